What follows belongs to an exercise in optimizing a design on an open flow for small area; a production flow would make more cautious choices. The RTL was checked by simulation tests, not by an equivalence proof against the original design. Order is by start time. A run may have started before the one above it ended, and the first run may already hold edits. The series may have gaps, and a smaller design here may also do less where the tests do not look. Power is estimated from default activity; no workload was simulated.

==> flow/design.v <==
module hsync_controller
  (input  logic       reset,
   input  logic       clck,
   output logic       sync,
   output logic [9:0] x,
   output logic       lineStart,
   input  logic       activeLine);
   logic [9:0]        counter;
   localparam int     FRONT_PORCH = 16;
   localparam int     SYNC_WIDTH = 96;
   localparam int     BACK_PORCH = 48;
   localparam int     ACTIVE_PIXELS = 640;
   always_ff @(posedge clck) begin
      if(reset) begin
         counter <= 0;
      end else begin
         if(counter == FRONT_PORCH + SYNC_WIDTH + BACK_PORCH + ACTIVE_PIXELS - 1) begin
            counter <= 0;
         end else begin
            counter <= counter + 1;
         end
      end
   end
   assign lineStart = counter == FRONT_PORCH + SYNC_WIDTH + BACK_PORCH + ACTIVE_PIXELS - 1;
   always_ff @(posedge clck) begin
      if(reset) begin
         sync <= 1;
         x <= 0;
      end else begin
         sync <= counter < FRONT_PORCH || counter >= FRONT_PORCH + SYNC_WIDTH;
         if(counter < FRONT_PORCH + SYNC_WIDTH + BACK_PORCH) begin
            x <= 0;
         end else begin
            if(activeLine) begin
               x <= counter - (FRONT_PORCH + SYNC_WIDTH + BACK_PORCH);
            end else begin
               x <= 0;
            end
         end
      end
   end
endmodule
module vsync_controller
  (input  logic       reset,
   input  logic       clck,
   input  logic       lineStart,
   output logic       vsync,
   output logic [8:0] y,
   output logic       activeLine);
   logic [9:0]        counter;
   localparam int     FRONT_PORCH = 10;
   localparam int     SYNC_WIDTH = 2;
   localparam int     BACK_PORCH = 33;
   localparam int     ACTIVE_LINES = 480;
   always_ff @(posedge clck) begin
      if(reset) begin
         vsync <= 1;
         activeLine <= 0;
         y <= 0;
      end else if(lineStart) begin
         vsync <= counter < FRONT_PORCH || counter >= FRONT_PORCH + SYNC_WIDTH;
         activeLine <= counter >= FRONT_PORCH + SYNC_WIDTH + BACK_PORCH;
         if(counter < FRONT_PORCH + SYNC_WIDTH + BACK_PORCH) begin
            y <= 0;
         end else begin
            y <= counter - (FRONT_PORCH + SYNC_WIDTH + BACK_PORCH);
         end
      end
   end
   always_ff @(posedge clck) begin
      if(reset) begin
         counter <= 0;
      end else begin
         if(lineStart) begin
            if(counter == FRONT_PORCH + SYNC_WIDTH + BACK_PORCH + ACTIVE_LINES - 1) begin
               counter <= 0;
            end else begin
               counter <= counter + 1;
            end
         end
      end
   end
endmodule
module vga
  (input  logic clck,
   input  logic reset,
   input  logic left_btn,
   input  logic right_btn,
   input  logic [9:0] serve_x,
   input  logic [8:0] serve_y,
   input  logic [2:0] serve_xv,
   input  logic [2:0] serve_yv,
   input  logic [9:0] paddle_x0,
   output logic hsync,
   output logic vsync,
   output logic r,
   output logic g,
   output logic b);
   logic        lineStart;
   logic        activeLine;
   logic [9:0]  x;
   logic [8:0]  y;
   hsync_controller hsc(reset, clck, hsync, x, lineStart, activeLine);
   vsync_controller vsc(reset, clck, lineStart, vsync, y, activeLine);
   logic left;
   logic right;
   debounce ldb(left_btn, clck, reset, left);
   debounce rdb(right_btn, clck, reset, right);
   logic paddle_update;
   logic paddle_pixel;
   logic [9:0] paddleX;
   paddle pad(left, right, paddle_update, clck, reset, paddle_x0, x, y, paddle_pixel, paddleX);
   logic ball_update;
   logic ball_pixel;
   ball ball_(clck, reset, serve_x, serve_y, serve_xv, serve_yv, x, y, ball_update, paddleX, ball_pixel);
   logic [2:0] paddleColour;
   logic       paddleColourUpdate;
   logic       paddleColourUpdate_prev;
   assign paddleColourUpdate = left || right;
   always_ff @(posedge clck) begin
      if(reset) begin
         paddleColour <= 1;
         paddleColourUpdate_prev <= 0;
      end else begin
         paddleColourUpdate_prev <= paddleColourUpdate;
         if(paddleColourUpdate && !paddleColourUpdate_prev) begin
            if(paddleColour == 7) begin
               paddleColour <= 1;
            end else begin
               paddleColour <= paddleColour + 1;
            end
         end
      end
   end
   logic [2:0] update_counter;
   assign paddle_update = update_counter == 0;
   assign ball_update = update_counter == 1;
   always_ff @(posedge clck) begin
      if(reset) begin
         update_counter <= 2;
      end else begin
         case(update_counter)
           0 : begin
              update_counter <= 1;
           end
           1 : begin
              update_counter <= 2;
           end
           2 : begin
              if(activeLine) begin
                 update_counter <= 3;
              end
           end
           3 : begin
              if(!activeLine) begin
                 update_counter <= 0;
              end
           end
           default : begin
              update_counter <= 2;
           end
         endcase
      end
   end
   assign r = (paddle_pixel & paddleColour[0]) | ball_pixel;
   assign g = (paddle_pixel & paddleColour[1]) | ball_pixel;
   assign b = (paddle_pixel & paddleColour[2]) | ball_pixel;
endmodule
module paddle
  (input  logic       left,
   input  logic       right,
   input  logic       update,
   input  logic       clck,
   input  logic       reset,
   input  logic [9:0] start_x,
   input  logic [9:0] vgax,
   input  logic [8:0] vgay,
   output logic       pixel,
   output logic [9:0] x);
   localparam int     SCREEN_WIDTH = 640;
   localparam int     PADDLE_WIDTH = 50;
   localparam int     PADDLE_MIN_Y = 440;
   localparam int     PADDLE_MAX_Y = 460;
   localparam int     X_SPEED = 2;
   always_ff @(posedge clck) begin
      if(reset) begin
         x <= start_x;
      end else if(update) begin
         if(!left && right) begin
            if(x + X_SPEED + PADDLE_WIDTH >= SCREEN_WIDTH) begin
               x <= SCREEN_WIDTH - PADDLE_WIDTH;
            end else begin
               x <= x + X_SPEED;
            end
         end else if(left && !right) begin
            if(x <= X_SPEED + 2) begin
               x <= 2;
            end else begin
               x <= x - X_SPEED;
            end
         end
      end
   end
   always_ff @(posedge clck) begin
      if(reset) begin
         pixel <= 0;
      end else begin
         pixel <= vgay >= PADDLE_MIN_Y && vgay <= PADDLE_MAX_Y && vgax >= x && vgax <= x + PADDLE_WIDTH;
      end
   end
endmodule
module ball
  (input  logic       clck,
   input  logic       reset,
   input  logic [9:0] serve_x,
   input  logic [8:0] serve_y,
   input  logic [2:0] serve_xv,
   input  logic [2:0] serve_yv,
   input  logic [9:0] vgax,
   input  logic [8:0] vgay,
   input  logic       update,
   input  logic [9:0] paddleX,
   output logic       pixel);
   localparam int SCREEN_WIDTH  = 640;
   localparam int SCREEN_HEIGHT = 480;
   localparam int BALL_SIZE = 10;
   logic [9:0]  x;
   logic [9:0]  y;
   logic [3:0]  xv;
   logic [3:0]  yv;
   logic [9:0]  nx;
   logic [9:0]  ny;
   assign nx = x + xv - 4;
   assign ny = y + yv - 4;
   logic [3:0]  xw;
   always_comb begin
      xw = xv;
      if(xv < 4 && nx < 8 - xv) begin
         xw = 8 - xv;
      end else if(xv > 4 && nx >= SCREEN_WIDTH - BALL_SIZE - (xv - 4)) begin
         xw = 8 - xv;
      end
   end
   always_ff @(posedge clck) begin
      if(reset) begin
         x <= serve_x;
         y <= {1'b0, serve_y};
         xv <= {1'b0, serve_xv};
         yv <= {1'b0, serve_yv};
      end else begin
         if(update) begin
            x <= nx;
            y <= ny;
            xv <= xw;
            if(yv < 4 && ny < 8 - yv) begin
               yv <= 8 - yv;
            end else if(yv > 4 && (ny >= 440 - BALL_SIZE - (yv - 4) && nx + BALL_SIZE >= paddleX && nx <= paddleX + 50)) begin
               yv <= 8 - yv;
               if(nx + 10 - paddleX < 60 / 5)
                 if(xw < 3) xv <= 1; else xv <= xw - 2;
               else if(nx + 10 - paddleX < 2 * 60 / 5)
                 if(xw < 2) xv <= 1; else xv <= xw - 1;
               else if(nx + 10 - paddleX < 3 * 60 / 5);
               else if(nx + 10 - paddleX < 4 * 60 / 5)
                 if(xw > 6) xv <= 7; else xv <= xw + 1;
               else if(nx + 10 - paddleX < 5 * 60 / 5)
                 if(xw > 5) xv <= 7; else xv <= xw + 2;
            end else if(yv > 4 &&
                        (ny >= SCREEN_HEIGHT - BALL_SIZE - (yv - 4))) begin
               yv <= 8 - yv;
            end
         end
      end
   end
   always_ff @(posedge clck) begin
      if(reset) begin
         pixel <= 0;
      end else begin
         pixel <= vgax >= x && vgax <= x + BALL_SIZE && vgay >= y && vgay <= y + BALL_SIZE;
      end
   end
endmodule
module debounce
  (input  logic btn,
   input  logic clck,
   input  logic reset,
   output logic debounced
   );
   logic [9:0]  divide;
   logic [15:0] buffer;
   always_ff @(posedge clck) begin
      if(reset) begin
         divide <= 0;
         buffer <= 0;
         debounced <= 0;
      end else begin
         if(divide == 0) begin
            buffer <= {buffer[14:0], ~btn};
            debounced <= |{buffer[14:0], ~btn};
         end
         divide <= divide + 1;
      end
   end
endmodule
==> flow/run.sh <==
#!/bin/bash
# synth_recipe.tcl (not shown) runs the flow's synth.tcl, then flattens the netlist and writes it again
# the make line also repeats each setting of config.mk as NAME=value (left out here)
make -C /OpenROAD-flow-scripts/flow DESIGN_CONFIG=/design/flow/config.mk WORK_HOME=/design/flow/orfs CLKGATE_MAP_FILE= SYNTH_SCRIPT=/design/flow/synth_recipe.tcl finish
==> flow/config.mk <==
export PLATFORM = sky130hd
export DESIGN_NAME = vga
export DESIGN_NICKNAME = vga
export VERILOG_FILES = /design/flow/design.v
export SDC_FILE = /design/flow/constraint.sdc
export NUM_CORES = 4
export LEC_CHECK = 0
export CAP_MARGIN = 20
export CORE_MARGIN = 2
export CORE_UTILIZATION = 40
export PLACE_DENSITY = 0.6
export SLEW_MARGIN = 20
==> flow/constraint.sdc <==
create_clock -name core_clock -period 10.0 [get_ports {clck}]
set_input_delay 2.0000 -clock core_clock [delete_from_list [all_inputs] [get_ports {clck}]]
set_output_delay 2.0000 -clock core_clock [all_outputs]
set_load 0.01 [all_outputs]
==> impl_metrics.yaml, run 1 <==
timing:
  slew_violations: 0
  rsz0062_at_grt: "no"
  timing.final.crit_share_pct: 63.7
  fmax_ghz: 0.157
  slew_headroom_pct: 29.5
  finalHoldViolations: 0
  worstMarginPinSlew_ps: 1060
  finalSetupViolCount: 0
  tns_ps: 0
  fin_worst_skew_ps: 14.3
  min_period_ps: 6370
  whs_ps: 467
setup_path:
  critPathLaunchType: "flop"
  path_max_fanout: 17
  cp_common_cell: "ha_1"
  path_class: "reg -> reg"
  crit_chain: "inv_1, ha_1, inv_1, ha_1, a21oi_1, xnor2_1, o21ai_0, or3_1, nor2_1, xor2_1, ha_1, and2_1, a221oi_1, o211a_1, ha_1, a31o_2, and2_1, and4_1, a21oi_1, mux2_2, o21ai_1, a221oi_2"
  cpMaxStageDelayCell: "dfxtp_1"
  arrival_ps: 6530
  max_stage_delay_ps: 680
  required_ps: 10160
  end_kind: "flop"
yosys:
  synth_seq_area_share_pct: 27.1
  synthArstFlopShare_pct: 0
  yosys.cell_types.count: 93
  synth.top_cell.area_share_pct: 20.0
  ys_seq_elements: 140
  synth_common_cells: "ha_1, nor2_1, dfxtp_1"
  synthCells: 1346
  synth_edf_count: 35
  avgSynthCellArea_sq_um: 8.65
  synth_ff_type: "dfxtp_1"
  yosys_warnings: 6
  syn_area_sq_um: 11600
  syn_nets: 1573
  synth_area_leaders: "ha_1, dfxtp_1, edfxtp_1"
  synth_top_cell_by_area: "ha_1"
  synth_most_common_cell: "ha_1"
layout:
  layout.nets: 1593
  multi_input_area_sq_um: 7970
  num_antenna_cells: 0
  ff_latch_area_sq_um: 3150
  syn2layout_area_growth_pct: 11.4
  nFillCells: 2824
  drive_gt1_share_pct: 5.73
floorplan:
  rows: 62
  ioPinCount: 44
  core_sq_um: 28700
  start_util_pct: 40.6
  die_area_sq_um: 30500
  die_h_um: 175
  chipWidth_um: 175
power_and_ir_drop:
  share_seq_of_total_power_pct: 17.2
  internal_power_uw: 2090
  pwr-share-clk_pct: 15.1
  ir_worst_vdd_v: 0.000191
  switching_power_uw: 2020
  netSwitchingFraction_pct: 49.2
  p_leak_uw: 0.00576
  power_density_nw_per_um2: 317
  pwr-share-comb_pct: 67.6
clock_tree:
  htree_levels: 4
  cts-root-buf: "clkbuf_16"
  insertion_delay_ps: 440
  cts_repair_resize_count: 0
  post_cts_buffers: 0
  clock_path_buffers: 2
  holdBufCountCts: 0
  clkTransAtPathRegs_ps: 80
  cts_buffers: 17
  numClockSinks: 140
  cts_tree: "yes"
flow_run:
  cap_violations: 0
run_status:
  status: "complete, no violations"
placed_design:
  port_buffers: 43
  gp_congestion: 0.880
  post-dp-hpwl_um: 21200
worst_hold_path:
  hp-class: "reg -> reg"
detailed_routing:
  drt_iter0_markers: 588
  firstDrtPassIters: 8
  via_per_inst: 5.37
  routedWlPerCell_um: 15.9
  wirelength_um: 28100
  ant_nets: 0
  routed-via-count: 9463
  drc_errors: 0
global_route:
  antenna_found_initial: 0
  grt_first_pass_wirelength_um: 46100
  grt-ovfl-total: 0
  grt_pass1_vias: 9040
  grt_max_degree: 78
  grt_use_total_pct: 18.6
-- power groups by stage --
| stage | Clock (uW) | Sequential, uW | Combinational (uW) |
|---|---|---|---|
| after floorplan | 0 | 688 | 2150 |
| after CTS | 637 | 708 | 2750 |
| after global placement | 0 | 717 | 2680 |
| after global routing | 660 | 716 | 3090 |
| after detailed placement | 0 | 719 | 2720 |
| final | 622 | 708 | 2780 |
-- per-layer routing --
| layer | vias to the layer above | wire, um | global-route usage [%] |
|---|---|---|---|
| met5 | - | 0 | 0 |
| met4 | 0 | 580 | 5.63 |
| met3 | 43 | 1060 | 2.98 |
| met2 | 192 | 12600 | 30.2 |
| met1 | 4364 | 13800 | 25.4 |
| li1 | 4864 | - | - |
-- metrics by stage --
step	instances	power (uW)	setup WS, ps	utilization, %	area (sq um)
after floorplan	1346	2840	4650	-	11600
after global placement	1730	3400	3940	43.2	12400
after detailed placement	1730	3440	3740	43.2	12400
after CTS	1762	4090	3700	45.1	13000
after global routing	1763	4460	3160	45.2	13000
final	1763	4110	3630	45.2	13000
-- area by class of cell --
type                       instances  share of cell area, %
multi-input combinational       1070                   61.5
clock inverter                    14                  0.984
timing repair buffer              47                   3.56
tap                              384                   3.70
inverter                          90                   2.60
clock buffer                      18                   3.39
sequential                       140                   24.3
-- critical path, delay by kind of cell (launching register included) --
kind	cells	cell delay, ps
compound gates	8	1600
fa+ha+maj	4	1240
simple gates	5	1190
xor+xnor	2	780
flops	1	680
buf+inv	2	310
mux	1	280
-- cells by family (layout without fill, tap and decap cells) --
logic type | count (synthesis) | after routing | synth area share (%)
xor+xnor | 102 | 102 | 7.74
simple gates | 448 | 448 | 19.1
buf+inv | 136 | 169 | 4.44
fa+ha+maj | 188 | 188 | 20.3
compound gates | 285 | 285 | 17.1
flops | 140 | 140 | 27.1
mux | 47 | 47 | 4.20
-- sequential cells by signal (all words and copies together), names as in the netlist, 3 cells and up --
register and count:
ball_.yv 4, ldb.buffer 15, ball_.y 10, rdb.buffer 15
vsc.y 9, hsc.counter 10, paddleColour 3, ldb.divide 10
ball_.xv 4, ball_.x 10, rdb.divide 10, vsc.counter 10
pad.x 10, hsc.x 10
-- final timing paths --
| check | startpoint | to | slack [ps] | depth (start not counted) |
|---|---|---|---|---|
| setup / recovery | ball_.xv[3] | ball_.xv[2] | 3630 | 22 |
| hold / removal | rdb.divide[0] | rdb.divide[0] | 470 | 1 |
| setup reg to reg | ball_.xv[3] | ball_.xv[2] | 3630 | 22 |
| hold reg to reg | rdb.divide[0] | rdb.divide[0] | 470 | 1 |
-- cell usage in the layout, fill, tap and decap left out, drive strengths merged, types with 18 or more instances in the layout --
cell | Yosys | final
ha | 186 | 186
nor2 | 160 | 160
dfxtp | 105 | 105
inv | 88 | 96
nand2 | 82 | 82
o21ai | 66 | 66
xnor2 | 62 | 62
a21oi | 54 | 54
a21o | 43 | 43
clkdlybuf4s50 | 0 | 42
xor2 | 40 | 40
nand3 | 39 | 39
edfxtp | 35 | 35
mux2i | 32 | 32
nor3 | 28 | 28
nand4 | 19 | 19
clkbuf | 34 | 18
==> run 2, diff against run 1 <==
==> flow/design.v (replaced) <==
module vga
  (input  logic clck,
   input  logic reset,
   input  logic left_btn,
   input  logic right_btn,
   input  logic [9:0] serve_x,
   input  logic [8:0] serve_y,
   input  logic [2:0] serve_xv,
   input  logic [2:0] serve_yv,
   input  logic [9:0] paddle_x0,
   output logic hsync,
   output logic vsync,
   output logic r,
   output logic g,
   output logic b);
   function automatic ge10(input [9:0] a, input [9:0] c);
      integer i;
      begin
         ge10 = 1'b1;
         for(i = 0; i < 10; i = i + 1) ge10 = (a[i] & ~c[i]) | ((a[i] | ~c[i]) & ge10);
      end
   endfunction
   logic [9:0] p;       
   logic [9:0] ln;      
   logic       first;   
   logic lineEnd;
   assign lineEnd = p == 638;
   logic upd_p, upd_b;
   assign upd_p = ln == 480 && p == 641;
   assign upd_b = ln == 480 && p == 642;
   always_ff @(posedge clck) begin
      if(reset) begin
         p <= 640;
         ln <= 479;
         first <= 1;
      end else begin
         p <= (p == 799) ? 10'd0 : p + 10'd1;
         if(lineEnd) ln <= (ln == 524) ? 10'd0 : ln + 10'd1;
         if(upd_b) first <= 0;
      end
   end
   logic active;
   assign active = !first && ln < 480;
   assign hsync = !(p >= 657 && p <= 752);
   assign vsync = (p == 639) ? !(ln == 491 || ln == 492) : !(ln == 490 || ln == 491);
   logic [9:0] div;
   logic [4:0] cl, cr;    
   always_ff @(posedge clck) begin
      if(reset) begin
         div <= 0;
         cl <= 16;
         cr <= 16;
      end else begin
         div <= div + 10'd1;
         if(div == 0) begin
            if(!left_btn) cl <= 0; else if(!cl[4]) cl <= cl + 5'd1;
            if(!right_btn) cr <= 0; else if(!cr[4]) cr <= cr + 5'd1;
         end
      end
   end
   logic left, right;
   assign left = !cl[4];
   assign right = !cr[4];
   logic [2:0] colour;
   logic       prev;
   always_ff @(posedge clck) begin
      if(reset) begin
         colour <= 1;
         prev <= 0;
      end else begin
         prev <= left | right;
         if((left | right) && !prev)
           colour <= (colour == 7) ? 3'd1 : colour + 3'd1;
      end
   end
   logic [9:0] px;
   always_ff @(posedge clck) begin
      if(reset) begin
         px <= paddle_x0;
      end else if(upd_p && !first) begin
         if(!left && right) begin
            if(px >= 588) px <= 590; else px <= px + 10'd2;
         end else if(left && !right) begin
            if(px <= 4) px <= 2; else px <= px - 10'd2;
         end
      end
   end
   logic [9:0] bx;
   logic [8:0] by;
   logic [2:0] xv, yv;
   logic [9:0] nbx;
   logic [8:0] nby;
   logic [2:0] nxv, nyv;
   ball_next bn(bx, by, xv, yv, px, nbx, nby, nxv, nyv);
   always_ff @(posedge clck) begin
      if(reset) begin
         bx <= serve_x;
         by <= serve_y;
         xv <= serve_xv;
         yv <= serve_yv;
      end else if(upd_b && !first) begin
         bx <= nbx;
         by <= nby;
         xv <= nxv;
         yv <= nyv;
      end
   end
   logic bcol, brow, pcol, prow;
   assign bcol = (p < 640) ? (ge10(p, bx) && ge10(bx + 10'd10, p)) : (bx == 0);
   assign brow = ge10(ln, {1'b0, by}) && ge10({1'b0, by} + 10'd10, ln);
   assign pcol = p < 640 && ge10(p, px) && ge10(px + 10'd50, p);
   assign prow = ln >= 440 && ln <= 460;
   logic bp1, pp1, bp2, pp2;
   always_ff @(posedge clck) begin
      if(reset) begin
         bp1 <= 0; pp1 <= 0; bp2 <= 0; pp2 <= 0;
      end else begin
         bp1 <= active && brow && bcol;
         pp1 <= active && prow && pcol;
         bp2 <= bp1;
         pp2 <= pp1;
      end
   end
   assign r = (pp2 & colour[0]) | bp2;
   assign g = (pp2 & colour[1]) | bp2;
   assign b = (pp2 & colour[2]) | bp2;
endmodule
module ball_next
  (input  logic [9:0] bx,
   input  logic [8:0] by,
   input  logic [2:0] xv,
   input  logic [2:0] yv,
   input  logic [9:0] px,
   output logic [9:0] nbx,
   output logic [8:0] nby,
   output logic [2:0] nxv,
   output logic [2:0] nyv);
   logic [9:0] nx;
   logic [8:0] ny;
   assign nx = bx + {{7{~xv[2]}}, ~xv[2], xv[1:0]};
   assign ny = by + {{6{~yv[2]}}, ~yv[2], yv[1:0]};
   logic [2:0] xw;
   always_comb begin
      xw = xv;
      if(!xv[2] && nx < 10'(8 - xv)) xw = -xv;
      else if(xv > 4 && nx >= 10'(634 - xv)) xw = -xv;
   end
   logic [10:0] d;
   assign d = {1'b0, nx} + 11'd10 - {1'b0, px};
   logic hitx;
   assign hitx = !d[10] && d <= 60;
   always_comb begin
      nbx = nx;
      nby = ny;
      nxv = xw;
      nyv = yv;
      if(!yv[2] && ny < 9'(8 - yv)) begin
         nyv = -yv;
      end else if(yv > 4 && ny >= 9'(434 - yv) && hitx) begin
         nyv = -yv;
         if(d < 12)      nxv = (xw < 3) ? 3'd1 : xw - 3'd2;
         else if(d < 24) nxv = (xw < 2) ? 3'd1 : xw - 3'd1;
         else if(d < 36) ;
         else if(d < 48) nxv = (xw > 6) ? 3'd7 : xw + 3'd1;
         else if(d < 60) nxv = (xw > 5) ? 3'd7 : xw + 3'd2;
      end else if(yv > 4 && ny >= 9'(474 - yv)) begin
         nyv = -yv;
      end
   end
endmodule
==> run 2 against run 1 <==
Critical path type unchanged. Combinational power is 42% lower. Core utilization is 0.37 points higher. Critical path depth is 3 lower. Flip-flop and latch count is 56 lower. Global-route usage is 0.84 points higher. Power is 42% lower.
==> impl_metrics.yaml, run 2 <==
run_status:
  status: "complete, no violations"
detailed_routing:
  routedWlPerCell_um: 15.6
  drt_iter0_markers: 394
  wirelength_um: 20500
  firstDrtPassIters: 5
  routed-via-count: 7277
  ant_nets: 0
  via_per_inst: 5.55
  drc_errors: 0
yosys:
  synth_top_cell_by_area: "edfxtp_1"
  synth_most_common_cell: "nand2_1"
  synth_area_leaders: "edfxtp_1, ha_1, dfxtp_1"
  yosys_warnings: 2
  syn_area_sq_um: 7990
  synth_seq_area_share_pct: 25.4
  ys_seq_elements: 84
  synth_edf_count: 35
  synth_ff_type: "dfxtp_1"
  synth.top_cell.area_share_pct: 13.1
  syn_nets: 1148
  synthCells: 1023
  synth_common_cells: "nand2_1, nor2_1, inv_1"
  avgSynthCellArea_sq_um: 7.81
  synthArstFlopShare_pct: 0
  yosys.cell_types.count: 79
clock_tree:
  clock_path_buffers: 2
  cts_buffers: 9
  cts_tree: "yes"
  insertion_delay_ps: 360
  clkTransAtPathRegs_ps: 60
  post_cts_buffers: 0
  cts_repair_resize_count: 0
  numClockSinks: 84
  cts-root-buf: "clkbuf_16"
  htree_levels: 3
  holdBufCountCts: 0
global_route:
  grt-ovfl-total: 0
  grt_use_total_pct: 19.4
  grt_max_degree: 55
  grt_pass1_vias: 6661
  grt_first_pass_wirelength_um: 33900
  antenna_found_initial: 0
layout:
  syn2layout_area_growth_pct: 11.3
  final_common_cell: "nand2_1"
  num_antenna_cells: 0
  drive_gt1_share_pct: 4.87
  stdcell_area_sq_um: 8890
  layout.nets: 1167
  layout.cells.most_common_list: "nand2_1, nor2_1, inv_1"
  final_cells: 1312
setup_path:
  end_kind: "flop"
  critPathLaunchType: "flop"
  arrival_ps: 5900
  required_ps: 10080
  path_class: "reg -> reg"
  path_max_fanout: 13
floorplan:
  die_h_um: 145
  core_sq_um: 19500
  rows: 51
  ioPinCount: 44
  start_util_pct: 40.9
  die_area_sq_um: 21100
  chipWidth_um: 145
placed_design:
  post-dp-hpwl_um: 15500
  placedCellCount: 1296
  port_buffers: 43
  gp_congestion: 0.875
  place_area_sq_um: 8600
power_and_ir_drop:
  total_power_uw: 2390
  ir_worst_vdd_v: 0.000161
  power_density_nw_per_um2: 269
  p_leak_uw: 0.00365
timing:
  rsz0062_at_grt: "no"
  worstMarginPinSlew_ps: 857
  slew_headroom_pct: 42.3
  fin_worst_skew_ps: 10.1
  tns_ps: 0
  timing.final.crit_share_pct: 58.2
  finalSetupViolCount: 0
  slew_violations: 0
  min_period_ps: 5820
  finalHoldViolations: 0
  fmax_ghz: 0.172
worst_hold_path:
  hp-class: "reg -> reg"
flow_run:
  cap_violations: 0
==> run 2: power breakdown <==
part           switching (uW)  total (uW)  leakage, uW  internal [uW]
Sequential               55.2         453     0.000742            398
Combinational            1000        1600      0.00276            603
Clock                     147         339     0.000149            192
Total                    1200        2390      0.00365           1190
==> run 2: worst max-delay path, stage by stage, from the launching register on <==
cell and delay (ps):
edfxtp_1 590, ha_1 260, inv_1 70, fa_1 450
nand2b_1 180, a21oi_1 250, o22ai_1 150, xnor2_1 400
ha_1 310, ha_1 350, o21a_1 140, o21ai_1 80
a221oi_2 280, o21ai_1 100, and3_1 190, or4b_4 620
or3_1 510, or2_0 270, a211oi_2 180, a21o_1 150
==> run 2: kinds of logic (layout without fill, tap and decap cells) <==
| kind of cell | Yosys count | after routing | share of synthesized area [%] |
|---|---|---|---|
| flip-flops | 84 | 84 | 25.4 |
| AO/OA/AOI/OAI | 262 | 262 | 21.5 |
| buffers and inverters | 124 | 148 | 6.17 |
| AND/OR/NAND/NOR | 374 | 374 | 22.3 |
| adder cells (fa/ha/maj) | 108 | 108 | 16.7 |
| XOR/XNOR | 63 | 63 | 6.90 |
| multiplexers | 8 | 8 | 1.06 |
==> run 2: final cells by class <==
| class | instances | area [sq um] |
|---|---|---|
| clock inverters | 4 | 28.8 |
| well taps | 265 | 332 |
| clock buffers | 12 | 268 |
| inverters | 87 | 327 |
| flip-flops and latches | 84 | 2030 |
| repair buffers | 45 | 440 |
| fillers | 2008 | 10600 |
| multi-input cells | 815 | 5470 |
==> run 2: per-layer routing <==
metal | routed length, um | track usage (%)
met1 | 10500 | 28.6
met2 | 9020 | 30.2
met5 | 0 | 0
met3 | 862 | 2.66
met4 | 163 | 4.46
==> run 2: path summary, 6_finish.rpt <==
path	from	to	slack, ps	cells after the start
min reg2reg	pp1	pp2	440	1
max reg2reg	xv[0]	xv[0]	4180	19
min	pp1	pp2	440	1
max	xv[0]	xv[0]	4180	19
==> run 2: through the flow <==
stage | util, % | hold slack [ps] | setup slack, ps
floorplan | - | 414 | 4830
global placement | 44.0 | 423 | 4330
detailed placement | 44.0 | 428 | 4210
CTS | 45.6 | 444 | 4190
global route | 45.6 | 465 | 3780
finish | 45.6 | 442 | 4180
==> run 3, diff against run 2 <==
==> flow/flow/run.sh (new file) <==
#!/bin/bash
# Standard ORFS layout, with an area-oriented ABC script in synthesis and
# no full/half adder cell extraction (ABC maps the adders instead).
set -euo pipefail
W=$PWD
rm -rf "$W/scripts_own"
cp -r "$FLOW_HOME/scripts" "$W/scripts_own"
cp "$W/flow/abc_area.script" "$W/scripts_own/abc_area.script"
bash "$W/standard.sh" SCRIPTS_DIR="$W/scripts_own" ADDER_MAP_FILE= ABC_AREA=1 finish > "$W/flow_make.log" 2>&1
==> flow/flow/abc_area.script (new file) <==
strash
ifraig
scorr
dc2
strash
dch -f
map -a
topo
stime -c
==> flow/standard.sh (new file) <==
#!/bin/bash
# synth_recipe.tcl (not shown) runs the flow's synth.tcl, then flattens the netlist and writes it again
# the make line also repeats each setting of config.mk as NAME=value (left out here)
make -C /OpenROAD-flow-scripts/flow DESIGN_CONFIG=/design/flow/config.mk WORK_HOME=/design/flow/orfs CLKGATE_MAP_FILE= SYNTH_SCRIPT=/design/flow/synth_recipe.tcl "${@:-finish}"
removed: flow/run.sh
==> run 3 against run 2 <==
Critical path depth is 8 higher. Sequential share of layout area up 4.5 points. Worst hold slack got worse by 45 ps. Synthesized cell count is 0.98% lower. Wire length down 14%. Cell count down 1.8%. Sequential power decreased by 8.6%. Clock skew decreased by 3.7 ps. Die area decreased by 20%. Synthesized area down 20%. Largest cell class unchanged. Largest power group is now registers.
==> impl_metrics.yaml, run 3 <==
run_status:
  status: "complete, no violations"
detailed_routing:
  wirelength_um: 17700
  ant_nets: 0
  routedWlPerCell_um: 13.7
  via_per_inst: 5.25
  drt_iter0_markers: 426
  firstDrtPassIters: 5
  drc_errors: 0
  routed-via-count: 6770
setup_path:
  arrival_ps: 5550
  path_max_fanout: 13
  critical_path_buf_inv_count: 4
  required_ps: 10110
  crit_family: "simple AND/OR/NAND/NOR gates"
  path_class: "reg -> reg"
  max_stage_delay_ps: 710
  cpMaxStageDelayCell: "edfxtp_1"
  cp_common_cell: "nor2_1"
  end_kind: "flop"
  critPathLaunchType: "flop"
worst_hold_path:
  hp-class: "reg -> reg"
yosys:
  syn_nets: 1052
  syn_area_sq_um: 6380
  synthArstFlopShare_pct: 0
  ys_seq_elements: 84
  avgSynthCellArea_sq_um: 6.29
  synth_edf_count: 35
  synth_area_leaders: "edfxtp_1, dfxtp_1, nor2_1"
  synthCells: 1013
  yosys_warnings: 2
  synth_common_cells: "nor2_1, clkinv_1, nand2_1"
  yosys.cell_types.count: 36
  synth_ff_type: "dfxtp_1"
  synth_top_cell_by_area: "edfxtp_1"
  synth.top_cell.area_share_pct: 16.5
  synth_seq_area_share_pct: 31.9
  synth_most_common_cell: "nor2_1"
layout:
  layout.nets: 1107
  syn2layout_area_growth_pct: 16.4
  final_cells: 1289
  final_util_pct: 47.2
  num_antenna_cells: 0
  nFillCells: 1659
  layout.cells.most_common_list: "nor2_1, clkinv_1, nand2_1"
  final_common_cell: "nor2_1"
  drive_gt1_share_pct: 2.80
timing:
  worstMarginPinSlew_ps: 1040
  fmax_ghz: 0.184
  slew_violations: 0
  finalHoldViolations: 0
  fin_ws_ps: 4560
  slew_headroom_pct: 30.2
  min_period_ps: 5440
  rsz0062_at_grt: "no"
  timing.final.crit_share_pct: 54.4
  fin_worst_skew_ps: 6.41
  finalSetupViolCount: 0
  tns_ps: 0
clock_tree:
  clkTransAtPathRegs_ps: 60
  cts_tree: "yes"
  insertion_delay_ps: 360
  htree_levels: 3
  cts_buffers: 9
  clock_path_buffers: 2
  post_cts_buffers: 0
  holdBufCountCts: 0
  cts_repair_resize_count: 0
  cts-root-buf: "clkbuf_16"
  numClockSinks: 84
placed_design:
  gp_congestion: 0.937
  placedCellCount: 1273
  pre_cts_ws_ps: 4660
  port_buffers: 43
  post-dp-hpwl_um: 13600
floorplan:
  chipWidth_um: 130
  rows: 46
  die_h_um: 130
  ioPinCount: 44
  die_area_sq_um: 17000
  core_sq_um: 15700
  start_util_pct: 40.6
global_route:
  grt_first_pass_wirelength_um: 29300
  grt_max_degree: 61
  grt_pass1_vias: 6032
  grt_use_total_pct: 21.8
  grt-ovfl-total: 0
  antenna_found_initial: 0
power_and_ir_drop:
  total_power_uw: 1140
  ir_worst_vdd_v: 0.0000915
  p_leak_uw: 0.00271
  power_density_nw_per_um2: 154
flow_run:
  cap_violations: 0
run 3: cell types whose count changed after synthesis, sizes merged, moves of 33 or more:
cell,previous run,this run
ha,83,0
nand2,111,149
nor2,98,242
o21ai,68,101
clkinv,0,174
inv,87,0
run 3: final cells by class:
type / instances / area [sq um] / share of cell area, %
Clock buffer: 15 / 333 / 4.48
Clock inverter: 1 / 5.00 / 0.0674
Inverter: 174 / 653 / 8.80
Multi-Input combinational cell: 754 / 3690 / 49.7
Sequential cell: 84 / 2030 / 27.4
Tap cell: 216 / 270 / 3.64
Timing Repair Buffer: 45 / 440 / 5.93
run 3: final timing paths:
| path | start | to | slack [ps] | depth (start not counted) |
|---|---|---|---|---|
| max | xv[2] | xv[1] | 4560 | 27 |
| min | pp1 | pp2 | 400 | 2 |
| max reg2reg | xv[2] | xv[1] | 4560 | 27 |
| min reg2reg | pp1 | pp2 | 400 | 2 |
run 3: layer usage:
layer  vias to the layer above  global-route usage, %  share of wire [%]
li1                       3550                      -                  -
met1                      3048                   30.4                 50
met2                       146                   35.0                 45
met3                        26                   3.85                4.3
met4                         0                   5.38                1.6
met5                         -                      0                  0
run 3: worst min-delay path: cells and delay by family (launching register included):
family	cells	cell delay, ps
buf+inv	1	40
flops	1	300
simple gates	1	30
run 3: cells by family after synthesis:
logic type               Yosys count  share of synthesized area (%)
AO/OA/AOI/OAI                    249                           23.1
XOR/XNOR                          30                           4.12
adder cells (fa/ha/maj)            4                          0.628
buffers and inverters            175                           10.3
flip-flops                        84                           31.9
AND/OR/NAND/NOR                  471                           30.0
run 3: through the flow:
| step | cell area, sq um | hold WS [ps] |
|---|---|---|
| 6_report | 7420 | 397 |
| 2_1_floorplan | 6380 | 383 |
| 4_1_cts | 7420 | 399 |
| 3_5_place_dp | 7080 | 389 |
| 5_1_grt | 7420 | 406 |
| 3_3_place_gp | 7080 | 385 |
run 3: power by group:
part,total (uW),leakage (uW),switching (uW),internal [uW]
Clock,371,0.000166,143,229
Combinational,357,0.00180,229,128
Sequential,414,0.000743,32.0,382
Total,1140,0.00271,404,739
==> run 4, diff against run 3 <==
==> flow/design.v (replaced) <==
module vga
  (input  logic clck,
   input  logic reset,
   input  logic left_btn,
   input  logic right_btn,
   input  logic [9:0] serve_x,
   input  logic [8:0] serve_y,
   input  logic [2:0] serve_xv,
   input  logic [2:0] serve_yv,
   input  logic [9:0] paddle_x0,
   output logic hsync,
   output logic vsync,
   output logic r,
   output logic g,
   output logic b);
   logic [9:0] p;       
   logic [9:0] ln;      
   logic       first;   
   logic lineEnd;
   assign lineEnd = p == 638;
   always_ff @(posedge clck) begin
      if(reset) begin
         p <= 639;
         ln <= 479;
         first <= 1;
      end else begin
         p <= (p == 799) ? 10'd0 : p + 10'd1;
         if(lineEnd) begin
            ln <= (ln == 524) ? 10'd0 : ln + 10'd1;
            if(ln == 481) first <= 0;
         end
      end
   end
   logic active;
   assign active = !first && ln < 480;
   assign hsync = !(p >= 656 && p <= 751);
   assign vsync = !(ln == 490 || ln == 491);
   logic [9:0] div;
   logic [4:0] cl, cr;    
   always_ff @(posedge clck) begin
      if(reset) begin
         div <= 0;
         cl <= 16;
         cr <= 16;
      end else begin
         div <= div + 10'd1;
         if(div == 0) begin
            if(!left_btn) cl <= 0; else if(!cl[4]) cl <= cl + 5'd1;
            if(!right_btn) cr <= 0; else if(!cr[4]) cr <= cr + 5'd1;
         end
      end
   end
   logic left, right;
   assign left = !cl[4];
   assign right = !cr[4];
   logic [2:0] colour;
   logic       prev;
   always_ff @(posedge clck) begin
      if(reset) begin
         colour <= 1;
         prev <= 0;
      end else begin
         prev <= left | right;
         if((left | right) && !prev)
           colour <= (colour == 7) ? 3'd1 : colour + 3'd1;
      end
   end
   logic [9:0] q;
   logic upd_p;
   assign upd_p = !first && ln == 480 && p == 640;
   always_ff @(posedge clck) begin
      if(reset) begin
         q <= 10'd639 - paddle_x0;
      end else if(upd_p && !left && right) begin
         q <= (q <= 52) ? 10'd51 : q - 10'd1;
      end else if(upd_p && left && !right) begin
         q <= (q >= 636) ? 10'd639 : q + 10'd3;
      end else begin
         q <= (q == 799) ? 10'd0 : q + 10'd1;
      end
   end
   logic [9:0] e;
   logic [8:0] by;
   logic [2:0] xv, yv;
   logic upd_b, upd_h;
   assign upd_b = !first && ln == 480 && p == 641;
   assign upd_h = !first && ln == 481 && e == 11;
   logic wl, wr, wt, wb, wp;
   always_comb begin
      case(xv)
        3'd1: wl = e >= 632;
        3'd2: wl = e >= 634;
        3'd3: wl = e >= 636;
        default: wl = 0;
      endcase
      case(xv)
        3'd5: wr = e <= 13;
        3'd6: wr = e <= 15;
        3'd7: wr = e <= 17;
        default: wr = 0;
      endcase
      case(yv)
        3'd1: wt = by < 10;
        3'd2: wt = by < 8;
        3'd3: wt = by < 6;
        default: wt = 0;
      endcase
      case(yv)
        3'd5: begin wp = by >= 429; wb = by >= 469; end
        3'd6: begin wp = by >= 428; wb = by >= 468; end
        3'd7: begin wp = by >= 427; wb = by >= 467; end
        default: begin wp = 0; wb = 0; end
      endcase
   end
   logic hit;
   assign hit = q >= 1 && q <= 61;
   always_ff @(posedge clck) begin
      if(reset) begin
         e <= 10'd639 - serve_x;
         by <= serve_y;
         xv <= serve_xv;
         yv <= serve_yv;
      end else begin
         if(upd_b) begin
            e <= e + 10'd5 - {7'd0, xv};
            by <= by + {{6{~yv[2]}}, ~yv[2], yv[1:0]};
            if(wl | wr) xv <= -xv;
            if(wt) yv <= -yv;
         end else begin
            e <= (e == 799) ? 10'd0 : e + 10'd1;
         end
         if(upd_h) begin
            if(wp && hit) begin
               yv <= -yv;
               if(q < 13)      xv <= (xv < 3) ? 3'd1 : xv - 3'd2;
               else if(q < 25) xv <= (xv < 2) ? 3'd1 : xv - 3'd1;
               else if(q < 37) ;
               else if(q < 49) xv <= (xv > 6) ? 3'd7 : xv + 3'd1;
               else if(q < 61) xv <= (xv > 5) ? 3'd7 : xv + 3'd2;
            end else if(wb) begin
               yv <= -yv;
            end
         end
      end
   end
   logic xzero;
   always_ff @(posedge clck) begin
      if(p == 639) xzero <= e == 639;
   end
   logic bcol, brow, pcol, prow;
   assign bcol = (p < 640) ? (e <= 10) : xzero;
   assign brow = ln[8:0] >= by && ln[8:0] <= by + 9'd10;
   assign pcol = p < 640 && q <= 50;
   assign prow = ln >= 440 && ln <= 460;
   logic bp, pp;
   always_ff @(posedge clck) begin
      if(reset) begin
         bp <= 0; pp <= 0;
      end else begin
         bp <= active && brow && bcol;
         pp <= active && prow && pcol;
      end
   end
   assign r = (pp & colour[0]) | bp;
   assign g = (pp & colour[1]) | bp;
   assign b = (pp & colour[2]) | bp;
endmodule
==> flow/flow/run.sh (replaced) <==
#!/bin/bash
set -euo pipefail
W=$PWD
rm -rf "$W/scripts_own"
cp -r "$FLOW_HOME/scripts" "$W/scripts_own"
cp "$W/flow/abc_area.script" "$W/scripts_own/abc_area.script"
bash "$W/standard.sh" SCRIPTS_DIR="$W/scripts_own" ADDER_MAP_FILE= ABC_AREA=1 \
  "BUFFER_PORTS_ARGS=-buffer_cell sky130_fd_sc_hd__buf_1" finish > "$W/flow_make.log" 2>&1
==> flow/flow/abc_area.script (replaced) <==
strash
ifraig
scorr
dc2
strash
&get -n
&deepsyn -T 60
&put
dch -f
amap
topo
stime -c
--- a/flow/config.mk
+++ b/flow/config.mk
@@ -9,4 +9,5 @@
 export CORE_MARGIN = 2
 export CORE_UTILIZATION = 40
+export CTS_BUF_LIST = sky130_fd_sc_hd__clkbuf_8
 export PLACE_DENSITY = 0.6
 export SLEW_MARGIN = 20
==> run 4 against run 3 <==
Via count decreased by 30%. First-iteration DRC count decreased by 34%. Non-clock buffer count unchanged. Critical endpoint is now q[9]. Combinational power decreased by 55%. Critical path type unchanged.
==> impl_metrics.yaml, run 4 <==
detailed_routing:
  firstDrtPassIters: 4
  wirelength_um: 11800
  drc_errors: 0
  drt_iter0_markers: 282
  routedWlPerCell_um: 13.8
  ant_nets: 0
  routed-via-count: 4735
  via_per_inst: 5.51
power_and_ir_drop:
  total_power_uw: 806
  power_density_nw_per_um2: 156
  ir_worst_vdd_v: 0.0000893
  p_leak_uw: 0.00178
floorplan:
  rows: 39
  die_h_um: 111
  core_sq_um: 11300
  ioPinCount: 44
  start_util_pct: 40.6
  die_area_sq_um: 12400
  chipWidth_um: 111
global_route:
  grt-ovfl-total: 0
  antenna_found_initial: 0
  grt_max_degree: 52
  grt_pass1_vias: 4402
  grt_first_pass_wirelength_um: 20400
  grt_use_total_pct: 19.8
timing:
  slew_violations: 0
  tns_ps: 0
  finalHoldViolations: 0
  finalSetupViolCount: 0
  timing.final.crit_share_pct: 38.9
  slew_headroom_pct: 47.9
  fmax_ghz: 0.257
  rsz0062_at_grt: "no"
  worstMarginPinSlew_ps: 770
  whs_ps: 445
  min_period_ps: 3890
  fin_worst_skew_ps: 12.4
yosys:
  synthCells: 655
  yosys_warnings: 1
  syn_nets: 694
  synth_area_leaders: "dfxtp_1, nor2_1, edfxtp_1"
  ys_seq_elements: 83
  synth_edf_count: 12
  synth_ff_type: "dfxtp_1"
  synthArstFlopShare_pct: 0
  yosys.cell_types.count: 44
  avgSynthCellArea_sq_um: 7.03
  synth.top_cell.area_share_pct: 30.9
  synth_most_common_cell: "nor2_1"
  synth_common_cells: "nor2_1, clkinv_1, dfxtp_1"
  synth_seq_area_share_pct: 38.7
  syn_area_sq_um: 4600
  synth_top_cell_by_area: "dfxtp_1"
setup_path:
  arrival_ps: 4150
  critPathLaunchType: "flop"
  r2r-end: "q[9]"
  crit_family: "simple AND/OR/NAND/NOR gates"
  crit_chain: "clkinv_1, nor3_1, nand4_1, or3_1, nor4b_1, nand4_1, clkinv_1, nor2_1, nor3_1, nand2_1, nor3_1, clkinv_1, nor2b_1, nor3_1, a221o_1"
  end_kind: "flop"
  max_stage_delay_ps: 720
  path_max_fanout: 8
  cpMaxStageDelayCell: "nor4b_1"
  path_class: "reg -> reg"
  worstReg2RegStart: "ln[5]"
  r2r.worst_path.cells: 15
  r2r_slack_ps: 6110
  cp_common_cell: "nor3_1"
  critical_path_buf_inv_count: 3
  required_ps: 10270
clock_tree:
  cts_repair_resize_count: 0
  cts_buffers: 9
  holdBufCountCts: 0
  numClockSinks: 83
  cts-root-buf: "clkbuf_8"
  clock_path_buffers: 2
  htree_levels: 3
  post_cts_buffers: 0
  insertion_delay_ps: 370
  cts_tree: "yes"
  clkTransAtPathRegs_ps: 90
flow_run:
  cap_violations: 0
run_status:
  status: "complete, no violations"
worst_hold_path:
  hp-class: "reg -> reg"
  hold_end: "p[0]"
  whs_path_depth: 1
  min_from: "p[0]"
layout:
  syn2layout_area_growth_pct: 12.1
  layout.nets: 750
  nFillCells: 1179
  final_common_cell: "nor2_1"
  num_antenna_cells: 0
  drive_gt1_share_pct: 2.51
  layout.cells.most_common_list: "nor2_1, clkinv_1, dfxtp_1"
placed_design:
  gp_congestion: 0.881
  post-dp-hpwl_um: 8930
  port_buffers: 43
run 4: changes by cell type after synthesis, sizes merged, moves of 11 or more:
cell / change
nor2: -97
nand2: -93
clkinv: -82
o21ai: -44
edfxtp: -23
dfxtp: +22
a21oi: -19
xor2: -18
nor3: +13
xnor2: -11
run 4: final cells by class:
cell class / instances / area (sq um) / area share [%]
timing repair buffer: 45 / 178 / 3.44
multi-input combinational: 480 / 2470 / 48.0
inverter: 92 / 345 / 6.70
sequential: 83 / 1780 / 34.5
clock inverter: 7 / 75.1 / 1.46
tap: 143 / 179 / 3.47
clock buffer: 9 / 124 / 2.40
run 4: through the flow:
stage	setup WS, ps	util, %	area, sq um	instances
final	6110	45.6	5160	859
after global routing	5560	45.6	5160	859
after CTS	6090	45.6	5160	859
after detailed placement	6020	43.8	4960	843
after global placement	6080	43.8	4960	843
after floorplan	6590	-	4600	655
run 4: routing by layer:
metal | vias up | track usage (%) | wire length (um)
met4 | 0 | 7.57 | 157
met5 | - | 0 | 0
met3 | 12 | 3.61 | 450
li1 | 2473 | - | -
met2 | 90 | 31.7 | 5410
met1 | 2160 | 26.6 | 5810
run 4: how the worst max path moves through the flow:
stage / start / endpoint / cells after the start
finish: ln[5] / q[9] / 15
global route: ln[5] / q[9] / 15
global placement: reset / e[1] / 7
CTS: ln[5] / q[9] / 15
floorplan: reset / e[1] / 4
detailed placement: reset / e[1] / 7
run 4: where the power goes:
part	switching [uW]	leakage (uW)	internal, uW
registers	30.2	0.000703	367
logic	102	0.000967	57.4
clock network	133	0.000106	117
total	265	0.00178	542
run 4: kinds of logic (layout without fill, tap and decap cells):
group,after synthesis,in the layout,share of synthesized area [%]
AO/OA/AOI/OAI,178,178,24.7
XOR/XNOR,1,1,0.190
buffers and inverters,92,153,7.50
flip-flops,83,83,38.7
AND/OR/NAND/NOR,301,301,28.9
==> run 5, diff against run 4 <==
--- a/flow/design.v
+++ b/flow/design.v
@@ -28,5 +28,5 @@
          if(lineEnd) begin
             ln <= (ln == 524) ? 10'd0 : ln + 10'd1;
-            if(ln == 481) first <= 0;
+            if(ln == 488) first <= 0;
          end
       end
@@ -36,5 +36,5 @@
    assign hsync = !(p >= 656 && p <= 751);
    assign vsync = !(ln == 490 || ln == 491);
-   logic [9:0] div;
+   logic [9:0] div;       
    logic [4:0] cl, cr;    
    always_ff @(posedge clck) begin
@@ -44,5 +44,5 @@
          cr <= 16;
       end else begin
-         div <= div + 10'd1;
+         div <= {div[8:0], div[9] ^ div[6] ^ (div[8:0] == 0)};
          if(div == 0) begin
             if(!left_btn) cl <= 0; else if(!cl[4]) cl <= cl + 5'd1;
@@ -81,33 +81,42 @@
    end
    logic [9:0] e;
-   logic [8:0] by;
+   logic [9:0] ry;
    logic [2:0] xv, yv;
-   logic upd_b, upd_h;
-   assign upd_b = !first && ln == 480 && p == 641;
-   assign upd_h = !first && ln == 481 && e == 11;
+   logic mv;             
+   assign mv = !first && ln[9:2] == 121 && ln[1:0] != 3;
+   logic hold_e;         
+   assign hold_e = mv && ln[1:0] == 0 &&
+                   (xv[2] ? (p < {8'd0, xv[1:0]}) : (xv[1:0] != 0 && p + {8'd0, xv[1:0]} >= 4));
+   logic ystep;          
+   assign ystep = mv && (yv[2] ? ln[1:0] < yv[1:0] : ln[1:0] < 2'(3'd4 - yv));
+   logic ry_inc;
+   assign ry_inc = (lineEnd && !(ystep && yv[2])) || (p == 639 && ystep && !yv[2]);
+   logic upd_w, upd_h;
+   assign upd_w = !first && ln == 487 && p == 640;
+   assign upd_h = !first && ln == 488 && e == 11;
    logic wl, wr, wt, wb, wp;
    always_comb begin
       case(xv)
-        3'd1: wl = e >= 632;
-        3'd2: wl = e >= 634;
+        3'd1: wl = e >= 634;
+        3'd2: wl = e >= 635;
         3'd3: wl = e >= 636;
         default: wl = 0;
       endcase
       case(xv)
-        3'd5: wr = e <= 13;
-        3'd6: wr = e <= 15;
-        3'd7: wr = e <= 17;
+        3'd5: wr = e <= 11;
+        3'd6: wr = e <= 12;
+        3'd7: wr = e <= 13;
         default: wr = 0;
       endcase
       case(yv)
-        3'd1: wt = by < 10;
-        3'd2: wt = by < 8;
-        3'd3: wt = by < 6;
+        3'd1: wt = ry >= 481;
+        3'd2: wt = ry >= 482;
+        3'd3: wt = ry >= 483;
         default: wt = 0;
       endcase
       case(yv)
-        3'd5: begin wp = by >= 429; wb = by >= 469; end
-        3'd6: begin wp = by >= 428; wb = by >= 468; end
-        3'd7: begin wp = by >= 427; wb = by >= 467; end
+        3'd5: begin wp = ry <= 59; wb = ry <= 19; end
+        3'd6: begin wp = ry <= 60; wb = ry <= 20; end
+        3'd7: begin wp = ry <= 61; wb = ry <= 21; end
         default: begin wp = 0; wb = 0; end
       endcase
@@ -118,15 +127,13 @@
       if(reset) begin
          e <= 10'd639 - serve_x;
-         by <= serve_y;
+         ry <= 10'd479 - {1'b0, serve_y};
          xv <= serve_xv;
          yv <= serve_yv;
       end else begin
-         if(upd_b) begin
-            e <= e + 10'd5 - {7'd0, xv};
-            by <= by + {{6{~yv[2]}}, ~yv[2], yv[1:0]};
+         if(!hold_e) e <= (e == 799) ? 10'd0 : e + 10'd1;
+         if(ry_inc) ry <= (ry == 524) ? 10'd0 : ry + 10'd1;
+         if(upd_w) begin
             if(wl | wr) xv <= -xv;
             if(wt) yv <= -yv;
-         end else begin
-            e <= (e == 799) ? 10'd0 : e + 10'd1;
          end
          if(upd_h) begin
@@ -150,5 +157,5 @@
    logic bcol, brow, pcol, prow;
    assign bcol = (p < 640) ? (e <= 10) : xzero;
-   assign brow = ln[8:0] >= by && ln[8:0] <= by + 9'd10;
+   assign brow = ry <= 10;
    assign pcol = p < 640 && q <= 50;
    assign prow = ln >= 440 && ln <= 460;
==> run 5 against run 4 <==
Power is 1.4% lower. Clock-buffer cell count is 3 higher. Synthesized cell count is 12% lower. Flip-flop and latch count is 1 higher. Synthesized area is 5.4% lower. Cell area is 4.6% lower. Combinational power is 19% lower. Sequential power is 5% higher. Worst hold slack worse by 23 ps. Critical path depth is 11 lower. Largest power group unchanged.
==> impl_metrics.yaml, run 5 <==
detailed_routing:
  routedWlPerCell_um: 13.5
  wirelength_um: 10500
  firstDrtPassIters: 5
  ant_nets: 0
  drc_errors: 0
  routed-via-count: 4143
  drt_iter0_markers: 289
  via_per_inst: 5.33
setup_path:
  critPathLaunchType: "flop"
  cpMaxStageDelayCell: "nor4_1"
  path_max_fanout: 4
  r2r.worst_path.cells: 10
  r2r-end: "q[3]"
  critical_path_buf_inv_count: 2
  crit_family: "simple AND/OR/NAND/NOR gates"
  crit_chain: "clkinv_1, nor4_1, nand2_1, buf_1"
  required_ps: 8000
  r2r_slack_ps: 6650
  path_class: "reg -> out"
  worstReg2RegStart: "p[5]"
  max_stage_delay_ps: 510
  end_kind: "primary output"
  arrival_ps: 1760
global_route:
  grt_max_degree: 54
  antenna_found_initial: 0
  grt_use_total_pct: 19.0
  grt_pass1_vias: 3910
  grt-ovfl-total: 0
  grt_first_pass_wirelength_um: 17700
timing:
  timing.final.crit_share_pct: 37.6
  slew_headroom_pct: 25.5
  fin_worst_skew_ps: 12.7
  finalSetupViolCount: 0
  rsz0062_at_grt: "no"
  fmax_ghz: 0.266
  tns_ps: 0
  finalHoldViolations: 0
  min_period_ps: 3760
  fin_ws_ps: 6240
  slew_violations: 0
  worstMarginPinSlew_ps: 1120
flow_run:
  cap_violations: 0
placed_design:
  pre_cts_ws_ps: 6090
  port_buffers: 43
  gp_congestion: 0.888
  post-dp-hpwl_um: 7790
yosys:
  synth_most_common_cell: "nor2_1"
  synth_seq_area_share_pct: 43.9
  yosys_warnings: 1
  synthArstFlopShare_pct: 0
  synth_common_cells: "nor2_1, clkinv_1, nand2_1"
  ys_seq_elements: 84
  syn_area_sq_um: 4350
  synth_area_leaders: "dfxtp_1, edfxtp_1, nor2_1"
  synth.top_cell.area_share_pct: 28.1
  synth_top_cell_by_area: "dfxtp_1"
  yosys.cell_types.count: 44
  synthCells: 575
  syn_nets: 614
  synth_edf_count: 23
  synth_ff_type: "dfxtp_1"
  avgSynthCellArea_sq_um: 7.57
run_status:
  status: "complete, no violations"
layout:
  layout.cells.most_common_list: "nor2_1, clkinv_1, nand2_1"
  multi_input_area_sq_um: 2160
  syn2layout_area_growth_pct: 13.0
  nFillCells: 1118
  num_antenna_cells: 0
  ff_latch_area_sq_um: 1910
  drive_gt1_share_pct: 2.67
  final_common_cell: "nor2_1"
  layout.nets: 671
  final_util_pct: 45.8
clock_tree:
  holdBufCountCts: 0
  cts_buffers: 9
  post_cts_buffers: 0
  cts-root-buf: "clkbuf_8"
  htree_levels: 3
  clkTransAtPathRegs_ps: 80
  cts_repair_resize_count: 0
  cts_tree: "yes"
  clock_path_buffers: 2
  numClockSinks: 84
  insertion_delay_ps: 360
worst_hold_path:
  hold_end: "div[5]"
  whs_path_depth: 2
  hp-class: "reg -> reg"
  min_from: "div[4]"
power_and_ir_drop:
  p_leak_uw: 0.00173
  power_density_nw_per_um2: 162
  ir_worst_vdd_v: 0.0000987
floorplan:
  core_sq_um: 10700
  rows: 38
  start_util_pct: 40.5
  die_area_sq_um: 11700
  ioPinCount: 44
  chipWidth_um: 108
  die_h_um: 108
## run 5: area by class of cell
cell class | count | area share (%)
multi-input combinational | 416 | 43.9
sequential | 84 | 38.9
inverter | 75 | 5.72
tap | 140 | 3.56
clock buffer | 12 | 3.36
clock inverter | 4 | 0.839
timing repair buffer | 46 | 3.76
## run 5: layer usage
layer	vias up	global-route usage, %	wire [um]
met5	-	0	0
met4	0	4.30	81
met1	1892	23.6	4930
met2	71	33.0	5020
met3	11	5.24	425
li1	2169	-	-
## run 5: power by group
group / internal [uW] / switching, uW
clock network: 133 / 118
registers: 382 / 33.4
logic: 49.1 / 79.3
## run 5: per-stage QoR
step,std cells,hold slack [ps],cell area [sq um],total power (uW)
after floorplan,575,397,4350,508
after CTS,777,428,4920,804
after detailed placement,761,413,4710,551
after global routing,777,455,4920,840
after global placement,761,408,4710,548
final,777,422,4920,795
## run 5: how the worst max path moves through the flow
| stage | slack, ps | depth (start not counted) | startpoint | end |
|---|---|---|---|---|
| global route | 6030 | 4 | ln[8] | vsync |
| detailed placement | 6090 | 6 | reset | ry[8] |
| finish | 6240 | 4 | ln[3] | vsync |
| CTS | 6280 | 4 | ln[8] | vsync |
| global placement | 6120 | 6 | reset | ry[8] |
| floorplan | 6200 | 2 | reset | ry[0] |
## run 5: worst min-delay path: cells and delay by family, from the launching register on
kind | cells | cell delay (ps)
flops | 1 | 310
simple gates | 1 | 30
buf+inv | 1 | 50
## run 5: cell families after synthesis
| family | share of synthesized area, % |
|---|---|
| compound gates | 20.5 |
| simple gates | 29.1 |
| flops | 43.9 |
| buf+inv | 6.47 |
==> run 6, diff against run 5 <==
==> flow/design.v (replaced) <==
module vga
  (input  logic clck,
   input  logic reset,
   input  logic left_btn,
   input  logic right_btn,
   input  logic [9:0] serve_x,
   input  logic [8:0] serve_y,
   input  logic [2:0] serve_xv,
   input  logic [2:0] serve_yv,
   input  logic [9:0] paddle_x0,
   output logic hsync,
   output logic vsync,
   output logic r,
   output logic g,
   output logic b);
   logic [9:0] p;
   logic [9:0] ln;
   logic       first;   
   logic lineEnd;       
   assign lineEnd = p == 862;
   always_ff @(posedge clck) begin
      if(reset) begin
         p <= 863;
         ln <= 978;
         first <= 1;
      end else begin
         p <= (&p) ? 10'd224 : p + 10'd1;
         if(lineEnd) begin
            ln <= (&ln) ? 10'd499 : ln + 10'd1;
            if(ln == 988) first <= 0;
         end
      end
   end
   logic active;
   assign active = !first && ln < 979;
   assign hsync = !(p >= 880 && p <= 975);
   assign vsync = !(ln == 989 || ln == 990);
   logic [9:0] div;
   logic [4:0] cl, cr;
   always_ff @(posedge clck) begin
      if(reset) begin
         div <= 0;
         cl <= 24;
         cr <= 24;
      end else begin
         div <= {div[8:0], div[9] ^ div[6] ^ (div[8:0] == 0)};
         if(div == 0) begin
            if(!left_btn) cl <= 1; else if(cl != 24) cl <= {cl[3:0], cl[4] ^ cl[2]};
            if(!right_btn) cr <= 1; else if(cr != 24) cr <= {cr[3:0], cr[4] ^ cr[2]};
         end
      end
   end
   logic left, right;
   assign left = cl != 24;
   assign right = cr != 24;
   logic [2:0] colour;
   logic       prev;
   always_ff @(posedge clck) begin
      if(reset) begin
         colour <= 1;
         prev <= 0;
      end else begin
         prev <= left | right;
         if((left | right) && !prev)
           colour <= (colour == 7) ? 3'd1 : colour + 3'd1;
      end
   end
   logic [9:0] q;
   logic upd_p;         
   assign upd_p = !first && ln == 979 && p == 864;
   always_ff @(posedge clck) begin
      if(reset) begin
         q <= ~paddle_x0;
      end else if(upd_p && !left && right) begin
         q <= (q <= 436) ? 10'd435 : q - 10'd1;
      end else if(upd_p && left && !right) begin
         q <= (q >= 1020) ? 10'd1023 : q + 10'd3;
      end else begin
         q <= (&q) ? 10'd224 : q + 10'd1;
      end
   end
   logic [9:0] e;
   logic [9:0] ry;
   logic [2:0] xv, yv;
   logic mv;             
   assign mv = !first && ln[9:2] == 246 && ln[1:0] != 3;
   logic c4;             
   assign c4 = p[9:2] == 56;
   logic hold_e;         
   assign hold_e = mv && ln[1:0] == 0 &&
                   (xv[2] ? (c4 && p[1:0] < xv[1:0]) : (xv[1:0] != 0 && !(c4 && {1'b0, p[1:0]} + {1'b0, xv[1:0]} < 4)));
   logic ystep;          
   assign ystep = mv && (yv[2] ? ln[1:0] < yv[1:0] : ln[1:0] < 2'(3'd4 - yv));
   logic ry_inc;
   assign ry_inc = (lineEnd && !(ystep && yv[2])) || (p == 863 && ystep && !yv[2]);
   logic upd_w, upd_h;
   assign upd_w = !first && ln == 987 && p == 863;
   assign upd_h = !first && ln == 988 && e == 395;
   logic wl, wr, wt, wb, wp;
   always_comb begin
      case(xv)
        3'd1: wl = e >= 1017;
        3'd2: wl = e >= 1018;
        3'd3: wl = e >= 1019;
        default: wl = 0;
      endcase
      case(xv)
        3'd5: wr = e <= 394;
        3'd6: wr = e <= 395;
        3'd7: wr = e <= 396;
        default: wr = 0;
      endcase
      case(yv)
        3'd1: wt = ry >= 501 && ry <= 503;
        3'd2: wt = ry >= 502 && ry <= 503;
        3'd3: wt = ry == 503;
        default: wt = 0;
      endcase
      case(yv)
        3'd5: begin wp = ry >= 544 && ry <= 604; wb = ry >= 544 && ry <= 564; end
        3'd6: begin wp = ry >= 544 && ry <= 605; wb = ry >= 544 && ry <= 565; end
        3'd7: begin wp = ry >= 544 && ry <= 606; wb = ry >= 544 && ry <= 566; end
        default: begin wp = 0; wb = 0; end
      endcase
   end
   logic hit;
   assign hit = q >= 385 && q <= 445;
   always_ff @(posedge clck) begin
      if(reset) begin
         e <= ~serve_x;
         ry <= {1'b1, ~serve_y};
         xv <= serve_xv;
         yv <= serve_yv;
      end else begin
         if(!hold_e) e <= (&e) ? 10'd224 : e + 10'd1;
         if(ry_inc) ry <= (&ry) ? 10'd499 : ry + 10'd1;
         if(upd_w) begin
            if(wl | wr) xv <= -xv;
            if(wt) yv <= -yv;
         end
         if(upd_h) begin
            if(wp && hit) begin
               yv <= -yv;
               if(q < 397)      xv <= (xv < 3) ? 3'd1 : xv - 3'd2;
               else if(q < 409) xv <= (xv < 2) ? 3'd1 : xv - 3'd1;
               else if(q < 421) ;
               else if(q < 433) xv <= (xv > 6) ? 3'd7 : xv + 3'd1;
               else if(q < 445) xv <= (xv > 5) ? 3'd7 : xv + 3'd2;
            end else if(wb) begin
               yv <= -yv;
            end
         end
      end
   end
   logic xzero;
   always_ff @(posedge clck) begin
      if(p == 863) xzero <= &e;
   end
   logic bcol, brow, pcol, prow;
   assign bcol = (p < 864) ? (e >= 384 && e <= 394) : xzero;
   assign brow = ry >= 544 && ry <= 554;
   assign pcol = p < 864 && q >= 384 && q <= 434;
   assign prow = ln >= 939 && ln <= 959;
   logic bp, pp;
   always_ff @(posedge clck) begin
      if(reset) begin
         bp <= 0; pp <= 0;
      end else begin
         bp <= active && brow && bcol;
         pp <= active && prow && pcol;
      end
   end
   assign r = (pp & colour[0]) | bp;
   assign g = (pp & colour[1]) | bp;
   assign b = (pp & colour[2]) | bp;
endmodule
==> run 6 against run 5 <==
Highest routed layer unchanged. Flip-flop and latch count stayed put. Wire length is 2.7% lower. Largest cell class unchanged. Critical path type unchanged. Combinational power is 16% higher. Sequential power hardly changed. First-iteration DRC count is 27% lower.
==> impl_metrics.yaml, run 6 <==
yosys:
  synth_ff_type: "dfxtp_1"
  synth_seq_area_share_pct: 44.3
  synthMuxAreaShare_pct: 0
  synth_edf_count: 22
  synth_common_cells: "nor2_1, clkinv_1, dfxtp_1"
  synthCells: 566
  avgSynthCellArea_sq_um: 7.59
  syn_area_sq_um: 4300
  ys_seq_elements: 84
  synthArstFlopShare_pct: 0
  synth_compound_area_share_pct: 22.4
  synth_xor_area_share_pct: 0
  synth.top_cell.area_share_pct: 28.9
  yosys_warnings: 1
  synth_top_cell_by_area: "dfxtp_1"
  syn_nets: 605
  yosys.cell_types.count: 38
  synth_most_common_cell: "nor2_1"
  synth_area_leaders: "dfxtp_1, edfxtp_1, nor2_1"
  synth_top_family_by_area: "simple AND/OR/NAND/NOR gates"
  synthAdderAreaFrac_pct: 0
  yosys.area_share.simple_pct: 25.6
setup_path:
  path_max_fanout: 4
  crit_chain: "nand3_1, nor2_1, nand3_1, or3_1, or3_1, buf_1"
  path_class: "reg -> out"
  critPathLaunchType: "flop"
  cpMaxStageDelayCell: "dfxtp_1"
  required_ps: 8000
  end_kind: "primary output"
  max_stage_delay_ps: 360
  r2r_slack_ps: 6370
  arrival_ps: 2070
layout:
  syn2layout_area_growth_pct: 13.1
  layout.cells.most_common_list: "nor2_1, clkinv_1, dfxtp_1"
  final_common_cell: "nor2_1"
  num_antenna_cells: 0
  drive_gt1_share_pct: 2.71
  nFillCells: 1079
  stdcell_area_sq_um: 4860
  layout.nets: 661
global_route:
  grt-ovfl-total: 0
  grt_max_degree: 55
  grt_use_total_pct: 18.5
  grt_first_pass_wirelength_um: 17100
  antenna_found_initial: 0
  grt_pass1_vias: 3783
clock_tree:
  numClockSinks: 84
  cts_buffers: 9
  holdBufCountCts: 0
  clock_path_buffers: 2
  htree_levels: 3
  cts_tree: "yes"
  post_cts_buffers: 0
  clkTransAtPathRegs_ps: 90
  cts_repair_resize_count: 0
  insertion_delay_ps: 360
  cts-root-buf: "clkbuf_8"
placed_design:
  gp_congestion: 0.796
  place_area_sq_um: 4640
  post-dp-hpwl_um: 7660
  port_buffers: 43
floorplan:
  ioPinCount: 44
  chipWidth_um: 108
  core_sq_um: 10400
  start_util_pct: 41.4
  rows: 37
  die_h_um: 108
  die_area_sq_um: 11600
worst_hold_path:
  hp-class: "reg -> reg"
timing:
  timing.final.crit_share_pct: 40.7
  tns_ps: 0
  fin_worst_skew_ps: 10.6
  slew_violations: 0
  finalHoldViolations: 0
  min_period_ps: 4070
  worstMarginPinSlew_ps: 976
  finalSetupViolCount: 0
  fmax_ghz: 0.246
  slew_headroom_pct: 34.5
  rsz0062_at_grt: "no"
power_and_ir_drop:
  power_density_nw_per_um2: 170
  ir_worst_vdd_v: 0.0000563
  p_leak_uw: 0.00170
detailed_routing:
  routed-via-count: 4085
  firstDrtPassIters: 5
  wirelength_um: 10200
  ant_nets: 0
  drc_errors: 0
  routedWlPerCell_um: 13.3
  via_per_inst: 5.35
  drt_iter0_markers: 212
run_status:
  status: "complete, no violations"
flow_run:
  cap_violations: 0
[run 6: logic make-up (layout without fill, tap and decap cells)]
| kind of cell | count (synthesis) | after routing |
|---|---|---|
| simple gates | 246 | 246 |
| compound gates | 148 | 148 |
| buf+inv | 88 | 149 |
| flops | 84 | 84 |
[run 6: stage by stage]
step | setup slack, ps | util, % | total power, uW | hold WS (ps) | std cells
after floorplan | 6460 | - | 525 | 397 | 566
after global placement | 6070 | 44.8 | 565 | 410 | 747
after detailed placement | 5990 | 44.8 | 568 | 414 | 747
after CTS | 5900 | 46.9 | 834 | 426 | 763
after global routing | 5810 | 46.9 | 877 | 448 | 763
final | 5930 | 46.9 | 826 | 422 | 763
[run 6: routing by layer]
metal / up-vias / share of wire (%) / global-route usage (%)
li1: 2118 / - / -
met1: 1879 / 49 / 24.7
met2: 73 / 46 / 29.7
met3: 15 / 3.6 / 2.60
met4: 0 / 1.8 / 8.06
met5: - / 0 / 0
[run 6: power breakdown]
| group | internal [uW] | switching [uW] |
|---|---|---|
| Sequential | 385 | 27.2 |
| Clock | 140 | 124 |
| Combinational | 56.5 | 92.4 |
[run 6: final cells by class]
| type | instances | area (sq um) | area share (%) |
|---|---|---|---|
| well taps | 136 | 170 | 3.50 |
| multi-input cells | 394 | 2060 | 42.5 |
| repair buffers | 45 | 178 | 3.66 |
| inverters | 88 | 330 | 6.80 |
| clock inverters | 7 | 91.3 | 1.88 |
| clock buffers | 9 | 124 | 2.55 |
| flip-flops and latches | 84 | 1900 | 39.1 |
[run 6: path summary, 6_finish.rpt]
path | startpoint | to | cells after the start
min | div[5] | div[6] | 2
max | ln[7] | vsync | 6
min reg2reg | div[5] | div[6] | 2
max reg2reg | ln[0] | q[6] | 14
[run 6: worst max-delay path: cells and delay by family, from the launching register on]
| kind | cells | cell delay, ps |
|---|---|---|
| buf+inv | 1 | 150 |
| flops | 1 | 360 |
| simple gates | 5 | 1210 |
==> run 7, diff against run 6 <==
==> flow/flow/run.sh (replaced) <==
#!/bin/bash
# Standard ORFS layout with these changes:
#  - synthesis maps with an area-oriented ABC script (flow/abc_area.script)
#    and without full/half adder cell extraction, so ABC optimises adders;
#  - ports are buffered with the smallest buffer, sky130_fd_sc_hd__buf_1;
#  - the clock tree is built from clkbuf_8 cells, without dummy loads.
# The make output of every step goes to flow_make.log here; ORFS keeps each
# tool's own log under orfs/logs/.
set -euo pipefail
W=$PWD
rm -rf "$W/scripts_own"
cp -r "$FLOW_HOME/scripts" "$W/scripts_own"
cp "$W/flow/abc_area.script" "$W/scripts_own/abc_area.script"
bash "$W/standard.sh" SCRIPTS_DIR="$W/scripts_own" ADDER_MAP_FILE= ABC_AREA=1 \
  "BUFFER_PORTS_ARGS=-buffer_cell sky130_fd_sc_hd__buf_1" \
  "CTS_ARGS=-sink_clustering_enable -repair_clock_nets -buf_list sky130_fd_sc_hd__clkbuf_8 -dont_use_dummy_load" \
  finish > "$W/flow_make.log" 2>&1
==> flow/flow/abc_area.script (replaced) <==
strash
ifraig
scorr
dc2
strash
&get -n
&deepsyn -T 60
&put
dch -f
amap -F 4 -A 10
topo
stime -c
--- a/flow/config.mk
+++ b/flow/config.mk
@@ -9,5 +9,4 @@
 export CORE_MARGIN = 2
 export CORE_UTILIZATION = 40
-export CTS_BUF_LIST = sky130_fd_sc_hd__clkbuf_8
 export PLACE_DENSITY = 0.6
 export SLEW_MARGIN = 20
==> run 7 against run 6 <==
Sequential share of layout area grew 0.78 points. Flip-flop and latch count is the same. Cell count shrank 0.66%. First-iteration DRC count shrank 7.1%. Clock skew grew 23 ps. Non-clock buffer count is the same. Cell area shrank 2.0%. Critical path depth shrank 1. Critical endpoint is now hsync. Largest power group unchanged.
==> impl_metrics.yaml, run 7 <==
global_route:
  grt_pass1_vias: 3729
  use_met1_pct: 26.3
  grt-ovfl-total: 0
  grt_max_degree: 58
  use_met2_pct: 29.8
  met3_usage_pct: 3.21
  antenna_found_initial: 0
  grt_first_pass_wirelength_um: 17400
  gr-max-usage-layer: "met2"
  grt_use_total_pct: 18.8
layout:
  final_cells: 758
  layout.nets: 663
  layout.cells.most_common_list: "nor2_1, clkinv_1, dfxtp_1"
  final_common_cell: "nor2_1"
  stdcell_area_sq_um: 4760
  final_util_pct: 45.9
  drive_gt1_share_pct: 1.93
  syn2layout_area_growth_pct: 11.0
  num_antenna_cells: 0
  nFillCells: 1078
placed_design:
  placedCellCount: 749
  gp_congestion: 0.898
  port_buffers: 43
  post-dp-hpwl_um: 7890
  place_area_sq_um: 4640
detailed_routing:
  firstDrtPassIters: 5
  wirelength_um: 10400
  drc_errors: 0
  ant_nets: 0
  routed-via-count: 4076
  via_per_inst: 5.38
  drt_iter0_markers: 197
  routedWlPerCell_um: 13.7
floorplan:
  ioPinCount: 44
  die_area_sq_um: 11600
  rows: 37
  chipWidth_um: 108
  start_util_pct: 41.4
  die_h_um: 108
  core_sq_um: 10400
worst_hold_path:
  whs_path_depth: 2
  hp-class: "reg -> reg"
  hold_end: "div[6]"
  min_from: "div[5]"
timing:
  rsz0062_at_grt: "no"
  slew_violations: 0
  tns_ps: 0
  worstMarginPinSlew_ps: 679
  min_period_ps: 3830
  slew_headroom_pct: 54.3
  fin_worst_skew_ps: 34.0
  timing.final.crit_share_pct: 38.3
  fmax_ghz: 0.261
  finalHoldViolations: 0
  finalSetupViolCount: 0
setup_path:
  arrival_ps: 1830
  r2r.worst_path.cells: 17
  critPathLaunchType: "flop"
  worstReg2RegStart: "p[8]"
  path_max_fanout: 4
  r2r-end: "ln[8]"
  end_kind: "primary output"
  required_ps: 8000
  path_class: "reg -> out"
  r2r_slack_ps: 6330
power_and_ir_drop:
  p_leak_uw: 0.00161
  power_density_nw_per_um2: 157
  ir_worst_vdd_v: 0.0000872
  total_power_uw: 749
clock_tree:
  holdBufCountCts: 0
  cts_buffers: 9
  clkTransAtPathRegs_ps: 70
  numClockSinks: 84
  insertion_delay_ps: 360
  cts-root-buf: "clkbuf_8"
  cts_tree: "yes"
  htree_levels: 3
  clock_path_buffers: 2
  post_cts_buffers: 0
  cts_repair_resize_count: 0
yosys:
  syn_nets: 607
  yosys.cell_types.count: 38
  avgSynthCellArea_sq_um: 7.56
  synth_area_leaders: "dfxtp_1, edfxtp_1, nor2_1"
  syn_area_sq_um: 4290
  synth_most_common_cell: "nor2_1"
  synth_common_cells: "nor2_1, clkinv_1, dfxtp_1"
  synthArstFlopShare_pct: 0
  synth_top_cell_by_area: "dfxtp_1"
  synthCells: 568
  synth_edf_count: 22
  ys_seq_elements: 84
  synth.top_cell.area_share_pct: 28.9
  yosys_warnings: 1
  synth_seq_area_share_pct: 44.3
  synth_ff_type: "dfxtp_1"
flow_run:
  cap_violations: 0
run_status:
  status: "complete, no violations"
==> run 7: power breakdown <==
group | total (uW) | switching (uW) | leakage (uW) | internal, uW
registers | 413 | 27.3 | 0.000733 | 385
logic | 150 | 95.4 | 0.000815 | 54.3
clock network | 187 | 106 | 0.0000647 | 80.7
==> run 7: per-layer routing <==
metal / wire, um / share of wire (%) / vias to the layer above
li1: - / - / 2116
met1: 5040 / 48 / 1849
met2: 4760 / 46 / 98
met5: 0 / 0 / -
met4: 126 / 1.2 / 0
met3: 462 / 4.4 / 13
==> run 7: area by class of cell <==
cell class / instances / area (sq um) / area share [%]
sequential: 84 / 1900 / 39.9
tap: 136 / 170 / 3.57
inverter: 93 / 349 / 7.33
clock buffer: 9 / 124 / 2.60
multi-input combinational: 391 / 2040 / 42.8
timing repair buffer: 45 / 178 / 3.73
==> run 7: kinds of logic after synthesis <==
family          after synthesis  share of synthesized area, %
flops                        84                          44.3
buf+inv                      93                          8.13
compound gates              158                          23.3
simple gates                233                          24.2
==> run 7: critical path, cell delays in order (launching register included) <==
cell and delay, ps:
dfxtp_1 340, clkinv_1 110, nor2_1 160, o21ai_0 270
or3_1 460, buf_1 140
==> run 7: how the worst max path moves through the flow <==
stage	startpoint	endpoint	slack (ps)	cells past startpoint
after floorplan	reset	e[0]	6490	3
final	p[8]	hsync	6170	5
after CTS	p[8]	hsync	6150	5
after detailed placement	reset	e[1]	6090	5
after global routing	p[8]	hsync	6020	5
after global placement	reset	e[1]	6110	5
==> run 7: stage by stage <==
stage               hold slack (ps)  setup WS, ps
global placement                403          6110
detailed placement              415          6090
floorplan                       397          6490
CTS                             426          6150
global route                    447          6020
finish                          421          6170
==> run 8, diff against run 7 <==
--- a/flow/design.v
+++ b/flow/design.v
@@ -18,8 +18,8 @@
    logic       first;   
    logic lineEnd;       
-   assign lineEnd = p == 862;
+   assign lineEnd = &p;
    always_ff @(posedge clck) begin
       if(reset) begin
-         p <= 863;
+         p <= 224;
          ln <= 978;
          first <= 1;
@@ -32,18 +32,22 @@
       end
    end
+   logic actcol;        
+   assign actcol = p >= 385 || p == 224;
    logic active;
    assign active = !first && ln < 979;
-   assign hsync = !(p >= 880 && p <= 975);
+   assign hsync = !(p >= 241 && p <= 336);
    assign vsync = !(ln == 989 || ln == 990);
-   logic [9:0] div;
+   logic [4:0] dh;
+   logic sample;
+   assign sample = p[4:0] == 0 && dh == 0;
    logic [4:0] cl, cr;
    always_ff @(posedge clck) begin
       if(reset) begin
-         div <= 0;
+         dh <= 0;
          cl <= 24;
          cr <= 24;
       end else begin
-         div <= {div[8:0], div[9] ^ div[6] ^ (div[8:0] == 0)};
-         if(div == 0) begin
+         if(&p[4:0]) dh <= dh + 5'd1;
+         if(sample) begin
             if(!left_btn) cl <= 1; else if(cl != 24) cl <= {cl[3:0], cl[4] ^ cl[2]};
             if(!right_btn) cr <= 1; else if(cr != 24) cr <= {cr[3:0], cr[4] ^ cr[2]};
@@ -68,5 +72,5 @@
    logic [9:0] q;
    logic upd_p;         
-   assign upd_p = !first && ln == 979 && p == 864;
+   assign upd_p = !first && ln == 979 && p == 225;
    always_ff @(posedge clck) begin
       if(reset) begin
@@ -86,5 +90,5 @@
    assign mv = !first && ln[9:2] == 246 && ln[1:0] != 3;
    logic c4;             
-   assign c4 = p[9:2] == 56;
+   assign c4 = p[9:2] == 64;
    logic hold_e;         
    assign hold_e = mv && ln[1:0] == 0 &&
@@ -93,7 +97,7 @@
    assign ystep = mv && (yv[2] ? ln[1:0] < yv[1:0] : ln[1:0] < 2'(3'd4 - yv));
    logic ry_inc;
-   assign ry_inc = (lineEnd && !(ystep && yv[2])) || (p == 863 && ystep && !yv[2]);
+   assign ry_inc = (lineEnd && !(ystep && yv[2])) || (p == 224 && ystep && !yv[2]);
    logic upd_w, upd_h;
-   assign upd_w = !first && ln == 987 && p == 863;
+   assign upd_w = !first && ln == 987 && p == 224;
    assign upd_h = !first && ln == 988 && e == 395;
    logic wl, wr, wt, wb, wp;
@@ -155,10 +159,10 @@
    logic xzero;
    always_ff @(posedge clck) begin
-      if(p == 863) xzero <= &e;
+      if(p == 224) xzero <= &e;
    end
    logic bcol, brow, pcol, prow;
-   assign bcol = (p < 864) ? (e >= 384 && e <= 394) : xzero;
+   assign bcol = actcol ? (e >= 384 && e <= 394) : xzero;
    assign brow = ry >= 544 && ry <= 554;
-   assign pcol = p < 864 && q >= 384 && q <= 434;
+   assign pcol = actcol && q >= 384 && q <= 434;
    assign prow = ln >= 939 && ln <= 959;
    logic bp, pp;
==> run 8 against run 7 <==
Worst setup slack worse by 98 ps. Cell area shrank 3.4%. Power down 11%. Register-to-register slack better by 130 ps. Clock power is 2% lower. Global-route usage up 1.4 points. Synthesized cell count down 3.2%. Largest power group unchanged.
==> impl_metrics.yaml, run 8 <==
run_status:
  status: "complete, no violations"
clock_tree:
  numClockSinks: 79
  cts_buffers: 9
  clock_path_buffers: 2
  clkTransAtPathRegs_ps: 70
  htree_levels: 3
  cts_repair_resize_count: 0
  cts_tree: "yes"
  post_cts_buffers: 0
  holdBufCountCts: 0
  cts-root-buf: "clkbuf_8"
  insertion_delay_ps: 360
timing:
  worstMarginPinSlew_ps: 727
  fmax_ghz: 0.255
  finalHoldViolations: 0
  finalSetupViolCount: 0
  timing.final.crit_share_pct: 39.2
  rsz0062_at_grt: "no"
  tns_ps: 0
  fin_worst_skew_ps: 7.11
  slew_violations: 0
  slew_headroom_pct: 51.1
  min_period_ps: 3920
yosys:
  synth_ff_type: "dfxtp_1"
  syn_area_sq_um: 4120
  synth_common_cells: "nor2_1, clkinv_1, dfxtp_1"
  syn_nets: 589
  synth_edf_count: 22
  synth_area_leaders: "dfxtp_1, edfxtp_1, nor2_1"
  yosys.cell_types.count: 36
  synth.top_cell.area_share_pct: 27.7
  synth_most_common_cell: "nor2_1"
  synthCells: 550
  synth_seq_area_share_pct: 43.7
  yosys_warnings: 1
  avgSynthCellArea_sq_um: 7.50
  synthArstFlopShare_pct: 0
  ys_seq_elements: 79
  synth_top_cell_by_area: "dfxtp_1"
global_route:
  grt_use_total_pct: 20.2
  grt_pass1_vias: 3782
  antenna_found_initial: 0
  grt_max_degree: 34
  grt_first_pass_wirelength_um: 17800
  grt-ovfl-total: 0
detailed_routing:
  routed-via-count: 3998
  wirelength_um: 10300
  ant_nets: 0
  firstDrtPassIters: 5
  drt_iter0_markers: 154
  routedWlPerCell_um: 14.0
  via_per_inst: 5.40
  drc_errors: 0
layout:
  layout.nets: 646
  layout.cells.most_common_list: "nor2_1, clkinv_1, dfxtp_1"
  final_util_pct: 45.2
  final_common_cell: "nor2_1"
  nFillCells: 1070
  num_antenna_cells: 0
  ff_latch_area_sq_um: 1800
  multi_input_area_sq_um: 1980
  drive_gt1_share_pct: 2.15
  syn2layout_area_growth_pct: 11.6
power_and_ir_drop:
  p_leak_uw: 0.00154
  ir_worst_vdd_v: 0.0000701
  power_density_nw_per_um2: 145
floorplan:
  rows: 37
  chipWidth_um: 106
  start_util_pct: 40.5
  ioPinCount: 44
  die_h_um: 106
  core_sq_um: 10200
  die_area_sq_um: 11100
setup_path:
  required_ps: 8000
  critPathLaunchType: "flop"
  arrival_ps: 1920
  r2r_slack_ps: 6460
  crit_family: "simple AND/OR/NAND/NOR gates"
  r2r-end: "ln[8]"
  path_class: "reg -> out"
  crit_chain: "clkinv_1, nor3_1, nand2_1, clkinv_1, nand2_1, nor2_1, nand4_1, buf_1"
  critical_path_buf_inv_count: 3
  worstReg2RegStart: "p[0]"
  max_stage_delay_ps: 340
  end_kind: "primary output"
  cpMaxStageDelayCell: "dfxtp_1"
  startpoint: "ln[8]"
  path_max_fanout: 4
  r2r.worst_path.cells: 19
placed_design:
  port_buffers: 43
  post-dp-hpwl_um: 7940
  gp_congestion: 0.891
worst_hold_path:
  min_from: "dh[4]"
  whs_path_depth: 1
  hp-class: "reg -> reg"
  hold_end: "dh[4]"
flow_run:
  cap_violations: 0
-- run 8: cell types whose count changed after synthesis, moves of 3 or more --
cell and delta:
nand4_1 +4, nand2_1 +14, nor2_1 -9, a22oi_1 -3, o22a_1 -4, o32ai_1 +3, nor3_1 +3, dfxtp_1 -5
clkinv_1 -3, a211oi_1 +5, o22ai_1 -9, nand3_1 -4, o221ai_1 +4, nor2b_1 -6
-- run 8: area by class of cell --
class,count,area share (%)
well taps,136,3.70
inverters,90,7.34
repair buffers,46,4.02
flip-flops and latches,79,39.2
multi-input cells,381,43.1
clock buffers,9,2.69
-- run 8: worst max path at each step --
stage            end  cells after the start
5_1_grt        ln[8]                     19
3_3_place_gp    e[0]                      6
6_report       vsync                      8
4_1_cts        vsync                      8
3_5_place_dp    e[0]                      6
2_1_floorplan   e[0]                      3
-- run 8: metrics by stage --
stage          total power [uW]  hold WS (ps)  std cells  area [sq um]  setup WS [ps]
6_report                    665           457        741          4600           6080
5_1_grt                     709           480        741          4600           5880
4_1_cts                     673           456        741          4600           6070
3_5_place_dp                488           446        732          4480           5840
3_3_place_gp                486           438        732          4480           5860
2_1_floorplan               452           427        550          4120           6580
-- run 8: cells by family (layout without fill, tap and decap cells) --
group | after synthesis | in the layout | share of synthesized area, %
flops | 79 | 79 | 43.7
buf+inv | 90 | 145 | 8.19
simple gates | 224 | 224 | 23.5
compound gates | 157 | 157 | 24.6
-- run 8: report_power, final --
part           internal, uW  switching, uW  total [uW]
Sequential              353           21.6         375
Clock                  80.3            103         183
Combinational          39.3           67.7         107
-- run 8: metal layers --
layer / up-vias / GRT usage, % / wire length (um)
met5: - / 0 / 0
met3: 22 / 3.96 / 378
met1: 1823 / 26.9 / 4980
li1: 2081 / - / -
met2: 72 / 31.8 / 4720
met4: 0 / 8.83 / 265
==> run 9, diff against run 8 <==
--- a/flow/design.v
+++ b/flow/design.v
@@ -45,25 +45,24 @@
       if(reset) begin
          dh <= 0;
-         cl <= 24;
-         cr <= 24;
+         cl <= 0;
+         cr <= 0;
       end else begin
-         if(&p[4:0]) dh <= dh + 5'd1;
+         if(&p[4:0]) dh <= {dh[3:0], dh[4] ^ dh[2] ^ (dh[3:0] == 0)};
          if(sample) begin
-            if(!left_btn) cl <= 1; else if(cl != 24) cl <= {cl[3:0], cl[4] ^ cl[2]};
-            if(!right_btn) cr <= 1; else if(cr != 24) cr <= {cr[3:0], cr[4] ^ cr[2]};
+            cl <= !left_btn ? 5'd30 : {cl[3:0], cl[4] & cl[3]};
+            cr <= !right_btn ? 5'd30 : {cr[3:0], cr[4] & cr[3]};
          end
       end
    end
    logic left, right;
-   assign left = cl != 24;
-   assign right = cr != 24;
+   assign left = cl != 0;
+   assign right = cr != 0;
    logic [2:0] colour;
    logic       prev;
    always_ff @(posedge clck) begin
+      prev <= left | right;
       if(reset) begin
          colour <= 1;
-         prev <= 0;
       end else begin
-         prev <= left | right;
          if((left | right) && !prev)
            colour <= (colour == 7) ? 3'd1 : colour + 3'd1;
==> flow/flow/abc_area.script (replaced) <==
strash
ifraig
scorr
dc2
strash
&get -n
&deepsyn -T 120
&put
dch -f
amap -F 4 -A 10
topo
stime -c
==> run 9 against run 8 <==
Wire length decreased by 0.43%. Sequential share of layout area fell by 0.39 points. Maximum frequency shrank 1.2%.
==> impl_metrics.yaml, run 9 <==
worst_hold_path:
  hold_end: "cl[4]"
  min_from: "cl[4]"
  hp-class: "reg -> reg"
  whs_path_depth: 2
setup_path:
  crit_family: "simple AND/OR/NAND/NOR gates"
  end_kind: "flop"
  worstReg2RegStart: "p[0]"
  r2r-end: "ln[8]"
  critPathLaunchType: "flop"
  critical_path_buf_inv_count: 6
  required_ps: 10240
  r2r.worst_path.cells: 20
  cp_common_cell: "clkinv_1"
  max_stage_delay_ps: 450
  path_class: "reg -> reg"
  cpMaxStageDelayCell: "nor4_1"
  arrival_ps: 4210
  r2r_slack_ps: 6030
  path_max_fanout: 5
  crit_chain: "nand2_1, nor2_1, clkinv_1, nor2_1, clkinv_1, nor2_1, nand2_1, nor2_1, clkinv_1, nor3_1, nand2_1, nor3_1, clkinv_1, nor4_1, clkinv_1, nor2_1, and3_1, nand2_1, clkinv_1, o21ai_0"
floorplan:
  core_sq_um: 10200
  rows: 37
  chipWidth_um: 106
  start_util_pct: 40.7
  die_h_um: 106
  die_area_sq_um: 11300
  ioPinCount: 44
global_route:
  grt_max_degree: 55
  grt_pass1_vias: 3897
  antenna_found_initial: 0
  grt-ovfl-total: 0
  grt_first_pass_wirelength_um: 17900
  grt_use_total_pct: 19.7
clock_tree:
  clock_path_buffers: 2
  holdBufCountCts: 0
  cts_buffers: 9
  insertion_delay_ps: 360
  numClockSinks: 79
  post_cts_buffers: 0
  cts_tree: "yes"
  clkTransAtPathRegs_ps: 80
  cts_repair_resize_count: 0
  htree_levels: 3
  cts-root-buf: "clkbuf_8"
timing:
  slew_headroom_pct: 52.3
  min_period_ps: 3970
  timing.final.crit_share_pct: 39.7
  finalHoldViolations: 0
  whs_ps: 470
  finalSetupViolCount: 0
  fin_ws_ps: 6030
  fmax_ghz: 0.252
  rsz0062_at_grt: "no"
  slew_violations: 0
  tns_ps: 0
  worstMarginPinSlew_ps: 709
  fin_worst_skew_ps: 12.0
power_and_ir_drop:
  pwr-share-comb_pct: 15.0
  internal_power_uw: 468
  power_density_nw_per_um2: 141
  p_leak_uw: 0.00156
  netSwitchingFraction_pct: 28.6
  switching_power_uw: 188
  share_seq_of_total_power_pct: 56.5
  ir_worst_vdd_v: 0.0000854
  pwr-share-clk_pct: 28.5
flow_run:
  cap_violations: 0
yosys:
  synth_top_family_by_area: "compound AO/OA/AOI/OAI gates"
  synth.top_cell.area_share_pct: 27.4
  synth_edf_count: 22
  synthCells: 558
  syn_nets: 597
  avgSynthCellArea_sq_um: 7.47
  yosys.cell_types.count: 41
  synth_seq_area_share_pct: 43.2
  syn_area_sq_um: 4170
  synth_ff_type: "dfxtp_1"
  synth_common_cells: "nor2_1, clkinv_1, dfxtp_1"
  synth_most_common_cell: "nor2_1"
  yosys.area_share.simple_pct: 23.4
  synth_compound_area_share_pct: 24.7
  synthAdderAreaFrac_pct: 0
  synthArstFlopShare_pct: 0
  synth_area_leaders: "dfxtp_1, edfxtp_1, nor2_1"
  synth_xor_area_share_pct: 0
  synth_top_cell_by_area: "dfxtp_1"
  synthMuxAreaShare_pct: 0
  ys_seq_elements: 79
  yosys_warnings: 1
run_status:
  status: "complete, no violations"
placed_design:
  pre_cts_ws_ps: 5880
  gp_congestion: 0.868
  post-dp-hpwl_um: 7840
  place_area_sq_um: 4520
  placedCellCount: 740
  port_buffers: 43
layout:
  final_common_cell: "nor2_1"
  final_cells: 749
  syn2layout_area_growth_pct: 11.5
  nFillCells: 1053
  layout.cells.most_common_list: "nor2_1, clkinv_1, dfxtp_1"
  layout.nets: 654
  num_antenna_cells: 0
  drive_gt1_share_pct: 2.12
  stdcell_area_sq_um: 4650
detailed_routing:
  drt_iter0_markers: 216
  wirelength_um: 10300
  routedWlPerCell_um: 13.8
  via_per_inst: 5.40
  drc_errors: 0
  ant_nets: 0
  firstDrtPassIters: 5
  routed-via-count: 4044
## run 9: tightest hold or removal path, cell delays in order, from the launching register on
cell and delay [ps]:
dfxtp_1 320, clkinv_1 60, a21oi_1 50
## run 9: cells by family (layout without fill, tap and decap cells)
| group | after synthesis | count (layout) |
|---|---|---|
| flip-flops | 79 | 79 |
| buffers and inverters | 96 | 151 |
| AND/OR/NAND/NOR | 224 | 224 |
| AO/OA/AOI/OAI | 159 | 159 |
## run 9: per-stage QoR
stage | util [%] | power [uW]
after global routing | 45.4 | 695
after global placement | 44.2 | 474
final | 45.4 | 656
after CTS | 45.4 | 660
after detailed placement | 44.2 | 476
after floorplan | - | 442
## run 9: worst max path at each step
stage | slack, ps | depth (start not counted) | from | endpoint
floorplan | 6690 | 6 | reset | cl[3]
global placement | 5960 | 9 | reset | cl[0]
CTS | 6050 | 20 | p[0] | ln[8]
global route | 5310 | 20 | p[0] | ln[8]
detailed placement | 5880 | 9 | reset | cl[0]
finish | 6030 | 20 | p[0] | ln[8]
## run 9: final cells by class
cell class	instances	area, sq um	area share, %
clock buffers	9	124	2.66
inverters	96	360	7.75
multi-input cells	383	2010	43.2
flip-flops and latches	79	1800	38.8
well taps	136	170	3.66
repair buffers	46	185	3.98
## run 9: metal layers
metal,track usage (%),part of all wire [%]
met1,25.9,48
met2,32.1,46
met3,5.76,5.2
met4,4.70,1.2
met5,0,0
## run 9: power groups by stage
stage	Combinational [uW]	Sequential, uW	Clock [uW]
global placement	96.1	378	0
CTS	98.0	371	191
global route	114	374	207
detailed placement	97.7	378	0
floorplan	70.0	372	0
finish	98.2	371	187
==> run 10, diff against run 9 <==
--- a/flow/design.v
+++ b/flow/design.v
@@ -85,5 +85,6 @@
    logic [9:0] e;
    logic [9:0] ry;
-   logic [2:0] xv, yv;
+   logic       sx, sy;
+   logic [1:0] mx, my;
    logic mv;             
    assign mv = !first && ln[9:2] == 246 && ln[1:0] != 3;
@@ -91,65 +92,52 @@
    assign c4 = p[9:2] == 64;
    logic hold_e;         
-   assign hold_e = mv && ln[1:0] == 0 &&
-                   (xv[2] ? (c4 && p[1:0] < xv[1:0]) : (xv[1:0] != 0 && !(c4 && {1'b0, p[1:0]} + {1'b0, xv[1:0]} < 4)));
+   assign hold_e = mv && ln[1:0] == 0 && mx != 0 && (sx ^ (c4 && p[1:0] < mx));
    logic ystep;          
-   assign ystep = mv && (yv[2] ? ln[1:0] < yv[1:0] : ln[1:0] < 2'(3'd4 - yv));
+   assign ystep = mv && ln[1:0] < my;
    logic ry_inc;
-   assign ry_inc = (lineEnd && !(ystep && yv[2])) || (p == 224 && ystep && !yv[2]);
+   assign ry_inc = (lineEnd && !(ystep && !sy)) || (p == 224 && ystep && sy);
    logic upd_w, upd_h;
    assign upd_w = !first && ln == 987 && p == 224;
-   assign upd_h = !first && ln == 988 && e == 395;
+   assign upd_h = !first && ln == 988 && e == 458;
    logic wl, wr, wt, wb, wp;
+   assign wl = sx && mx != 0 && e >= 10'd1020 - {8'd0, mx};
+   assign wr = !sx && mx != 0 && e <= 10'd393 + {8'd0, mx};
+   assign wt = sy && my != 0 && ry >= 10'd504 - {8'd0, my} && ry <= 503;
+   assign wp = !sy && my != 0 && ry >= 544 && ry <= 10'd603 + {8'd0, my};
+   assign wb = !sy && my != 0 && ry >= 544 && ry <= 10'd563 + {8'd0, my};
+   logic hit;
+   assign hit = q[9:6] == 7 && q[5:0] <= 60;
+   logic [2:0] dx, dn;
+   assign dx = sx ? -{1'b0, mx} : {1'b0, mx};
    always_comb begin
-      case(xv)
-        3'd1: wl = e >= 1017;
-        3'd2: wl = e >= 1018;
-        3'd3: wl = e >= 1019;
-        default: wl = 0;
-      endcase
-      case(xv)
-        3'd5: wr = e <= 394;
-        3'd6: wr = e <= 395;
-        3'd7: wr = e <= 396;
-        default: wr = 0;
-      endcase
-      case(yv)
-        3'd1: wt = ry >= 501 && ry <= 503;
-        3'd2: wt = ry >= 502 && ry <= 503;
-        3'd3: wt = ry == 503;
-        default: wt = 0;
-      endcase
-      case(yv)
-        3'd5: begin wp = ry >= 544 && ry <= 604; wb = ry >= 544 && ry <= 564; end
-        3'd6: begin wp = ry >= 544 && ry <= 605; wb = ry >= 544 && ry <= 565; end
-        3'd7: begin wp = ry >= 544 && ry <= 606; wb = ry >= 544 && ry <= 566; end
-        default: begin wp = 0; wb = 0; end
-      endcase
+      if(q[5:0] < 12)      dn = (dx[2] && dx[1:0] < 3) ? 3'b101 : dx - 3'd2;
+      else if(q[5:0] < 24) dn = (dx == 3'b101) ? 3'b101 : dx - 3'd1;
+      else if(q[5:0] < 36) dn = dx;
+      else if(q[5:0] < 48) dn = (dx == 3'd3) ? 3'd3 : dx + 3'd1;
+      else if(q[5:0] < 60) dn = (!dx[2] && dx[1:0] > 1) ? 3'd3 : dx + 3'd2;
+      else             dn = dx;
    end
-   logic hit;
-   assign hit = q >= 385 && q <= 445;
    always_ff @(posedge clck) begin
       if(reset) begin
          e <= ~serve_x;
          ry <= {1'b1, ~serve_y};
-         xv <= serve_xv;
-         yv <= serve_yv;
+         sx <= !serve_xv[2];
+         mx <= serve_xv[2] ? serve_xv[1:0] : -serve_xv[1:0];
+         sy <= !serve_yv[2];
+         my <= serve_yv[2] ? serve_yv[1:0] : -serve_yv[1:0];
       end else begin
          if(!hold_e) e <= (&e) ? 10'd224 : e + 10'd1;
          if(ry_inc) ry <= (&ry) ? 10'd499 : ry + 10'd1;
          if(upd_w) begin
-            if(wl | wr) xv <= -xv;
-            if(wt) yv <= -yv;
+            if(wl | wr) sx <= !sx;
+            if(wt) sy <= !sy;
          end
          if(upd_h) begin
             if(wp && hit) begin
-               yv <= -yv;
-               if(q < 397)      xv <= (xv < 3) ? 3'd1 : xv - 3'd2;
-               else if(q < 409) xv <= (xv < 2) ? 3'd1 : xv - 3'd1;
-               else if(q < 421) ;
-               else if(q < 433) xv <= (xv > 6) ? 3'd7 : xv + 3'd1;
-               else if(q < 445) xv <= (xv > 5) ? 3'd7 : xv + 3'd2;
+               sy <= !sy;
+               sx <= dn[2];
+               mx <= dn[2] ? -dn[1:0] : dn[1:0];
             end else if(wb) begin
-               yv <= -yv;
+               sy <= !sy;
             end
          end
==> run 10 against run 9 <==
Synthesized cell count down 2.0%. Still clean. Sequential share of layout area up 0.85 points. Clock-buffer cell count unchanged. Worst setup slack better by 57 ps. Cell area down 1.0%. Clock power about the same. Non-clock buffer count down 1. Worst hold slack worse by 6.3 ps. First-iteration DRC count down 18%. Combinational power up 14%. Sequential power up 1%.
==> impl_metrics.yaml, run 10 <==
global_route:
  grt_use_total_pct: 18.9
  grt_max_degree: 48
  grt_pass1_vias: 3643
  grt-ovfl-total: 0
  grt_first_pass_wirelength_um: 17000
  antenna_found_initial: 0
yosys:
  synth.top_cell.area_share_pct: 26.7
  synthMuxAreaShare_pct: 0
  synth_top_family_by_area: "compound AO/OA/AOI/OAI gates"
  yosys.area_share.simple_pct: 22.0
  synth_area_leaders: "dfxtp_1, edfxtp_1, nor2_1"
  synth_xor_area_share_pct: 0
  yosys_warnings: 1
  syn_nets: 586
  synth_common_cells: "nor2_1, clkinv_1, o21ai_0"
  synthAdderAreaFrac_pct: 0
  synth_top_cell_by_area: "dfxtp_1"
  synth_edf_count: 24
  synth_ff_type: "dfxtp_1"
  syn_area_sq_um: 4130
  yosys.cell_types.count: 43
  synth_seq_area_share_pct: 44.1
  ys_seq_elements: 79
  avgSynthCellArea_sq_um: 7.55
  synthCells: 547
  synth_compound_area_share_pct: 25.3
  synthArstFlopShare_pct: 0
  synth_most_common_cell: "nor2_1"
floorplan:
  start_util_pct: 40.5
  die_h_um: 106
  core_sq_um: 10200
  ioPinCount: 44
  chipWidth_um: 106
  rows: 37
  die_area_sq_um: 11100
timing:
  rsz0062_at_grt: "no"
  slew_headroom_pct: 30.4
  fmax_ghz: 0.255
  timing.final.crit_share_pct: 39.2
  tns_ps: 0
  finalHoldViolations: 0
  worstMarginPinSlew_ps: 1040
  finalSetupViolCount: 0
  min_period_ps: 3920
  slew_violations: 0
  fin_worst_skew_ps: 22.7
detailed_routing:
  firstDrtPassIters: 5
  ant_nets: 0
  routedWlPerCell_um: 13.7
  drc_errors: 0
  drt_iter0_markers: 178
  wirelength_um: 10100
  routed-via-count: 3970
  via_per_inst: 5.39
setup_path:
  startpoint: "reset"
  path_class: "in -> reg"
  max_stage_delay_ps: 440
  required_ps: 10290
  end_kind: "flop"
  crit_chain: "clkbuf_2, buf_4, clkinv_1, buf_4, nand2_1, a21oi_1, nor2_1, clkinv_1, nor2_1, o21ai_0, o21ai_0, a31o_1"
  critPathLaunchType: "primary input"
  cpMaxStageDelayCell: "buf_4"
  r2r_slack_ps: 6140
  r2r.worst_path.cells: 16
  crit_end: "q[2]"
  path_max_fanout: 47
  worstReg2RegStart: "p[7]"
  r2r-end: "q[8]"
  arrival_ps: 4210
layout:
  layout.cells.most_common_list: "nor2_1, clkinv_1, o21ai_0"
  num_antenna_cells: 0
  layout.nets: 642
  stdcell_area_sq_um: 4600
  drive_gt1_share_pct: 2.00
  syn2layout_area_growth_pct: 11.4
  final_cells: 737
  final_common_cell: "nor2_1"
clock_tree:
  insertion_delay_ps: 350
  clock_path_buffers: 2
  numClockSinks: 79
  holdBufCountCts: 0
  cts_tree: "yes"
  cts-root-buf: "clkbuf_8"
  htree_levels: 3
  post_cts_buffers: 0
  cts_repair_resize_count: 0
  clkTransAtPathRegs_ps: 80
  cts_buffers: 9
power_and_ir_drop:
  power_density_nw_per_um2: 146
  ir_worst_vdd_v: 0.0000635
  p_leak_uw: 0.00157
placed_design:
  placedCellCount: 728
  gp_congestion: 0.912
  post-dp-hpwl_um: 7680
  place_area_sq_um: 4480
  port_buffers: 43
run_status:
  status: "complete, no violations"
flow_run:
  cap_violations: 0
worst_hold_path:
  hp-class: "reg -> reg"
## run 10: worst min-delay path by stage
stage                     start    end  cells after the start
after floorplan            p[0]   p[0]                      1
after global placement     q[0]   q[0]                      1
final                      q[0]   q[0]                      1
after detailed placement   q[0]   q[0]                      1
after global routing      cr[1]  cr[1]                      2
after CTS                  q[0]   q[0]                      1
## run 10: per-stage QoR
| stage | util (%) | hold WS (ps) | setup slack, ps | total power (uW) |
|---|---|---|---|---|
| floorplan | - | 435 | 6500 | 458 |
| global placement | 43.9 | 455 | 5870 | 492 |
| detailed placement | 43.9 | 460 | 5770 | 494 |
| CTS | 45.2 | 470 | 6110 | 677 |
| global route | 45.2 | 496 | 5790 | 711 |
| finish | 45.2 | 463 | 6080 | 671 |
## run 10: cell families after synthesis
logic type,after synthesis
buffers and inverters,95
AND/OR/NAND/NOR,206
flip-flops,79
AO/OA/AOI/OAI,167
## run 10: critical path, delay by kind of cell
family / cells / cell delay, ps
simple gates: 3 / 570
compound gates: 4 / 360
buf+inv: 5 / 1230
## run 10: metal layers
metal / track usage (%) / share of wire [%] / vias to the layer above / wire (um)
met5: 0 / 0 / - / 0
met4: 5.92 / 1.7 / 0 / 174
met3: 3.59 / 4.3 / 13 / 435
met2: 30.8 / 46 / 87 / 4690
met1: 25.3 / 48 / 1813 / 4810
li1: - / - / 2057 / -
## run 10: power by group
| part | total, uW | internal (uW) | switching [uW] |
|---|---|---|---|
| clock network | 184 | 80.6 | 103 |
| registers | 376 | 356 | 19.5 |
| logic | 112 | 40.1 | 71.6 |
| total | 671 | 477 | 194 |
## run 10: final cells by class
cell class / count / area [sq um]
clock buffers: 9 / 124
fillers: 1089 / 5590
inverters: 95 / 357
multi-input cells: 373 / 1950
flip-flops and latches: 79 / 1820
well taps: 136 / 170
repair buffers: 45 / 178
==> run 11, diff against run 10 <==
==> flow/flow/run.sh (replaced) <==
#!/bin/bash
# Standard ORFS layout with these changes:
#  - synthesis maps with an area-oriented ABC script (flow/abc_area.script)
#    and without full/half adder cell extraction, so ABC optimises adders;
#    the script's randomised &deepsyn runs with four seeds, each synthesis
#    in a work folder of its own (orfs_s0..3, logs in synth_s0..3.log), and
#    the flow goes on from the smallest netlist;
#  - ports are buffered with the smallest buffer, sky130_fd_sc_hd__buf_1;
#  - the clock tree is built from clkbuf_8 cells, without dummy loads.
# The make output of the layout goes to flow_make.log here; ORFS keeps each
# tool's own log under orfs/logs/.
set -euo pipefail
W=$PWD
KNOBS=(ADDER_MAP_FILE= ABC_AREA=1
  "BUFFER_PORTS_ARGS=-buffer_cell sky130_fd_sc_hd__buf_1"
  "CTS_ARGS=-sink_clustering_enable -repair_clock_nets -buf_list sky130_fd_sc_hd__clkbuf_8 -dont_use_dummy_load")
for s in 0 1 2 3; do
  rm -rf "$W/scripts_s$s" "$W/orfs_s$s"
  cp -r "$FLOW_HOME/scripts" "$W/scripts_s$s"
  sed "s/&deepsyn -T \([0-9]*\)/\&deepsyn -T \1 -S $s/" "$W/flow/abc_area.script" > "$W/scripts_s$s/abc_area.script"
  sed "s|WORK_HOME=[^ ]*|WORK_HOME=$W/orfs_s$s|" "$W/standard.sh" > "$W/standard_s$s.sh"
  bash "$W/standard_s$s.sh" SCRIPTS_DIR="$W/scripts_s$s" "${KNOBS[@]}" synth > "$W/synth_s$s.log" 2>&1 &
done
wait
best=""; bestarea=""
for s in 0 1 2 3; do
  f="$W/orfs_s$s/reports/sky130hd/vga/base/synth_stat.txt"
  [[ -f "$f" ]] || continue
  a=$(awk '/Chip area for module/ {print $NF}' "$f")
  echo "seed $s synthesis area $a" >> "$W/synth_pick.log"
  if [[ -z "$best" ]] || awk -v a="$a" -v b="$bestarea" 'BEGIN {exit !(a < b)}'; then best=$s; bestarea=$a; fi
done
echo "picked seed $best ($bestarea)" >> "$W/synth_pick.log"
rm -rf "$W/orfs"
cp -a "$W/orfs_s$best" "$W/orfs"
bash "$W/standard.sh" SCRIPTS_DIR="$W/scripts_s$best" "${KNOBS[@]}" finish > "$W/flow_make.log" 2>&1
==> run 11 against run 10 <==
Sequential share of layout area rose by 0.62 points. Via count fell by 1.8%. Register-to-register slack barely moved. Critical path depth fell by 5. Core utilization rose by 0.95 points. Global-route usage rose by 0.28 points. Synthesized cell count fell by 4.8%. Worst setup slack got worse by 210 ps. Cell count fell by 3.8%. Flip-flop and latch count did not move. Critical endpoint is now vsync. Highest routed layer unchanged.
==> impl_metrics.yaml, run 11 <==
run_status:
  status: "complete, no violations"
setup_path:
  crit_family: "simple AND/OR/NAND/NOR gates"
  cp_common_cell: "or3_1"
  critical_path_buf_inv_count: 2
  startpoint: "ln[7]"
  crit_chain: "and3_1, nand2_1, clkinv_1, nand3_1, or3_1, or3_1, buf_1"
  max_stage_delay_ps: 390
  cpMaxStageDelayCell: "or3_1"
  arrival_ps: 2130
  end_kind: "primary output"
  worstReg2RegStart: "p[0]"
  critPathLaunchType: "flop"
  path_class: "reg -> out"
  path_max_fanout: 4
  required_ps: 8000
yosys:
  synth_seq_area_share_pct: 45.0
  synth_top_cell_by_area: "dfxtp_1"
  synthCells: 521
  syn_area_sq_um: 4050
  synthArstFlopShare_pct: 0
  synth_area_leaders: "dfxtp_1, edfxtp_1, nor2_1"
  yosys.cell_types.count: 40
  synth_ff_type: "dfxtp_1"
  synth_edf_count: 24
  syn_nets: 560
  synth_common_cells: "nor2_1, clkinv_1, dfxtp_1"
  yosys_warnings: 1
  ys_seq_elements: 79
  synth.top_cell.area_share_pct: 27.2
  synth_most_common_cell: "nor2_1"
  avgSynthCellArea_sq_um: 7.78
timing:
  slew_violations: 0
  worstMarginPinSlew_ps: 659
  fin_ws_ps: 5870
  finalSetupViolCount: 0
  min_period_ps: 4130
  timing.final.crit_share_pct: 41.3
  finalHoldViolations: 0
  tns_ps: 0
  fmax_ghz: 0.242
  fin_worst_skew_ps: 30.0
  rsz0062_at_grt: "no"
  slew_headroom_pct: 55.6
layout:
  layout.nets: 617
  final_cells: 709
  layout.cells.most_common_list: "nor2_1, clkinv_1, dfxtp_1"
  final_common_cell: "nor2_1"
  syn2layout_area_growth_pct: 11.7
  drive_gt1_share_pct: 2.26
  multi_input_area_sq_um: 1920
  num_antenna_cells: 0
  ff_latch_area_sq_um: 1820
  nFillCells: 1034
  final_util_pct: 46.1
clock_tree:
  numClockSinks: 79
  clkTransAtPathRegs_ps: 90
  cts_repair_resize_count: 0
  htree_levels: 3
  cts_tree: "yes"
  post_cts_buffers: 0
  clock_path_buffers: 2
  cts-root-buf: "clkbuf_8"
  cts_buffers: 9
  insertion_delay_ps: 370
  holdBufCountCts: 0
detailed_routing:
  firstDrtPassIters: 5
  routed-via-count: 3897
  ant_nets: 0
  wirelength_um: 10000
  drt_iter0_markers: 207
  routedWlPerCell_um: 14.2
  drc_errors: 0
  via_per_inst: 5.50
worst_hold_path:
  hp-class: "reg -> reg"
  min_from: "cl[4]"
power_and_ir_drop:
  pwr-share-clk_pct: 28.2
  total_power_uw: 660
  internal_power_uw: 471
  switching_power_uw: 189
  power_density_nw_per_um2: 146
  p_leak_uw: 0.00152
  netSwitchingFraction_pct: 28.6
  pwr-share-comb_pct: 15.2
  share_seq_of_total_power_pct: 56.6
  ir_worst_vdd_v: 0.0000579
flow_run:
  cap_violations: 0
floorplan:
  rows: 36
  chipWidth_um: 105
  die_area_sq_um: 11000
  core_sq_um: 9820
  die_h_um: 105
  start_util_pct: 41.3
  ioPinCount: 44
global_route:
  grt_max_degree: 52
  antenna_found_initial: 0
  grt_first_pass_wirelength_um: 16900
  grt_use_total_pct: 19.2
  grt-ovfl-total: 0
  grt_pass1_vias: 3739
placed_design:
  gp_congestion: 0.896
  pre_cts_ws_ps: 5800
  port_buffers: 43
  post-dp-hpwl_um: 7440
  placedCellCount: 700
run 11: cell count changes after synthesis, sizes merged, moves of 4 or more:
cell,delta
nor2,-16
nand3,+4
o21ai,-12
clkinv,-13
nand2,+5
or3,-5
or2,-4
run 11: layout make-up:
class	count	share of cell area [%]
timing repair buffer	46	4.09
multi-input combinational	360	42.5
tap	133	3.68
clock buffer	9	2.74
sequential	79	40.2
inverter	82	6.80
run 11: power groups by stage:
stage | logic [uW] | registers (uW) | clock network, uW
after floorplan | 71.9 | 375 | 0
after global placement | 97.9 | 380 | 0
after detailed placement | 99.9 | 380 | 0
after CTS | 100 | 373 | 194
after global routing | 116 | 377 | 205
final | 100 | 374 | 186
run 11: cell families after synthesis:
logic type / Yosys count / synth area share [%]
compound gates: 162 / 25.6
xor+xnor: 1 / 0.216
buf+inv: 82 / 7.60
flops: 79 / 45.0
simple gates: 197 / 21.7
run 11: path summary, 6_finish.rpt:
| path | to | slack [ps] | cells past startpoint |
|---|---|---|---|
| worst max-delay path | vsync | 5870 | 7 |
| worst min-delay path | cl[4] | 460 | 2 |
| worst max register to register | ln[8] | 6150 | 18 |
| worst min register to register | cl[4] | 460 | 2 |
run 11: through the flow:
stage               cell area (sq um)  hold slack, ps
floorplan                        4050             431
global placement                 4400             448
detailed placement               4400             453
CTS                              4530             463
global route                     4530             491
finish                           4530             461
run 11: layer usage:
metal  part of all wire [%]  vias to the layer above  track usage (%)
met5                      0                        -                0
met4                    2.3                        0             7.52
met3                    5.0                       17             5.43
met2                     46                       84             31.1
met1                     46                     1796             24.1
li1                       -                     2000                -
run 11: worst reg2reg max path: stages (launching register included):
cell and delay (ps):
dfxtp_1 390, nand2_1 100, nor2_1 140, clkinv_1 100, nor2_1 140, clkinv_1 120, nor3_1 310, nand2_1 150
nor2_1 140, clkinv_1 100, nor2_1 340, clkinv_1 230, nor4_1 590, and3_1 300, and3_1 210, and3_1 180
nand2_1 80, clkinv_1 50, o21ai_0 60
==> run 12, diff against run 11 <==
--- a/flow/flow/run.sh
+++ b/flow/flow/run.sh
@@ -3,7 +3,7 @@
 #  - synthesis maps with an area-oriented ABC script (flow/abc_area.script)
 #    and without full/half adder cell extraction, so ABC optimises adders;
-#    the script's randomised &deepsyn runs with four seeds, each synthesis
-#    in a work folder of its own (orfs_s0..3, logs in synth_s0..3.log), and
-#    the flow goes on from the smallest netlist;
+#    the script's randomised &deepsyn runs with eight seeds, four at a
+#    time, each synthesis in a work folder of its own (orfs_s0..7, logs in
+#    synth_s0..7.log), and the flow goes on from the smallest netlist;
 #  - ports are buffered with the smallest buffer, sky130_fd_sc_hd__buf_1;
 #  - the clock tree is built from clkbuf_8 cells, without dummy loads.
@@ -15,14 +15,18 @@
   "BUFFER_PORTS_ARGS=-buffer_cell sky130_fd_sc_hd__buf_1"
   "CTS_ARGS=-sink_clustering_enable -repair_clock_nets -buf_list sky130_fd_sc_hd__clkbuf_8 -dont_use_dummy_load")
-for s in 0 1 2 3; do
+synth_seed() {
+  local s=$1
   rm -rf "$W/scripts_s$s" "$W/orfs_s$s"
   cp -r "$FLOW_HOME/scripts" "$W/scripts_s$s"
   sed "s/&deepsyn -T \([0-9]*\)/\&deepsyn -T \1 -S $s/" "$W/flow/abc_area.script" > "$W/scripts_s$s/abc_area.script"
   sed "s|WORK_HOME=[^ ]*|WORK_HOME=$W/orfs_s$s|" "$W/standard.sh" > "$W/standard_s$s.sh"
-  bash "$W/standard_s$s.sh" SCRIPTS_DIR="$W/scripts_s$s" "${KNOBS[@]}" synth > "$W/synth_s$s.log" 2>&1 &
-done
+  bash "$W/standard_s$s.sh" SCRIPTS_DIR="$W/scripts_s$s" "${KNOBS[@]}" synth > "$W/synth_s$s.log" 2>&1 || true
+}
+for s in 0 1 2 3; do synth_seed $s & done
+wait
+for s in 4 5 6 7; do synth_seed $s & done
 wait
 best=""; bestarea=""
-for s in 0 1 2 3; do
+for s in 0 1 2 3 4 5 6 7; do
   f="$W/orfs_s$s/reports/sky130hd/vga/base/synth_stat.txt"
   [[ -f "$f" ]] || continue
==> run 12 against run 11 <==
Clock power decreased by 2%. Worst hold slack improved by 4.0 ps. Core utilization decreased by 0.17 points. Non-clock buffer count unchanged. Largest cell class unchanged. Largest power group unchanged.
==> impl_metrics.yaml, run 12 <==
floorplan:
  rows: 36
  ioPinCount: 44
  chipWidth_um: 104
  die_area_sq_um: 10900
  core_sq_um: 9770
  start_util_pct: 41.1
  die_h_um: 104
placed_design:
  post-dp-hpwl_um: 7100
  pre_cts_ws_ps: 5630
  port_buffers: 43
  gp_congestion: 0.883
  placedCellCount: 688
layout:
  layout.cells.most_common_list: "nor2_1, clkinv_1, dfxtp_1"
  num_antenna_cells: 0
  multi_input_area_sq_um: 1890
  ff_latch_area_sq_um: 1820
  final_common_cell: "nor2_1"
  final_cells: 697
  nFillCells: 1026
  syn2layout_area_growth_pct: 11.8
  drive_gt1_share_pct: 2.30
  layout.nets: 605
timing:
  rsz0062_at_grt: "no"
  fin_worst_skew_ps: 20.5
  timing.final.crit_share_pct: 44.6
  fin_ws_ps: 5540
  min_period_ps: 4460
  slew_headroom_pct: 44.2
  slew_violations: 0
  fmax_ghz: 0.224
  tns_ps: 0
  finalSetupViolCount: 0
  worstMarginPinSlew_ps: 828
  finalHoldViolations: 0
power_and_ir_drop:
  netSwitchingFraction_pct: 28.0
  power_density_nw_per_um2: 146
  pwr-share-comb_pct: 15.2
  share_seq_of_total_power_pct: 57.1
  internal_power_uw: 472
  p_leak_uw: 0.00148
  switching_power_uw: 183
  pwr-share-clk_pct: 27.7
  ir_worst_vdd_v: 0.0000740
global_route:
  grt_pass1_vias: 3496
  grt_use_total_pct: 18.2
  grt_max_degree: 53
  antenna_found_initial: 0
  grt-ovfl-total: 0
  grt_first_pass_wirelength_um: 16300
setup_path:
  required_ps: 8000
  crit_family: "simple AND/OR/NAND/NOR gates"
  worstReg2RegStart: "p[0]"
  critPathLaunchType: "flop"
  r2r-end: "ln[4]"
  max_stage_delay_ps: 380
  r2r.worst_path.cells: 19
  path_class: "reg -> out"
  path_max_fanout: 3
  end_kind: "primary output"
  cpMaxStageDelayCell: "or3_1"
  arrival_ps: 2460
  crit_chain: "clkinv_1, nor3_1, nand2_1, clkinv_1, o21ai_0, or3_1, or2_0, or3_1, buf_1"
  critical_path_buf_inv_count: 3
  r2r_slack_ps: 6210
detailed_routing:
  dr.max_layer_used: "met4"
  met3_length_um: 407
  ant_nets: 0
  routed-via-count: 3726
  drc_errors: 0
  via_per_inst: 5.35
  route.met2.wl_um: 4270
  firstDrtPassIters: 4
  routedWlPerCell_um: 13.4
  wl_met1_um: 4610
  drt_iter0_markers: 158
  wirelength_um: 9350
worst_hold_path:
  hold_end: "cr[4]"
  hp-class: "reg -> reg"
  whs_path_depth: 2
  min_from: "cr[4]"
yosys:
  synthCells: 509
  synth_ff_type: "dfxtp_1"
  yosys.cell_types.count: 43
  synth_common_cells: "nor2_1, clkinv_1, dfxtp_1"
  synthArstFlopShare_pct: 0
  synth.top_cell.area_share_pct: 27.4
  synth_seq_area_share_pct: 45.4
  avgSynthCellArea_sq_um: 7.89
  ys_seq_elements: 79
  synth_top_cell_by_area: "dfxtp_1"
  syn_nets: 548
  syn_area_sq_um: 4020
  synth_most_common_cell: "nor2_1"
  synth_area_leaders: "dfxtp_1, edfxtp_1, nor2_1"
  yosys_warnings: 1
  synth_edf_count: 24
clock_tree:
  cts_repair_resize_count: 0
  cts-root-buf: "clkbuf_8"
  numClockSinks: 79
  holdBufCountCts: 0
  clkTransAtPathRegs_ps: 90
  cts_buffers: 9
  clock_path_buffers: 2
  cts_tree: "yes"
  htree_levels: 3
  post_cts_buffers: 0
  insertion_delay_ps: 340
flow_run:
  cap_violations: 0
run_status:
  status: "complete, no violations"
-- run 12: power by group through the flow --
stage                     clock network, uW  logic, uW  registers (uW)
after CTS                               191        100             375
after global routing                    201        115             378
after floorplan                           0       72.5             376
after detailed placement                  0       99.6             382
final                                   182       99.4             375
after global placement                    0       98.3             381
-- run 12: stage by stage --
step	hold WS [ps]	utilization, %	cell area, sq um	power (uW)
2_1_floorplan	434	-	4020	448
3_3_place_gp	457	44.7	4370	480
3_5_place_dp	455	44.7	4370	481
4_1_cts	469	45.9	4490	665
5_1_grt	495	45.9	4490	695
6_report	465	45.9	4490	656
-- run 12: layer usage --
metal,up-vias,global-route usage [%]
met5,-,0
met3,6,4.64
met1,1681,25.3
met4,0,3.86
met2,83,28.9
li1,1956,-
-- run 12: logic make-up (layout without fill, tap and decap cells) --
kind of cell / after synthesis / after routing / synth area share (%)
AO/OA/AOI/OAI: 153 / 153 / 25.0
XOR/XNOR: 1 / 1 / 0.218
buffers and inverters: 80 / 135 / 7.48
flip-flops: 79 / 79 / 45.4
AND/OR/NAND/NOR: 196 / 196 / 21.9
-- run 12: layout make-up --
class                           instances  area share [%]
Timing Repair Buffer                   46            4.12
Inverter                               80            6.69
Clock buffer                            9            2.76
Tap cell                              133            3.71
Multi-Input combinational cell        350            42.2
Sequential cell                        79            40.6
-- run 12: worst register-to-register path, stage by stage (launching register included) --
cell and delay, ps:
dfxtp_1 490, nand2_1 140, nor2_1 150, clkinv_1 100, nor2_1 140, clkinv_1 140
nor3_1 360, nand2_1 130, nor2_1 390, clkinv_1 170, nor2_1 180, nand2_1 90
nor2_1 170, nand2_1 110, nor2_1 220, nand2_1 120, nand3_1 120, clkinv_1 90
o221ai_1 250, o32a_1 180
-- run 12: how the worst max path moves through the flow --
stage                     startpoint  endpoint  slack, ps  cells after the start
after floorplan                ln[9]     vsync       6230                      8
after global placement         reset     ry[8]       5720                      7
after detailed placement       reset     ry[8]       5630                      7
after CTS                      ln[9]     vsync       5490                      9
after global routing           ln[8]     vsync       5300                      9
final                          ln[9]     vsync       5540                      9

[what the ideal ports hide]
How much do the figures lean on ideal ports? The routed layouts below were timed once more, with nothing changed but the port constraints. Step 1 sets driving cells, clkbuf_16 on the clock port and buf_2 on the other inputs (assumed; they add their load-dependent delay and slew). Step 2, shift: input delay + t, output delay - t, t = (earliest + latest rising clock arrival at the registers) / 2. This alone moves slack from input paths to output paths. Three values: ideal, step 1, step 2; two values: the first two.
run | t, ns | setup WS [ns] | worst data-port slew with drivers (ns) | pins driven straight from the clock port
run 1 | 0.478 | 3.632 / 3.632 / 3.632 | 0.06 | 1
run 2 | 0.395 | 4.182 / 4.182 / 4.182 | 0.04 | 1
run 3 | 0.395 | 4.560 / 4.560 / 4.560 | 0.04 | 1
run 4 | 0.396 | 6.113 / 6.113 / 5.994 | 0.04 | 1
run 5 | 0.388 | 6.236 / 6.205 / 6.102 | 0.04 | 1
run 6 | 0.386 | 5.929 / 5.894 / 5.993 | 0.04 | 1
run 7 | 0.373 | 6.174 / 6.141 / 6.026 | 0.04 | 1
run 8 | 0.394 | 6.076 / 6.042 / 5.819 | 0.04 | 1
run 9 | 0.386 | 6.028 / 6.028 / 5.900 | 0.04 | 1
run 10 | 0.369 | 6.085 / 6.087 / 5.727 | 0.03 | 1
run 11 | 0.392 | 5.872 / 5.838 / 5.803 | 0.04 | 1
run 12 | 0.368 | 5.539 / 5.507 / 5.651 | 0.04 | 1
After both steps every run listed still meets setup and hold. The setup slack of run 10, which loses most, moves by +0.002 ns with the drivers and by -0.358 ns with both steps.
